From an optimization exercise on the open Yosys and OpenROAD flow, aimed at small area; shortcuts taken in it are not production practice.
At most, simulation tests tie the RTL to the original design; equivalence was not proved.
The runs stand in the order in which they began. Some may have run side by side, so a run need not build on the results above it, and the first need not be the original design.
Some runs may be left out. An edit can pass the tests and still lose a function that they never use.
No functional check of the RTL was part of runs 4 and 12.
Power and IR drop assume default switching activity.

## flow/config.mk

```make
export PLATFORM = sky130hd
export DESIGN_NAME = top_module
export DESIGN_NICKNAME = top_module
export VERILOG_FILES = /design/flow/design.v
export SDC_FILE = /design/flow/constraint.sdc
export NUM_CORES = 4
export LEC_CHECK = 0
export CAP_MARGIN = 20
export CORE_MARGIN = 2
export CORE_UTILIZATION = 40
export SLEW_MARGIN = 20
```

## flow/constraint.sdc

```tcl
create_clock -name core_clock -period 10.0 [get_ports {mclk}]
set_input_delay 2.0000 -clock core_clock [delete_from_list [all_inputs] [get_ports {mclk}]]
set_output_delay 2.0000 -clock core_clock [all_outputs]
set_load 0.01 [all_outputs]
```

## flow/design.v

```verilog
`timescale 1ns / 1ps
module one_bit_fa(A,B,Cin,S,Cout);
input A,B,Cin;
output S,Cout;
assign S=(A^B)^Cin;
assign Cout=(A&B)|((A^B)&Cin);
endmodule
`timescale 1ns / 1ps
module four_bit_fa(A1,B1,S1_f);
input [3:0] A1,B1;
output [7:0] S1_f;
wire Cin1;
wire cout0, cout1, cout2, cout3;
wire [3:0] S1;
assign Cin1=1'b0;
one_bit_fa FA0(.A(A1[0]),.B(B1[0]),.Cin(Cin1),.S(S1[0]),.Cout(cout0));
one_bit_fa FA1(.A(A1[1]),.B(B1[1]),.Cin(cout0),.S(S1[1]),.Cout(cout1));
one_bit_fa FA2(.A(A1[2]),.B(B1[2]),.Cin(cout1),.S(S1[2]),.Cout(cout2));
one_bit_fa FA3(.A(A1[3]),.B(B1[3]),.Cin(cout2),.S(S1[3]),.Cout(cout3));
assign S1_f = {3'b0, cout3, S1};
endmodule
`timescale 1ns / 1ps
module sub_mod(
    input [3:0] a,
    input [3:0] b,
    output [7:0] result
);
    wire [3:0] b_complement;
    wire [3:0] difference; 
    assign b_complement = ~b + 1;
    four_bit_fa subtractor_adder(
        .A1(a),
        .B1(b_complement),
        .S1_f(difference)  
    );
    assign result = {4'b0, difference};  
endmodule
`timescale 1ns / 1ps
module combinational_mult(
    input [3:0] a,
    input [3:0] b,
    output [7:0] p
);
    wire [3:0] m0;
    wire [3:0] m1;
    wire [3:0] m2;
    wire [3:0] m3;
    wire [7:0] s1, s2, s3;
    assign m0 = {4{b[0]}} & a;
    assign m1 = {4{b[1]}} & a;
    assign m2 = {4{b[2]}} & a;
    assign m3 = {4{b[3]}} & a;
    assign s1 = m0 + (m1 << 1);
    assign s2 = s1 + (m2 << 2);
    assign s3 = s2 + (m3 << 3);
    assign p = s3;
endmodule
`timescale 1ns / 1ps
module divider_mod(
    input [3:0] dividend,
    input [3:0] divisor,
    output [7:0] quotient
);
    assign quotient = (divisor == 4'd0) ? 8'd0 : {4'b0, dividend / divisor};
endmodule
`timescale 1ns / 1ps
module and_mod(
    input [3:0] a,
    input [3:0] b,
    output [7:0] result
);
    assign result = {4'b0, a & b};
endmodule
`timescale 1ns / 1ps
module or_mod(
    input [3:0] a,
    input [3:0] b,
    output [7:0] result
);
    assign result = {4'b0, a | b};
endmodule
`timescale 1ns / 1ps
module xor_mod(
    input [3:0] a,
    input [3:0] b,
    output [7:0] result
);
    assign result = {4'b0, a ^ b};
endmodule
`timescale 1ns / 1ps
module not_mod(
    input [3:0] a,
    output [7:0] result
);
    assign result = {4'b0, ~a};
endmodule
`timescale 1ns / 1ps
module calculator(
    input clk,
    input rst,
    input [3:0] a,
    input [3:0] b,
    input [2:0] op,
    input button_press,              
    output reg [7:0] output_val,
    output reg done
);
    wire [7:0] add_val, sub_val, mult_val, div_val, and_val, or_val, xor_val, not_val;
    four_bit_fa add(.A1(a), .B1(b),.S1_f(add_val));
    sub_mod sub(.a(a), .b(b),.result(sub_val));
    combinational_mult mult(.a(a), .b(b),.p(mult_val));
    divider_mod div(.dividend(a), .divisor(b), .quotient(div_val));
    and_mod and_op(.a(a), .b(b), .result(and_val));
    or_mod or_op(.a(a), .b(b), .result(or_val));
    xor_mod xor_op(.a(a), .b(b), .result(xor_val));
    not_mod not_op(.a(a), .result(not_val));
    reg [2:0] state;
    parameter IDLE = 3'b000;
    parameter SETUP = 3'b001;
    parameter DONE = 3'b010;
    always @(posedge clk) begin
        if (rst) begin
            state <= IDLE;
            output_val <= 8'b0;
            done <= 0;
        end else begin
            case (state)
                IDLE: begin
                    done <= 0;
                    if (button_press) begin
                        state <= SETUP;
                    end
                end
                SETUP: begin
                    case (op)
                        3'b000: output_val <= add_val;      
                        3'b001: output_val <= sub_val;     
                        3'b010: output_val <= mult_val;    
                        3'b011: output_val <= div_val;  
                        3'b100: output_val <= and_val;
                        3'b101: output_val <= or_val;     
                        3'b110: output_val <= xor_val;   
                        3'b111: output_val <= not_val;    
                    endcase
                    done <= 1;
                    state <= DONE;
                end
                DONE: begin
                    if (!button_press) begin
                        state <= IDLE;
                        done <= 0;
                    end
                end
            endcase
        end
    end
endmodule
`timescale 1ns / 1ps
module debouncer(
    input wire RAW,
    input wire clk, input wire rst, output reg CLEAN
);
reg RAW_sync;
reg RAW_pipe;
reg[2:0] counter;
wire TC;
always @(posedge clk) begin
    if (rst) begin
        {RAW_sync, RAW_pipe} <= 2'b00;
        counter <= 3'b000;
    end else begin
    {RAW_sync, RAW_pipe} <= {RAW_pipe, RAW};
    if(~RAW_sync) 
        counter <= 3'b000;
    else
        counter <= counter + 3'b001;
    end
end
assign TC = (counter == 3'b111);
always @ (posedge clk) begin
    if(rst | ~RAW_sync)
        CLEAN <= 1'b0;
    else if (TC)
        CLEAN <= 1'b1;
    end
 endmodule
`timescale 1ns / 1ps
module double_dabble(
input clk,
input rst,
input en,
input [11:0] bin_d_in,
output [15:0] bcd_d_out,
output rdy
    );
    parameter IDLE=3'b000;
    parameter SETUP=3'b001;
    parameter ADD=3'b010;
    parameter SHIFT=3'b011;
    parameter DONE=3'b100;
    reg [27:0] bcd_data;
    reg [2:0] state;
    reg busy;
    reg [3:0] sh_counter;
    reg [1:0] add_counter;
    reg result_rdy;
    always @(posedge clk)
        begin
        if (rst) begin
            bcd_data <= 0;
            state <= 0;
            busy <= 0;
            sh_counter <= 0;
            add_counter <= 0;
            result_rdy <= 0;
        end else
        case(state)
            IDLE:
                begin
                    result_rdy<=0;
                    busy<=0;
                    if(en == 1)
                        state<= SETUP;
                end
            SETUP:
                begin
                busy<=1;
                bcd_data <= {16'b0, bin_d_in};  
                sh_counter <= 0;
                add_counter <= 0;
                state<=ADD;
                end
            ADD:
                begin
                case(add_counter)
                    0:
                        begin
                            if(bcd_data[15:12] >= 5)
                                bcd_data[15:12] <= bcd_data[15:12] + 3;
                            add_counter <= add_counter + 1;
                        end
                    1:
                        begin
                            if(bcd_data[19:16] >= 5)
                                bcd_data[19:16] <= bcd_data[19:16] + 3;
                            add_counter <= add_counter + 1;
                        end
                    2:
                        begin
                            if(bcd_data[23:20] >= 5)
                                bcd_data[23:20] <= bcd_data[23:20] + 3;
                            add_counter <= add_counter + 1;
                        end
                    3:
                        begin
                            if(bcd_data[27:24] >= 5)
                                bcd_data[27:24] <= bcd_data[27:24] + 3;
                            add_counter <= 0;
                            state <= SHIFT;
                        end
                    endcase
                end
            SHIFT:
                begin
                sh_counter<=sh_counter+1;
                bcd_data<=bcd_data<<1;
                if(sh_counter >= 11)
                    begin
                        state<=DONE;
                        result_rdy<=1;
                    end
                else
                    begin
                        state<=ADD;
                    end
                end
            DONE:
                begin
                result_rdy<=1;
                state<=IDLE;
                end
            default:
                begin
                state<=IDLE;
                end
            endcase
        end
    assign bcd_d_out=bcd_data[27:12];
    assign rdy=result_rdy;
endmodule
`timescale 1ns / 1ps
module seven_seg_decoder(
input [3:0] data_in,
output reg [6:0] seg
    );
always @*
    begin
        case (data_in)
            0:seg=7'b1000000;
            1:seg=7'b1111001;
            2:seg=7'b0100100;
            3:seg=7'b0110000;
            4:seg=7'b0011001;
            5:seg=7'b0010010;
            6:seg=7'b0000010;
            7:seg=7'b1111000;
            8:seg=7'b0000000;
            9:seg=7'b0010000;
            default: seg=7'b1111111;
        endcase
    end
endmodule
`timescale 1ns / 1ps
module anode_generator(clk,rst,bcd_in,seg_anode,bcd_out
);
    input clk;
    input rst;
    input [15:0] bcd_in;
    output reg [3:0] seg_anode;
    output reg [6:0] bcd_out;
    reg [9:0] g_count;
    reg [3:0] anode;
    always @(posedge clk)
        begin
        if (rst) begin
            g_count <= 0;
            anode <= 4'b1110;
            seg_anode <= 4'b1110;
            bcd_out <= 0;
        end else begin
        g_count <= g_count + 1;
        if (g_count == 1023) begin
            g_count <= 0;
            anode <= {anode[0], anode[3:1]};
        end
        seg_anode <= anode;
        case(anode)
            4'b1110: bcd_out <= bcd_in[3:0];
            4'b1101: bcd_out <= bcd_in[7:4];
            4'b1011: bcd_out <= bcd_in[11:8];
            4'b0111: bcd_out <= bcd_in[15:12];
            default: bcd_out <= 4'b1111;
        endcase
        end
    end
endmodule
`timescale 1ns / 1ps
module multiseg_driver(
input clk,
input rst,
input [15:0] bcd_in,
output [3:0] seg_anode,
output [6:0] seg_cathode
);
wire [3:0] bcd_val;
anode_generator AG(.clk(clk),.rst(rst),.bcd_in(bcd_in),.seg_anode(seg_anode),.bcd_out(bcd_val));
seven_seg_decoder SSD(.data_in(bcd_val),.seg(seg_cathode));
endmodule
`timescale 1ns / 1ps
module top_module(
    input mclk,            
    input [15:0] sw,        
    input rst,               
    input press,               
    output [6:0] seg,           
    output [3:0] an 
);
    wire [3:0] a = sw[3:0];  
    wire [3:0] b = sw[7:4];   
    wire [2:0] op = sw[15:13];     
    wire clean;
    reg press_status;
    debouncer button_debouncer(
        .RAW(press),
        .clk(mclk),
        .rst(rst),
        .CLEAN(clean)
    );
    always @(posedge mclk) begin
        if (rst)
            press_status <= 0;
        else
            press_status <= clean;
    end
    wire [7:0] calc_result;
    wire calc_done;
    reg [3:0] a_val, b_val;
    reg [2:0] op_val;
    always @(posedge mclk) begin
        if (rst) begin
            a_val <= 4'b0;
            b_val <= 4'b0;
            op_val <= 3'b0;
        end else if (clean && !press_status) begin
            a_val <= a;
            b_val <= b;
            op_val <= op;
        end 
    end
    calculator calculator(
        .clk(mclk),
        .rst(rst),
        .a(a_val),
        .b(b_val),
        .op(op_val),
        .button_press(clean && !press_status),
        .output_val(calc_result),
        .done(calc_done)
    );
    wire [15:0] bcd_result;
    wire bcd_ready;
    reg enable;
    reg [15:0] bcd_d_out;
    reg [2:0] state;
    parameter IDLE = 3'b000;
    parameter SETUP = 3'b001;
    parameter DONE = 3'b010;
    always @(posedge mclk) begin
        if (rst) begin
            enable <= 0;
            state <= IDLE;
            bcd_d_out <= 16'b0;
        end else begin
            case (state)
                IDLE: begin
                    if (calc_done) begin
                        enable <= 1;
                        state <= SETUP;
                    end
                end
                SETUP: begin
                    enable <= 0;
                    if (bcd_ready) begin
                        bcd_d_out <= bcd_result;
                        state <= DONE;
                    end
                end
                DONE: begin
                    if (clean && !press_status) begin
                        state <= IDLE;
                    end
                end
            endcase
        end
    end
    double_dabble dd(
        .clk(mclk),
        .rst(rst),
        .en(enable),
        .bin_d_in({4'b0, calc_result}),
        .bcd_d_out(bcd_result),
        .rdy(bcd_ready)
    );
    multiseg_driver ssd(
        .clk(mclk),
        .rst(rst),
        .bcd_in(bcd_d_out),
        .seg_anode(an),
        .seg_cathode(seg)
    );
endmodule
```

## flow/run.sh

```bash
#!/bin/bash
# synth_recipe.tcl (not shown) runs the flow's synth.tcl, then flattens the netlist and writes it again
# the make line also repeats each setting of config.mk as NAME=value (left out here)
make -C /OpenROAD-flow-scripts/flow DESIGN_CONFIG=/design/flow/config.mk WORK_HOME=/design/flow/orfs CLKGATE_MAP_FILE= SYNTH_SCRIPT=/design/flow/synth_recipe.tcl finish
```

==> flow_metrics.py, run 1 <==
metrics = {
    "logic_synthesis": {
        "synth-main-ff-cell": "dfxtp_1",
        "seq_area_frac_synth_pct": 33.5,
        "yosys_warnings": 8,
        "avgSynthCellArea_um2": 8.33,
        "synthMuxAreaShare_pct": 5.07,
        "synth_top_family_by_area": "simple AND/OR/NAND/NOR gates",
        "synthDominantCellAreaShare_pct": 33.5,
        "synth_edf_count": 0,
        "synth_fa_ha_area_share_pct": 14.2,
        "synthArstFlopShare_pct": 0,
        "synth_compound_area_share_pct": 18.1,
        "synthTopCellsByArea": "dfxtp_1 (34%), ha_1 (12%), a21oi_1 (6.1%)",
        "synth_xor_area_share_pct": 3.15,
        "ys_types": 67,
        "netlist_area_mm2": 0.00663,
        "synth_simple_gate_area_share_pct": 19.8,
        "syn-num-nets": 885,
        "syn_inst": 796,
        "synth-seq-cells": 111,
        "synth_area_leader_cell": "dfxtp_1",
    },
    "power": {
        "power.density_mw_per_mm2": 131,
        "p_leak_uw": 0.00275,
        "vdd_ir_drop_max_mv": 0.114,
        "power.total_uw": 948,
    },
    "worst_setup_path": {
        "ff2ff_setup_slack_ns": 5.41,
        "startpoint": "b_val[0]",
        "crit_arrival_ns": 4.79,
        "r2r_start": "b_val[0]",
        "r2r_cells": 17,
        "required_ns": 10.21,
        "cp-start-kind": "flop",
        "regToRegEndpoint": "calculator.output_val[0]",
        "critical_path_class": "flop to flop",
        "crit_fanout": 9,
        "cp-endpoint": "calculator.output_val[0]",
        "worst_setup_path_end_kind": "flop",
    },
    "finish": {
        "multiInputGateArea_mm2": 0.00400,
        "area_growth_pct": 9.24,
        "diodes": 0,
        "register_area_mm2": 0.00222,
        "fin_area_mm2": 0.00725,
        "nNetsFinal": 881,
        "drive_gt1_share_pct": 4.90,
        "fill_cells": 1644,
        "post-route-util_pct": 44.2,
    },
    "job": {
        "drv_cap": 0,
    },
    "routing": {
        "drtPass1Iterations": 4,
        "drcViolationCount": 0,
        "dr_total_vias": 5168,
        "routed_via_density": 5.09,
        "post_drt_wl_per_cell_um": 13.2,
        "ant_nets": 0,
        "drt_iter0_drc": 303,
        "routed_wl_mm": 13.4,
    },
    "cts": {
        "cts_made_buffers": 9,
        "cts_resized": 0,
        "ctsLongestPathBuffers": 2,
        "cts_tree": "done",
        "h-tree-depth": 3,
        "cts_root_buf": "clkbuf_16",
        "cts_sinks": 111,
        "clk_pin_slew_ns": 0.07,
        "hold_buffers": 0,
        "insertion_delay_ns": 0.35,
        "cts_setup_buffers": 0,
    },
    "placed_design": {
        "dp_hpwl_mm": 9.47,
        "place_area_mm2": 0.00697,
        "place.gp.congestion": 0.816,
        "numPortBuffers": 24,
    },
    "floorplan": {
        "num_rows": 47,
        "ios": 30,
        "die_x_um": 133,
        "dieArea_mm2": 0.0176,
        "die_h_um": 133,
        "core-area_mm2": 0.0164,
        "initial_core_util_pct": 40.4,
    },
    "global_routing": {
        "track_usage_pct": 15.7,
        "antenna_found_initial": 0,
        "grt_pass1_wl_mm": 22.9,
        "grt_pass1_vias": 4651,
        "gr-total-overflow": 0,
        "grt_max_degree": 53,
    },
    "sta": {
        "period_share_pct": 45.9,
        "finalHoldViolations": 0,
        "period_minus_slack_ns": 4.59,
        "slew_violations": 0,
        "fin_tns_setup_ns": 0,
        "fin_skew_ns": 0.00746,
        "tightest_slew_ns": 0.804,
        "rsz0062_at_grt": "false",
        "setup_violations": 0,
        "relSlewSlack_pct": 46.3,
        "fmax_ghz": 0.218,
        "worst_hold_slack_ns": 0.429,
    },
    "run_status": {
        "outcome": "complete, no violations",
    },
    "worst_hold_path": {
        "min_path_type": "flop to flop",
    },
}
[where the power goes]
group          leakage [µW]  internal (µW)  switching (µW)
combinational       0.00172           52.0            82.5
clock              0.000138            181             154
sequential         0.000896            460            18.3
[how the worst min path moves through the flow]
stage / startpoint / slack, ns / endpoint / cells past startpoint
6_report: button_debouncer.counter[0] / 0.43 / button_debouncer.counter[0] / 1
2_1_floorplan: button_debouncer.counter[0] / 0.40 / button_debouncer.counter[0] / 1
5_1_grt: button_debouncer.counter[0] / 0.45 / button_debouncer.counter[0] / 1
3_5_place_dp: button_debouncer.counter[0] / 0.42 / button_debouncer.counter[0] / 1
3_3_place_gp: button_debouncer.counter[0] / 0.41 / button_debouncer.counter[0] / 1
4_1_cts: button_debouncer.counter[0] / 0.43 / button_debouncer.counter[0] / 1
[logic make-up (layout without fill, tap and decap cells)]
kind of cell               after synthesis  count (layout)
AOI/OAI and AO/OA                      186             186
xor gates and xnor gates                23              23
adders and majority gates               70              70
buffers and inverters                   97              97
DFF                                    111             111
muxes                                   32              32
and+or+nand+nor                        277             277
[synthesized netlist by cell type, types with 5 or more instances]
cell type,n
buf_2,8
o21a_1,7
dfxtp_1,111
ha_1,61
fa_1,9
clkbuf_1,25
nand2_1,104
nor2_1,71
nor3b_1,5
nor3_1,10
a22oi_1,5
o21ai_0,23
xnor2_1,16
xor2_1,6
a211oi_1,12
a21o_1,10
nand3_1,12
nor2b_1,13
nand3b_1,17
buf_4,5
nand2b_1,15
inv_1,54
and3_1,6
a21oi_1,81
mux2i_1,28
[cell type report]
type,count,area share [%]
Clock buffer,12,3.54
Clock inverter,3,0.259
Inverter,54,2.80
Multi-Input combinational cell,588,55.2
Sequential cell,111,30.7
Tap cell,220,3.80
Timing Repair Buffer,28,3.70
[cells in the final DEF (no fill, tap or decap), types with 4 or more instances in the layout]
cell and count:
dfxtp_1 111, nand2_1 104, a21oi_1 81, nor2_1 71
ha_1 61, inv_1 54, mux2i_1 28, o21ai_0 23
clkdlybuf4s50_1 23, nand3b_1 17, xnor2_1 16, nand2b_1 15
nor2b_1 13, nand3_1 12, a211oi_1 12, nor3_1 10
a21o_1 10, fa_1 9, clkbuf_16 9, o21a_1 7
xor2_1 6, and3_1 6, nor3b_1 5, a22oi_1 5
buf_4 5, or2_2 4, a21boi_0 4
[state kept, by name (all words and copies together), names as in the netlist, 7 cells and up]
name,count
ssd.AG.g_count,10
dd.bcd_data,28
seg,7
calculator.output_val,8
bcd_d_out,16
[routing by layer]
metal	track usage (%)	up-vias	wire, µm
met5	0	-	0
met4	4.54	0	122
met3	3.10	5	397
met2	23.5	62	5790
met1	23.0	2395	7110
li1	-	2706	-
[stage by stage]
| stage | instances | setup WS [ns] |
|---|---|---|
| after floorplan | 796 | 6.15 |
| after global placement | 1001 | 5.37 |
| after detailed placement | 1001 | 5.38 |
| after CTS | 1016 | 5.37 |
| after global routing | 1016 | 5.09 |
| final | 1016 | 5.41 |
[worst max-delay path: stages, from the launching register on]
cell,delay [ns]
dfxtp_1,0.57
inv_1,0.21
ha_1,0.36
a21oi_1,0.19
ha_1,0.27
o21a_1,0.12
o21ai_1,0.27
or3_1,0.15
a21bo_2,0.22
ha_1,0.29
o21ai_0,0.08
a21oi_1,0.41
mux2_2,0.39
ha_1,0.27
o21a_1,0.10
o21a_1,0.16
o21ai_0,0.26
a211oi_1,0.12
==> run 2, diff against run 1 <==
==> flow/design.v (replaced) <==
`timescale 1ns / 1ps
`timescale 1ns / 1ps
`timescale 1ns / 1ps
`timescale 1ns / 1ps
`timescale 1ns / 1ps
`timescale 1ns / 1ps
`timescale 1ns / 1ps
`timescale 1ns / 1ps
`timescale 1ns / 1ps
`timescale 1ns / 1ps
`timescale 1ns / 1ps
`timescale 1ns / 1ps
`timescale 1ns / 1ps
`timescale 1ns / 1ps
`timescale 1ns / 1ps
`timescale 1ns / 1ps
module top_module(
    input mclk,
    input [15:0] sw,
    input rst,
    input press,
    output [6:0] seg,
    output [3:0] an
);
    reg [3:0] ds;
    localparam N0=4'd0, N1=4'd1, N2=4'd2, N3=4'd3, N4=4'd4, N5=4'd5, N6=4'd6, N7=4'd7,
               N8=4'd8, N9=4'd9, Q0=4'd10, Q9=4'd11, R0=4'd12, R1=4'd13, R9=4'd14;
    always @(posedge mclk) begin
        if (rst) ds <= N0;
        else case (ds)
            N0: ds <= press ? N1 : N0;
            N1: ds <= press ? N2 : N0;
            N2: ds <= press ? N3 : N0;
            N3: ds <= press ? N4 : N0;
            N4: ds <= press ? N5 : N0;
            N5: ds <= press ? N6 : N0;
            N6: ds <= press ? N7 : N0;
            N7: ds <= press ? N8 : N0;
            N8: ds <= press ? Q9 : Q0;
            N9: ds <= press ? N9 : N0;
            Q0: ds <= press ? R1 : R0;
            Q9: ds <= press ? R9 : R0;
            R0: ds <= press ? N1 : N0;
            R1: ds <= press ? N2 : N0;
            R9: ds <= press ? N9 : N0;
            default: ds <= N0;
        endcase
    end
    wire pe = (ds == R0) | (ds == R1) | (ds == R9);
    reg [6:0] t;
    wire tz = (t[5:0] == 6'd0);
    wire last = t[6] & tz;
    wire start = pe & tz;
    always @(posedge mclk) begin
        if (rst) t <= 7'd0;
        else if (start) t <= 7'b1100010;
        else t <= {t[5:0], (t[6] ^ t[5]) & ~tz};
    end
    wire [3:0] a = sw[3:0];
    wire [3:0] b = sw[7:4];
    wire [2:0] op = sw[15:13];
    reg [3:0] ra, rb;
    reg [4:0] ones;
    reg [3:0] tens;
    reg [1:0] hund;
    reg mdiv;
    reg [3:0] ones0;
    always @* case (op)
        3'd0: ones0 = a;
        3'd1: ones0 = a - b;
        3'd4: ones0 = a & b;
        3'd5: ones0 = a | b;
        3'd6: ones0 = a ^ b;
        3'd7: ones0 = ~a;
        default: ones0 = 4'd0;
    endcase
    wire [3:0] sub_s = mdiv ? ra : 4'd1;
    wire [3:0] add_s = mdiv ? 4'd1 : ra;
    wire [4:0] diff = {1'b0, rb} - {1'b0, sub_s};
    wire step = ~diff[4] & ~(mdiv & (ra == 4'd0));
    wire fold = (ones >= 5'd10);
    wire [4:0] sum = ones + (fold ? 5'b10110 : {1'b0, add_s});
    always @(posedge mclk) begin
        if (start) begin
            ra <= (op == 3'd0) ? 4'd1 : (op == 3'd3) ? b : a;
            rb <= (op == 3'd0 || op == 3'd2) ? b : (op == 3'd3) ? a : 4'd0;
            mdiv <= (op == 3'd3);
            ones <= {1'b0, ones0};
            tens <= 4'd0;
            hund <= 2'd0;
        end else begin
            if (fold | step) ones <= sum;
            if (fold) begin
                if (tens == 4'd9) begin tens <= 4'd0; hund <= hund + 2'd1; end
                else tens <= tens + 4'd1;
            end else if (step)
                rb <= diff[3:0];
        end
    end
    reg [9:0] d;
    always @(posedge mclk) begin
        if (rst) d <= 10'd0;
        else if (last) d <= {hund, tens, ones[3:0]};
    end
    reg [9:0] g;
    wire gz = (g[8:0] == 9'd0);
    reg fl;
    reg [1:0] sa;
    always @(posedge mclk) begin
        if (rst) begin g <= 10'd0; fl <= 1'b0; sa <= 2'd0; end
        else begin
            g <= {g[8:0], g[9] ^ g[6] ^ gz};
            fl <= 1'b1;
            if (gz & ~g[9] & fl) sa <= sa + 2'd1;
        end
    end
    reg [3:0] an_r;
    reg [3:0] dig;
    always @* case (sa)
        2'd0: begin an_r = 4'b1110; dig = d[3:0]; end
        2'd1: begin an_r = 4'b0111; dig = 4'd0; end
        2'd2: begin an_r = 4'b1011; dig = {2'b00, d[9:8]}; end
        default: begin an_r = 4'b1101; dig = d[7:4]; end
    endcase
    assign an = an_r;
    reg [6:0] s;
    always @* case (dig)
        4'd0: s = 7'b1000000;
        4'd1: s = 7'b1111001;
        4'd2: s = 7'b0100100;
        4'd3: s = 7'b0110000;
        4'd4: s = 7'b0011001;
        4'd5: s = 7'b0010010;
        4'd6: s = 7'b0000010;
        4'd7: s = 7'b1111000;
        4'd8: s = 7'b0000000;
        default: s = 7'b0010000;
    endcase
    assign seg = s;
endmodule
--- a/flow/config.mk
+++ b/flow/config.mk
@@ -5,6 +5,7 @@
 export SDC_FILE = /design/flow/constraint.sdc
 export NUM_CORES = 4
 export LEC_CHECK = 0
+export ABC_AREA = 1
 export CAP_MARGIN = 20
 export CORE_MARGIN = 2
 export CORE_UTILIZATION = 40
==> flow_metrics.py, run 2 <==
metrics = {
    "placed_design": {
        "numPortBuffers": 24,
        "dp_hpwl_mm": 5.01,
        "place.gp.congestion": 0.861,
    },
    "logic_synthesis": {
        "avgSynthCellArea_um2": 7.13,
        "netlist_area_mm2": 0.00336,
        "syn_inst": 472,
        "seq_area_frac_synth_pct": 36.0,
        "synth.most_common_cell": "nand2_1",
        "synth-seq-cells": 54,
        "yosys-top-cells-count": "nand2_1 (100), inv_1 (75), nor2_1 (60), dfxtp_1 (41), o21ai_0 (33)",
        "synth_edf_count": 13,
        "synth-main-ff-cell": "dfxtp_1",
        "synth_area_leader_cell": "dfxtp_1",
        "ys_types": 34,
        "syn-num-nets": 522,
        "synthTopCellsByArea": "dfxtp_1 (24%), edfxtp_1 (12%), nand2_1 (11%)",
        "synthDominantCellAreaShare_pct": 24.4,
        "synthArstFlopShare_pct": 0,
        "yosys_warnings": 1,
    },
    "power": {
        "power.density_mw_per_mm2": 180,
        "p_leak_uw": 0.00181,
        "vdd_ir_drop_max_mv": 0.0719,
    },
    "floorplan": {
        "ios": 30,
        "die_h_um": 95.7,
        "initial_core_util_pct": 41.2,
        "die_x_um": 95.7,
        "dieArea_mm2": 0.00916,
        "core-area_mm2": 0.00818,
        "num_rows": 33,
    },
    "worst_setup_path": {
        "cp_top_family": "buffers and inverters",
        "crit_buf_inv": 3,
        "required_ns": 8.00,
        "cp-start-kind": "flop",
        "r2r_cells": 10,
        "max_stage_delay_ns": 0.56,
        "cp_cell_sequence": "inv_1, ha_1, nand2_1, nand3_1, o21ai_0, inv_1, ha_1, nor3_1, clkdlybuf4s50_1",
        "crit_arrival_ns": 2.68,
        "slowest_stage": "clkdlybuf4s50_1",
        "cp.depth": 9,
        "worst_setup_path_end_kind": "output port",
        "critical_path_class": "flop to output port",
        "crit_fanout": 5,
    },
    "cts": {
        "clk_pin_slew_ns": 0.11,
        "cts_tree": "done",
        "cts_resized": 0,
        "h-tree-depth": 2,
        "cts_sinks": 54,
        "cts_made_buffers": 5,
        "cts_root_buf": "clkbuf_8",
        "hold_buffers": 0,
        "ctsLongestPathBuffers": 2,
        "insertion_delay_ns": 0.32,
        "cts_setup_buffers": 0,
    },
    "sta": {
        "slew_violations": 0,
        "rsz0062_at_grt": "false",
        "finalHoldViolations": 0,
        "tightest_slew_ns": 0.677,
        "setup_violations": 0,
        "fin_tns_setup_ns": 0,
        "relSlewSlack_pct": 54.7,
        "fin_skew_ns": 0.0112,
        "period_share_pct": 46.8,
        "period_minus_slack_ns": 4.68,
        "fmax_ghz": 0.213,
    },
    "routing": {
        "drtPass1Iterations": 4,
        "dr_total_vias": 2868,
        "ant_nets": 0,
        "top_layer": "met4",
        "wl_met1_mm": 3.36,
        "wl_met2_mm": 3.06,
        "routed_via_density": 4.80,
        "drcViolationCount": 0,
        "post_drt_wl_per_cell_um": 11.1,
        "routed_wl_mm": 6.65,
        "drt_iter0_drc": 112,
        "wl_met3_um": 198,
    },
    "worst_hold_path": {
        "hold_path_depth": 2,
        "min_path_type": "flop to flop",
    },
    "finish": {
        "nNetsFinal": 541,
        "multiInputGateArea_mm2": 0.00178,
        "post-route-util_pct": 46.0,
        "drive_gt1_share_pct": 4.67,
        "register_area_mm2": 0.00121,
        "area_growth_pct": 11.8,
        "top_regs": "d (10), g (10), t (7)",
        "final_common_cell": "nand2_1",
        "diodes": 0,
        "fill_cells": 853,
        "layout_common_cells": "nand2_1 (100), inv_1 (75), nor2_1 (60)",
    },
    "global_routing": {
        "grt_pass1_wl_mm": 11.7,
        "grt_max_degree": 20,
        "antenna_found_initial": 0,
        "track_usage_pct": 15.7,
        "grt_pass1_vias": 2728,
        "gr-total-overflow": 0,
    },
    "job": {
        "drv_cap": 0,
    },
    "run_status": {
        "outcome": "complete, no violations",
    },
}
## run 2: worst reg2reg max path, cell delays in order, from the launching register on
cell and delay (ns):
edfxtp_1 0.49, o21ai_1 0.24, nand2_1 0.28, inv_2 0.17
nand2_1 0.07, ha_1 0.33, a21oi_1 0.16, nand2_1 0.07
or2_2 0.27, nand3_1 0.07, nand2_1 0.06
## run 2: per-stage QoR
step | hold WS (ns) | std cells | setup slack (ns) | cell area, µm² | total power, µW
floorplan | 0.403 | 472 | 6.30 | 3360 | 491
finish | 0.428 | 597 | 5.32 | 3760 | 677
global route | 0.460 | 597 | 5.02 | 3760 | 740
global placement | 0.408 | 589 | 5.69 | 3660 | 544
CTS | 0.433 | 597 | 5.30 | 3760 | 687
detailed placement | 0.414 | 589 | 5.68 | 3660 | 550
## run 2: path summary, 6_finish.rpt
| path | startpoint | end | slack [ns] |
|---|---|---|---|
| setup / recovery | sa[0] | seg[1] | 5.32 |
| hold / removal | g[5] | g[6] | 0.43 |
| setup reg to reg | ones[1] | ones[3] | 7.57 |
| hold reg to reg | g[5] | g[6] | 0.43 |
## run 2: cell type report
cell class,instances,area share (%)
inverters,80,8.09
multi-input cells,326,47.2
well taps,105,3.49
clock buffers,5,1.83
clock inverters,3,0.765
repair buffers,24,6.39
flip-flops and latches,54,32.2
## run 2: power breakdown
group / leakage (µW) / switching [µW] / internal, µW
logic: 0.00130 / 142 / 101
clock network: 0.0000506 / 79.4 / 52.6
registers: 0.000458 / 28.3 / 274
## run 2: metal layers
metal | GRT usage (%) | vias to the layer above
li1 | - | 1546
met1 | 21.1 | 1287
met2 | 26.8 | 33
met3 | 2.11 | 2
met4 | 3.93 | 0
met5 | 0 | -
## run 2: kinds of logic (layout without fill, tap and decap cells)
group	after synthesis	in the layout	synth area share (%)
fa+ha+maj	31	31	12.2
simple gates	221	221	28.3
compound gates	71	71	11.5
flops	54	54	36.0
xor+xnor	3	3	0.781
buf+inv	92	112	11.2
==> run 3, diff against run 2 <==
==> flow/flow/run.sh (new file) <==
#!/bin/bash
# Layout flow: the standard ORFS flow, with three changes to how the
# layout is made:
#  - synthesis maps with an area-oriented ABC script (abc_area.script here)
#    and leaves adders to ABC instead of the full/half-adder cells;
#  - the port buffers are sky130_fd_sc_hd__buf_1.
# Everything else (registers, floorplan, power grid, CTS, routing) is the
# standard flow. Each step's full output goes to a log file in this folder.
set -euo pipefail
here=$(pwd)
mkdir -p "$here/synth_scripts"
cp -r "$FLOW_HOME/scripts/." "$here/synth_scripts/"
cp "$here/flow/abc_area.script" "$here/synth_scripts/abc_area.script"
bash standard.sh synth SCRIPTS_DIR="$here/synth_scripts" ADDER_MAP_FILE= > "$here/synth.log" 2>&1
bash standard.sh finish BUFFER_PORTS_ARGS="-buffer_cell sky130_fd_sc_hd__buf_1" > "$here/layout.log" 2>&1
test -f "$here/out/final.def"
==> flow/flow/abc_area.script (new file) <==
strash
&get -n
&fraig -x
&put
scorr
dc2
strash
&get -n
&dch -f
&nf -R 1000
&put
==> flow/standard.sh (new file) <==
#!/bin/bash
# synth_recipe.tcl (not shown) runs the flow's synth.tcl, then flattens the netlist and writes it again
# the make line also repeats each setting of config.mk as NAME=value (left out here)
make -C /OpenROAD-flow-scripts/flow DESIGN_CONFIG=/design/flow/config.mk WORK_HOME=/design/flow/orfs CLKGATE_MAP_FILE= SYNTH_SCRIPT=/design/flow/synth_recipe.tcl "${@:-finish}"
removed: flow/run.sh
==> flow_metrics.py, run 3 <==
metrics = {
    "run_status": {
        "outcome": "complete, no violations",
    },
    "placed_design": {
        "dp.cells": 423,
        "place.gp.congestion": 0.811,
        "numPortBuffers": 24,
        "dp_hpwl_mm": 3.93,
    },
    "worst_setup_path": {
        "cp-start-kind": "flop",
        "max_stage_delay_ns": 0.45,
        "crit_arrival_ns": 2.09,
        "crit_buf_inv": 2,
        "cp_top_family": "simple AND/OR/NAND/NOR gates",
        "required_ns": 8.00,
        "cp_cell_sequence": "clkinv_1, and3_1, a221oi_1, and2_0, nor2_1, and2_0, buf_1",
        "crit_top_cell": "and2_0",
        "slowest_stage": "dfxtp_1",
        "critical_path_class": "flop to output port",
        "crit_fanout": 8,
        "worst_setup_path_end_kind": "output port",
    },
    "floorplan": {
        "core-area_mm2": 0.00642,
        "die_x_um": 85.8,
        "die_h_um": 85.8,
        "dieArea_mm2": 0.00736,
        "initial_core_util_pct": 41.7,
        "num_rows": 29,
        "ios": 30,
    },
    "cts": {
        "cts_tree": "done",
        "insertion_delay_ns": 0.30,
        "clk_pin_slew_ns": 0.10,
        "cts_setup_buffers": 0,
        "cts_root_buf": "clkbuf_8",
        "cts_resized": 0,
        "ctsLongestPathBuffers": 2,
        "h-tree-depth": 2,
        "hold_buffers": 0,
        "cts_sinks": 54,
        "cts_made_buffers": 5,
    },
    "power": {
        "vdd_ir_drop_max_mv": 0.0811,
        "power.density_mw_per_mm2": 214,
        "p_leak_uw": 0.00108,
    },
    "job": {
        "drv_cap": 0,
    },
    "finish": {
        "top_regs": "d (10), g (10), t (7)",
        "diodes": 0,
        "layout_common_cells": "nand2_1 (49), dfxtp_1 (41), nor2_1 (35)",
        "fin_cells": 431,
        "nNetsFinal": 372,
        "area_growth_pct": 11.6,
        "final_common_cell": "nand2_1",
        "drive_gt1_share_pct": 2.54,
    },
    "sta": {
        "fin_tns_setup_ns": 0,
        "relSlewSlack_pct": 43.1,
        "period_minus_slack_ns": 4.09,
        "rsz0062_at_grt": "false",
        "worst_hold_slack_ns": 0.459,
        "fin_skew_ns": 0.00799,
        "period_share_pct": 40.9,
        "fmax_ghz": 0.244,
        "finalHoldViolations": 0,
        "slew_violations": 0,
        "setup_violations": 0,
        "tightest_slew_ns": 0.846,
    },
    "logic_synthesis": {
        "syn_inst": 321,
        "synthDominantCellAreaShare_pct": 30.7,
        "synth.most_common_cell": "nand2_1",
        "seq_area_frac_synth_pct": 45.3,
        "synth_area_leader_cell": "dfxtp_1",
        "avgSynthCellArea_um2": 8.33,
        "ys_types": 38,
        "yosys_warnings": 1,
        "syn-num-nets": 340,
        "netlist_area_mm2": 0.00268,
        "synthArstFlopShare_pct": 0,
        "synth-seq-cells": 54,
        "synthTopCellsByArea": "dfxtp_1 (31%), edfxtp_1 (15%), nand2_1 (6.9%)",
        "synth_edf_count": 13,
        "synth-main-ff-cell": "dfxtp_1",
        "yosys-top-cells-count": "nand2_1 (49), dfxtp_1 (41), nor2_1 (35), a21oi_1 (27), o21ai_0 (24)",
    },
    "routing": {
        "ant_nets": 0,
        "routed_wl_mm": 5.28,
        "drtPass1Iterations": 6,
        "drt_iter0_drc": 110,
        "drcViolationCount": 0,
        "dr_total_vias": 2263,
        "post_drt_wl_per_cell_um": 12.2,
        "routed_via_density": 5.25,
    },
    "global_routing": {
        "grt_pass1_wl_mm": 9.11,
        "grt_max_degree": 33,
        "track_usage_pct": 15.2,
        "grt_pass1_vias": 2012,
        "antenna_found_initial": 0,
        "gr-total-overflow": 0,
    },
    "worst_hold_path": {
        "min_path_type": "flop to flop",
    },
}
-- run 3: cell types whose count changed after synthesis, moves of 9 or more --
cell / before / now
inv_1: 75 / 0
nand2_1: 100 / 49
ha_1: 28 / 0
nor2_1: 60 / 35
nand3_1: 29 / 5
nor2b_1: 0 / 16
clkinv_1: 0 / 11
o21ai_0: 33 / 24
xor2_1: 1 / 10
-- run 3: area by class of cell --
type | count | area [µm²]
Fill cell | 632 | 3440
Multi-Input combinational cell | 256 | 1420
Sequential cell | 54 | 1210
Timing Repair Buffer | 25 | 97.6
Tap cell | 77 | 96.3
Clock buffer | 5 | 68.8
Clock inverter | 3 | 47.5
Inverter | 11 | 41.3
-- run 3: layer usage --
metal / share of wire, % / track usage [%] / up-vias
met3: 3.1 / 2.89 / 6
li1: - / - / 1202
met4: 0.93 / 3.90 / 0
met1: 51 / 21.7 / 1025
met5: 0 / 0 / -
met2: 45 / 23.8 / 30
-- run 3: report_power, final --
group          internal (µW)  leakage [µW]  switching, µW
logic                   80.1      0.000557            105
registers                275      0.000457           28.5
clock network           76.5     0.0000606           72.2
total                    432       0.00108            206
-- run 3: cells by family (layout without fill, tap and decap cells) --
logic type | count (synthesis) | after routing | synth area share, %
AND/OR/NAND/NOR | 154 | 154 | 27.8
AO/OA/AOI/OAI | 79 | 79 | 17.6
buffers and inverters | 11 | 44 | 1.54
flip-flops | 54 | 54 | 45.3
multiplexers | 3 | 3 | 1.12
adder cells (fa/ha/maj) | 3 | 3 | 1.12
XOR/XNOR | 17 | 17 | 5.57
-- run 3: final timing paths --
kind | start | endpoint | slack [ns] | cells after the start
setup reg to reg | t[1] | ones[2] | 6.67 | 7
setup / recovery | sa[0] | seg[1] | 5.91 | 7
hold reg to reg | d[5] | d[5] | 0.46 | 2
hold / removal | d[5] | d[5] | 0.46 | 2
-- run 3: worst min-delay path, stage by stage (launching register included) --
cell and delay (ns):
dfxtp_1 0.32, nand2_1 0.05, a21oi_1 0.05
-- run 3: through the flow --
step | worst slack, ns | total power [µW] | utilization, % | area, µm²
finish | 5.91 | 638 | 46.5 | 2990
global route | 5.65 | 685 | 46.5 | 2990
CTS | 5.89 | 645 | 46.5 | 2990
detailed placement | 5.99 | 493 | 44.7 | 2870
global placement | 6.03 | 487 | 44.7 | 2870
floorplan | 6.43 | 448 | - | 2680
==> run 4, diff against run 3 <==
--- a/flow/design.v
+++ b/flow/design.v
@@ -56,6 +56,7 @@
         else if (start) t <= 7'b1100010;
         else t <= {t[5:0], (t[6] ^ t[5]) & ~tz};
     end
+    localparam CNT = 2'd0, SUB = 2'd1, MUL = 2'd2, DIV = 2'd3;
     wire [3:0] a = sw[3:0];
     wire [3:0] b = sw[7:4];
     wire [2:0] op = sw[15:13];
@@ -63,29 +64,28 @@
     reg [4:0] ones;
     reg [3:0] tens;
     reg [1:0] hund;
-    reg mdiv;
-    reg [3:0] ones0;
-    always @* case (op)
-        3'd0: ones0 = a;
-        3'd1: ones0 = a - b;
-        3'd4: ones0 = a & b;
-        3'd5: ones0 = a | b;
-        3'd6: ones0 = a ^ b;
-        3'd7: ones0 = ~a;
-        default: ones0 = 4'd0;
+    reg [1:0] mode;
+    reg [3:0] lg;
+    always @* case (op[1:0])
+        2'd0: lg = a & b;
+        2'd1: lg = a | b;
+        2'd2: lg = a ^ b;
+        default: lg = ~a;
     endcase
-    wire [3:0] sub_s = mdiv ? ra : 4'd1;
-    wire [3:0] add_s = mdiv ? 4'd1 : ra;
+    wire use_ra = mode[0];                
+    wire [3:0] sub_s = use_ra ? ra : 4'd1;
+    wire [3:0] add_s = (mode == MUL) ? ra : 4'd1;
     wire [4:0] diff = {1'b0, rb} - {1'b0, sub_s};
-    wire step = ~diff[4] & ~(mdiv & (ra == 4'd0));
     wire fold = (ones >= 5'd10);
+    wire ok = ~diff[4] & ~((mode == DIV) & (ra == 4'd0));
+    wire step = ~fold & ok & (mode != SUB);
     wire [4:0] sum = ones + (fold ? 5'b10110 : {1'b0, add_s});
     always @(posedge mclk) begin
         if (start) begin
-            ra <= (op == 3'd0) ? 4'd1 : (op == 3'd3) ? b : a;
-            rb <= (op == 3'd0 || op == 3'd2) ? b : (op == 3'd3) ? a : 4'd0;
-            mdiv <= (op == 3'd3);
-            ones <= {1'b0, ones0};
+            ra <= b;
+            rb <= op[2] ? lg : a;
+            mode <= op[2] ? CNT : op[1:0];
+            ones <= (op == 3'd0) ? {1'b0, b} : 5'd0;
             tens <= 4'd0;
             hund <= 2'd0;
         end else begin
@@ -93,8 +93,9 @@
             if (fold) begin
                 if (tens == 4'd9) begin tens <= 4'd0; hund <= hund + 2'd1; end
                 else tens <= tens + 4'd1;
-            end else if (step)
-                rb <= diff[3:0];
+            end
+            if (step | (mode == SUB)) rb <= diff[3:0];
+            if (mode == SUB) mode <= CNT;
         end
     end
     reg [9:0] d;
==> flow/flow/run.sh (replaced) <==
#!/bin/bash
# Layout flow: the standard ORFS flow, with three changes to how the
# layout is made:
#  - synthesis maps with an area-oriented ABC script (abc_area.script here)
#    and leaves adders to ABC instead of the full/half-adder cells;
#  - the port buffers are sky130_fd_sc_hd__buf_1;
#  - clock tree synthesis clusters all sinks under few buffers and adds no
#    dummy loads.
# Everything else (registers, floorplan, power grid, CTS, routing) is the
# standard flow. Each step's full output goes to a log file in this folder.
set -euo pipefail
here=$(pwd)
mkdir -p "$here/synth_scripts"
cp -r "$FLOW_HOME/scripts/." "$here/synth_scripts/"
cp "$here/flow/abc_area.script" "$here/synth_scripts/abc_area.script"
bash standard.sh synth SCRIPTS_DIR="$here/synth_scripts" ADDER_MAP_FILE= > "$here/synth.log" 2>&1
bash standard.sh finish BUFFER_PORTS_ARGS="-buffer_cell sky130_fd_sc_hd__buf_1" \
  CTS_ARGS="-sink_clustering_enable -repair_clock_nets -dont_use_dummy_load -sink_clustering_size 64 -sink_clustering_max_diameter 300 -buf_list sky130_fd_sc_hd__clkbuf_16" > "$here/layout.log" 2>&1
test -f "$here/out/final.def"
==> flow_metrics.py, run 4 <==
metrics = {
    "cts": {
        "cts_root_buf": "clkbuf_16",
        "insertion_delay_ns": 0.29,
        "h-tree-depth": 2,
        "cts_tree": "done",
        "cts_sinks": 55,
        "cts_setup_buffers": 0,
        "cts_made_buffers": 5,
        "ctsLongestPathBuffers": 2,
        "cts_resized": 0,
        "clk_pin_slew_ns": 0.06,
        "hold_buffers": 0,
    },
    "routing": {
        "routed_via_density": 5.38,
        "drcViolationCount": 0,
        "post_drt_wl_per_cell_um": 12.7,
        "routed_wl_mm": 5.01,
        "ant_nets": 0,
        "dr_total_vias": 2120,
        "drt_iter0_drc": 84,
        "drtPass1Iterations": 4,
    },
    "power": {
        "internal-power_uw": 455,
        "p_leak_uw": 0.000995,
        "clkPwrFrac_pct": 23.9,
        "netSwitchingPower_uw": 204,
        "power.density_mw_per_mm2": 231,
        "p_seq_share_pct": 47.6,
        "vdd_ir_drop_max_mv": 0.119,
        "power_switching_share_pct": 31.0,
        "p_comb_share_pct": 28.5,
    },
    "sta": {
        "period_minus_slack_ns": 4.12,
        "tightest_slew_ns": 0.879,
        "period_share_pct": 41.2,
        "worst_hold_slack_ns": 0.456,
        "slew_violations": 0,
        "setup_violations": 0,
        "finalHoldViolations": 0,
        "fmax_ghz": 0.243,
        "rsz0062_at_grt": "false",
        "fin_skew_ns": 0.00826,
        "relSlewSlack_pct": 41.2,
        "fin_tns_setup_ns": 0,
    },
    "global_routing": {
        "track_usage_pct": 15.1,
        "gr-usage-met3_pct": 2.67,
        "top_usage_layer": "met2",
        "grt_pass1_vias": 1928,
        "grt_pass1_wl_mm": 8.75,
        "globalRouteMet1Util_pct": 21.1,
        "gr-total-overflow": 0,
        "grt_max_degree": 30,
        "grt_use_met2_pct": 22.9,
        "antenna_found_initial": 0,
    },
    "logic_synthesis": {
        "avgSynthCellArea_um2": 8.76,
        "synthTopCellsByArea": "dfxtp_1 (32%), edfxtp_1 (18%), a21oi_1 (5.9%)",
        "yosys_warnings": 1,
        "synthDominantCellAreaShare_pct": 31.6,
        "netlist_area_mm2": 0.00253,
        "synth_edf_count": 15,
        "ys_types": 36,
        "synth_area_leader_cell": "dfxtp_1",
        "seq_area_frac_synth_pct": 49.4,
        "syn_inst": 289,
        "synth.most_common_cell": "dfxtp_1",
        "yosys-top-cells-count": "dfxtp_1 (40), nand2_1 (38), a21oi_1 (30), nor2_1 (28), o21ai_0 (24)",
        "synth-seq-cells": 55,
        "synthArstFlopShare_pct": 0,
        "synth-main-ff-cell": "dfxtp_1",
        "syn-num-nets": 308,
    },
    "worst_setup_path": {
        "crit_arrival_ns": 2.12,
        "worst_setup_path_end_kind": "output port",
        "critical_path_class": "flop to output port",
        "crit_fanout": 7,
        "ff2ff_setup_slack_ns": 6.82,
        "required_ns": 8.00,
        "cp-start-kind": "flop",
    },
    "floorplan": {
        "die_x_um": 83.6,
        "ios": 30,
        "core-area_mm2": 0.00603,
        "dieArea_mm2": 0.00698,
        "die_h_um": 83.6,
        "initial_core_util_pct": 42.0,
        "num_rows": 28,
    },
    "finish": {
        "fin_area_mm2": 0.00285,
        "final_common_cell": "dfxtp_1",
        "layout_common_cells": "dfxtp_1 (40), nand2_1 (38), a21oi_1 (30)",
        "drive_gt1_share_pct": 1.88,
        "nNetsFinal": 340,
        "top_regs": "d (10), g (10), t (7)",
        "fin_cells": 394,
        "diodes": 0,
        "area_growth_pct": 12.5,
    },
    "placed_design": {
        "numPortBuffers": 24,
        "dp_hpwl_mm": 3.68,
        "dp.cells": 389,
        "place_area_mm2": 0.00272,
        "place.gp.congestion": 0.811,
    },
    "run_status": {
        "outcome": "complete, no violations",
    },
    "job": {
        "drv_cap": 0,
    },
    "worst_hold_path": {
        "min_path_type": "flop to flop",
    },
}
## run 4: cell count changes after synthesis, sizes merged, moves of 3 or more
cell    delta
a21oi      +3
a221oi     -4
a31oi      +5
and2       -4
mux2i      -3
nand2     -11
nand3      -4
nor2       -7
nor3       -7
o22ai      +3
xnor2      -3
## run 4: logic make-up after synthesis
family / synth area share [%]
flip-flops: 49.4
AO/OA/AOI/OAI: 20.9
AND/OR/NAND/NOR: 23.3
adder cells (fa/ha/maj): 0.395
XOR/XNOR: 4.50
buffers and inverters: 1.48
## run 4: layer usage
layer  wire length [µm]  share of wire (%)  vias to the layer above
li1                   -                  -                     1116
met1               2590                 52                      954
met2               2090                 42                       39
met3                228                4.5                       11
met4                107                2.1                        0
met5                  0                  0                        -
## run 4: stage by stage
| stage | worst slack [ns] | utilization, % | total power, µW |
|---|---|---|---|
| 2_1_floorplan | 6.33 | - | 461 |
| 3_3_place_gp | 6.19 | 45.2 | 502 |
| 3_5_place_dp | 6.18 | 45.2 | 505 |
| 4_1_cts | 5.87 | 47.3 | 665 |
| 5_1_grt | 5.60 | 47.3 | 709 |
| 6_report | 5.88 | 47.3 | 659 |
## run 4: final timing paths
kind	cells past startpoint	endpoint	start
setup / recovery	7	seg[1]	sa[1]
hold / removal	2	d[4]	d[4]
setup reg to reg	6	ones[3]	t[1]
hold reg to reg	2	d[4]	d[4]
## run 4: layout make-up
| type | instances | area (µm²) |
|---|---|---|
| clock buffers | 5 | 125 |
| fillers | 601 | 3180 |
| inverters | 10 | 37.5 |
| multi-input cells | 224 | 1240 |
| flip-flops and latches | 55 | 1250 |
| well taps | 75 | 93.8 |
| repair buffers | 25 | 97.6 |
## run 4: power groups by stage
stage | Combinational [µW] | Sequential, µW | Clock [µW]
after floorplan | 152 | 309 | 0
after global placement | 185 | 317 | 0
after detailed placement | 187 | 318 | 0
after CTS | 189 | 313 | 162
after global routing | 219 | 319 | 171
final | 188 | 314 | 158
## run 4: critical path, cell delays in order (launching register included)
cell	delay, ns
dfxtp_1	0.42
and2_0	0.31
clkinv_1	0.15
o221ai_1	0.16
o21bai_1	0.22
o21ai_0	0.21
nor3_1	0.21
buf_1	0.17
==> run 5, diff against run 4 <==
--- a/flow/design.v
+++ b/flow/design.v
@@ -22,31 +22,19 @@
     output [6:0] seg,
     output [3:0] an
 );
-    reg [3:0] ds;
-    localparam N0=4'd0, N1=4'd1, N2=4'd2, N3=4'd3, N4=4'd4, N5=4'd5, N6=4'd6, N7=4'd7,
-               N8=4'd8, N9=4'd9, Q0=4'd10, Q9=4'd11, R0=4'd12, R1=4'd13, R9=4'd14;
+    reg p1, p2;
+    reg [3:0] dc;
     always @(posedge mclk) begin
-        if (rst) ds <= N0;
-        else case (ds)
-            N0: ds <= press ? N1 : N0;
-            N1: ds <= press ? N2 : N0;
-            N2: ds <= press ? N3 : N0;
-            N3: ds <= press ? N4 : N0;
-            N4: ds <= press ? N5 : N0;
-            N5: ds <= press ? N6 : N0;
-            N6: ds <= press ? N7 : N0;
-            N7: ds <= press ? N8 : N0;
-            N8: ds <= press ? Q9 : Q0;
-            N9: ds <= press ? N9 : N0;
-            Q0: ds <= press ? R1 : R0;
-            Q9: ds <= press ? R9 : R0;
-            R0: ds <= press ? N1 : N0;
-            R1: ds <= press ? N2 : N0;
-            R9: ds <= press ? N9 : N0;
-            default: ds <= N0;
-        endcase
+        if (rst) begin p1 <= 1'b0; p2 <= 1'b0; dc <= 4'd0; end
+        else begin
+            p1 <= press;
+            p2 <= p1;
+            if (!p2) dc <= 4'd0;
+            else if (dc[3]) dc <= 4'b1001;
+            else dc <= dc + 4'd1;
+        end
     end
-    wire pe = (ds == R0) | (ds == R1) | (ds == R9);
+    wire pe = dc[3] & ~dc[0];
     reg [6:0] t;
     wire tz = (t[5:0] == 6'd0);
     wire last = t[6] & tz;
--- a/flow/flow/run.sh
+++ b/flow/flow/run.sh
@@ -15,5 +15,5 @@
 cp "$here/flow/abc_area.script" "$here/synth_scripts/abc_area.script"
 bash standard.sh synth SCRIPTS_DIR="$here/synth_scripts" ADDER_MAP_FILE= > "$here/synth.log" 2>&1
 bash standard.sh finish BUFFER_PORTS_ARGS="-buffer_cell sky130_fd_sc_hd__buf_1" \
-  CTS_ARGS="-sink_clustering_enable -repair_clock_nets -dont_use_dummy_load -sink_clustering_size 64 -sink_clustering_max_diameter 300 -buf_list sky130_fd_sc_hd__clkbuf_16" > "$here/layout.log" 2>&1
+  CTS_ARGS="-sink_clustering_enable -repair_clock_nets -dont_use_dummy_load -sink_clustering_size 64 -sink_clustering_max_diameter 300 -buf_list {sky130_fd_sc_hd__clkbuf_2 sky130_fd_sc_hd__clkbuf_4}" > "$here/layout.log" 2>&1
 test -f "$here/out/final.def"
--- a/flow/config.mk
+++ b/flow/config.mk
@@ -8,5 +8,5 @@
 export ABC_AREA = 1
 export CAP_MARGIN = 20
 export CORE_MARGIN = 2
-export CORE_UTILIZATION = 40
+export CORE_UTILIZATION = 70
 export SLEW_MARGIN = 20
==> flow_metrics.py, run 5 <==
metrics = {
    "worst_setup_path": {
        "crit_fanout": 7,
        "crit_arrival_ns": 2.31,
        "startpoint": "sa[1]",
        "ff2ff_setup_slack_ns": 7.26,
        "cp-endpoint": "seg[3]",
        "worst_setup_path_end_kind": "output port",
        "regToRegEndpoint": "rb[0]",
        "r2r_cells": 8,
        "r2r_start": "mode[0]",
        "critical_path_class": "flop to output port",
        "required_ns": 8.00,
        "cp-start-kind": "flop",
    },
    "sta": {
        "fin_tns_setup_ns": 0,
        "period_share_pct": 43.1,
        "rsz0062_at_grt": "false",
        "fin_skew_ns": 0.0218,
        "finalHoldViolations": 0,
        "layout_setup_ws_ns": 5.69,
        "relSlewSlack_pct": 30.3,
        "fmax_ghz": 0.232,
        "tightest_slew_ns": 1.03,
        "slew_violations": 0,
        "setup_violations": 0,
        "period_minus_slack_ns": 4.31,
    },
    "logic_synthesis": {
        "synthTopCellsByArea": "dfxtp_1 (33%), edfxtp_1 (18%), a21oi_1 (5.0%)",
        "seq_area_frac_synth_pct": 51.4,
        "synth_edf_count": 15,
        "synth-seq-cells": 57,
        "avgSynthCellArea_um2": 9.09,
        "yosys_warnings": 1,
        "ys_types": 39,
        "synthDominantCellAreaShare_pct": 33.5,
        "syn-num-nets": 295,
        "yosys-top-cells-count": "dfxtp_1 (42), nand2_1 (33), nor2_1 (26), a21oi_1 (25), nor2b_1 (19)",
        "netlist_area_mm2": 0.00251,
        "syn_inst": 276,
        "synth-main-ff-cell": "dfxtp_1",
        "synth_area_leader_cell": "dfxtp_1",
        "synthArstFlopShare_pct": 0,
        "synth.most_common_cell": "dfxtp_1",
    },
    "floorplan": {
        "dieArea_mm2": 0.00408,
        "core-area_mm2": 0.00339,
        "ios": 30,
        "die_x_um": 63.9,
        "num_rows": 21,
        "die_h_um": 63.9,
        "initial_core_util_pct": 74.0,
    },
    "cts": {
        "cts_tree": "done",
        "clk_pin_slew_ns": 0.09,
        "cts_made_buffers": 9,
        "cts_root_buf": "clkbuf_4",
        "cts_sinks": 57,
        "h-tree-depth": 3,
        "insertion_delay_ns": 0.39,
        "ctsLongestPathBuffers": 2,
        "cts_setup_buffers": 0,
        "hold_buffers": 0,
        "cts_resized": 0,
    },
    "power": {
        "vdd_ir_drop_max_mv": 0.129,
        "p_leak_uw": 0.000964,
        "power.density_mw_per_mm2": 224,
    },
    "finish": {
        "multiInputGateArea_mm2": 0.00118,
        "fill_cells": 239,
        "register_area_mm2": 0.00129,
        "final_common_cell": "dfxtp_1",
        "nNetsFinal": 333,
        "top_regs": "d (10), g (10), t (7)",
        "layout_common_cells": "dfxtp_1 (42), nand2_1 (33), nor2_1 (26)",
        "area_growth_pct": 9.47,
        "drive_gt1_share_pct": 3.85,
        "diodes": 0,
    },
    "routing": {
        "post_drt_wl_per_cell_um": 14.0,
        "ant_nets": 0,
        "drcViolationCount": 0,
        "routed_via_density": 5.94,
        "drtPass1Iterations": 6,
        "routed_wl_mm": 5.01,
        "dr_total_vias": 2127,
        "drt_iter0_drc": 206,
    },
    "job": {
        "drv_cap": 0,
    },
    "placed_design": {
        "dp_hpwl_mm": 3.52,
        "numPortBuffers": 24,
        "dp_slack_ns": 6.12,
        "place.gp.congestion": 0.812,
    },
    "global_routing": {
        "antenna_found_initial": 0,
        "track_usage_pct": 27.1,
        "gr-total-overflow": 0,
        "grt_pass1_wl_mm": 8.49,
        "grt_max_degree": 32,
        "grt_pass1_vias": 1951,
    },
    "worst_hold_path": {
        "min_path_type": "flop to flop",
    },
    "run_status": {
        "outcome": "complete, no violations",
    },
}
-- run 5: cell count changes after synthesis, moves of 3 or more --
cell and delta:
nand2_1 -5, a21oi_1 -5, xnor2_1 +3, nor3_1 +5
o21ai_0 -6, o22ai_1 -3
-- run 5: worst min-delay path by stage --
stage	from	to	cells past startpoint
6_report	p1	p2	1
3_5_place_dp	d[0]	d[0]	2
4_1_cts	t[2]	t[3]	1
2_1_floorplan	p1	p2	1
3_3_place_gp	p1	p2	1
5_1_grt	p1	p2	1
-- run 5: cell families (layout without fill, tap and decap cells) --
| kind of cell | count (synthesis) | in the layout | synth area share, % |
|---|---|---|---|
| AND/OR/NAND/NOR | 119 | 119 | 23.6 |
| AO/OA/AOI/OAI | 74 | 74 | 18.0 |
| flip-flops | 57 | 57 | 51.4 |
| XOR/XNOR | 14 | 14 | 4.89 |
| buffers and inverters | 11 | 47 | 1.65 |
| adder cells (fa/ha/maj) | 1 | 1 | 0.399 |
-- run 5: layout make-up --
class | count | area share, %
Tap cell | 46 | 2.09
Clock buffer | 9 | 2.46
Multi-Input combinational cell | 208 | 42.9
Sequential cell | 57 | 47.0
Timing Repair Buffer | 27 | 4.10
Inverter | 11 | 1.50
-- run 5: power breakdown --
| part | internal [µW] | switching [µW] | leakage (µW) |
|---|---|---|---|
| sequential | 290 | 30.7 | 0.000487 |
| clock | 41.7 | 69.8 | 0.0000414 |
| combinational | 82.2 | 102 | 0.000435 |
-- run 5: routing by layer --
metal	vias up	part of all wire (%)	wire length, µm	global-route usage (%)
met1	979	45	2230	33.6
li1	1070	-	-	-
met5	-	0	0	0
met4	0	1.6	82	12.2
met2	70	48	2390	44.4
met3	8	6.0	302	6.87
-- run 5: critical path, stage by stage (launching register included) --
cell and delay (ns):
dfxtp_1 0.46, and2_0 0.34, clkinv_1 0.14, o221ai_1 0.16, o21bai_1 0.22, and2_0 0.27, nor2_1 0.06, nor2_1 0.11
buf_1 0.16
-- run 5: stage by stage --
stage | util, % | std cells | hold WS, ns | instance area [µm²] | total power [µW]
6_report | 81.1 | 358 | 0.458 | 2750 | 616
5_1_grt | 81.1 | 358 | 0.470 | 2750 | 652
4_1_cts | 81.1 | 358 | 0.461 | 2750 | 615
3_5_place_dp | 79.1 | 349 | 0.447 | 2680 | 502
3_3_place_gp | 79.1 | 349 | 0.418 | 2680 | 494
2_1_floorplan | - | 276 | 0.414 | 2510 | 457
==> run 6, diff against run 5 <==
--- a/flow/flow/run.sh
+++ b/flow/flow/run.sh
@@ -15,5 +15,5 @@
 cp "$here/flow/abc_area.script" "$here/synth_scripts/abc_area.script"
 bash standard.sh synth SCRIPTS_DIR="$here/synth_scripts" ADDER_MAP_FILE= > "$here/synth.log" 2>&1
 bash standard.sh finish BUFFER_PORTS_ARGS="-buffer_cell sky130_fd_sc_hd__buf_1" \
-  CTS_ARGS="-sink_clustering_enable -repair_clock_nets -dont_use_dummy_load -sink_clustering_size 64 -sink_clustering_max_diameter 300 -buf_list {sky130_fd_sc_hd__clkbuf_2 sky130_fd_sc_hd__clkbuf_4}" > "$here/layout.log" 2>&1
+  CTS_ARGS="-sink_clustering_enable -repair_clock_nets -dont_use_dummy_load -sink_clustering_size 64 -sink_clustering_max_diameter 300 -buf_list sky130_fd_sc_hd__clkbuf_4" > "$here/layout.log" 2>&1
 test -f "$here/out/final.def"
--- a/flow/config.mk
+++ b/flow/config.mk
@@ -8,5 +8,5 @@
 export ABC_AREA = 1
 export CAP_MARGIN = 20
 export CORE_MARGIN = 2
-export CORE_UTILIZATION = 70
+export CORE_UTILIZATION = 40
 export SLEW_MARGIN = 20
==> flow_metrics.py, run 6 <==
metrics = {
    "power": {
        "power.density_mw_per_mm2": 220,
        "vdd_ir_drop_max_mv": 0.0937,
        "p_leak_uw": 0.000964,
    },
    "job": {
        "drv_cap": 0,
    },
    "cts": {
        "cts_resized": 0,
        "cts_setup_buffers": 0,
        "clk_pin_slew_ns": 0.11,
        "ctsLongestPathBuffers": 2,
        "insertion_delay_ns": 0.40,
        "cts_made_buffers": 9,
        "h-tree-depth": 3,
        "cts_sinks": 57,
        "cts_tree": "done",
        "cts_root_buf": "clkbuf_4",
        "hold_buffers": 0,
    },
    "routing": {
        "post_drt_wl_per_cell_um": 13.3,
        "ant_nets": 0,
        "drt_iter0_drc": 105,
        "dr_total_vias": 2067,
        "drtPass1Iterations": 4,
        "routed_wl_mm": 5.16,
        "drcViolationCount": 0,
        "routed_via_density": 5.34,
    },
    "logic_synthesis": {
        "synth-main-ff-cell": "dfxtp_1",
        "synth-seq-cells": 57,
        "synth_area_leader_cell": "dfxtp_1",
        "seq_area_frac_synth_pct": 51.4,
        "syn_inst": 276,
        "synthMuxAreaShare_pct": 0,
        "synth_compound_area_share_pct": 18.0,
        "synth_top_family_by_area": "simple AND/OR/NAND/NOR gates",
        "synth_fa_ha_area_share_pct": 0.399,
        "synth_simple_gate_area_share_pct": 23.6,
        "avgSynthCellArea_um2": 9.09,
        "synth_edf_count": 15,
        "synth_xor_area_share_pct": 4.89,
        "ys_types": 39,
        "synthDominantCellAreaShare_pct": 33.5,
        "netlist_area_mm2": 0.00251,
        "syn-num-nets": 295,
        "synth.most_common_cell": "dfxtp_1",
        "synthTopCellsByArea": "dfxtp_1 (33%), edfxtp_1 (18%), a21oi_1 (5.0%)",
        "yosys_warnings": 1,
        "yosys-top-cells-count": "dfxtp_1 (42), nand2_1 (33), nor2_1 (26), a21oi_1 (25), nor2b_1 (19)",
        "synthArstFlopShare_pct": 0,
    },
    "floorplan": {
        "initial_core_util_pct": 41.9,
        "die_h_um": 83.2,
        "dieArea_mm2": 0.00692,
        "die_x_um": 83.2,
        "core-area_mm2": 0.00599,
        "ios": 30,
        "num_rows": 28,
    },
    "worst_setup_path": {
        "worst_setup_path_end_kind": "output port",
        "critical_path_class": "flop to output port",
        "crit_fanout": 7,
        "max_stage_delay_ns": 0.45,
        "cp-start-kind": "flop",
        "required_ns": 8.00,
        "crit_arrival_ns": 2.33,
        "slowest_stage": "dfxtp_1",
        "r2r_start": "t[1]",
        "cp_top_family": "simple AND/OR/NAND/NOR gates",
        "crit_buf_inv": 2,
        "startpoint": "sa[1]",
        "cp_cell_sequence": "and2_0, clkinv_1, o221ai_1, o21bai_1, and2_0, nor2_1, nor2_1, buf_1",
    },
    "finish": {
        "fill_cells": 590,
        "diodes": 0,
        "drive_gt1_share_pct": 3.85,
        "nNetsFinal": 333,
        "area_growth_pct": 10.9,
        "top_regs": "d (10), g (10), t (7)",
        "final_common_cell": "dfxtp_1",
        "register_area_mm2": 0.00129,
        "multiInputGateArea_mm2": 0.00118,
        "layout_common_cells": "dfxtp_1 (42), nand2_1 (33), nor2_1 (26)",
    },
    "global_routing": {
        "gr-total-overflow": 0,
        "grt_pass1_vias": 1951,
        "grt_max_degree": 32,
        "grt_pass1_wl_mm": 8.73,
        "track_usage_pct": 15.7,
        "antenna_found_initial": 0,
    },
    "sta": {
        "layout_setup_ws_ns": 5.67,
        "worst_hold_slack_ns": 0.452,
        "finalHoldViolations": 0,
        "period_share_pct": 43.3,
        "relSlewSlack_pct": 49.2,
        "slew_violations": 0,
        "fin_tns_setup_ns": 0,
        "setup_violations": 0,
        "fmax_ghz": 0.231,
        "fin_skew_ns": 0.0286,
        "period_minus_slack_ns": 4.33,
        "rsz0062_at_grt": "false",
        "tightest_slew_ns": 0.750,
    },
    "placed_design": {
        "dp_hpwl_mm": 3.73,
        "dp_slack_ns": 6.10,
        "numPortBuffers": 24,
        "place.gp.congestion": 0.766,
    },
    "worst_hold_path": {
        "min_path_type": "flop to flop",
        "hold_start": "p1",
    },
    "run_status": {
        "outcome": "complete, no violations",
    },
}
run 6: where the power goes:
| group | switching (µW) | leakage (µW) | internal (µW) |
|---|---|---|---|
| logic | 96.7 | 0.000436 | 82.5 |
| registers | 28.5 | 0.000487 | 290 |
| clock network | 74.7 | 0.0000414 | 41.8 |
| total | 200 | 0.000964 | 414 |
run 6: final timing paths:
| path | to | slack (ns) | cells after the start |
|---|---|---|---|
| worst max-delay path | seg[0] | 5.67 | 8 |
| worst min-delay path | p2 | 0.45 | 1 |
| worst max register to register | rb[1] | 7.32 | 8 |
| worst min register to register | p2 | 0.45 | 1 |
run 6: final cells by class:
cell class	count	share of cell area, %
well taps	75	3.37
repair buffers	27	4.04
flip-flops and latches	57	46.4
multi-input cells	208	42.3
inverters	11	1.48
clock buffers	9	2.43
run 6: metal layers:
metal	part of all wire (%)	track usage, %	up-vias
met5	0	0	-
met1	51	21.3	957
met3	3.1	3.38	5
met2	44	23.2	35
li1	-	-	1070
met4	0.95	8.79	0
run 6: cells by family after synthesis:
| family | count (synthesis) |
|---|---|
| and+or+nand+nor | 119 |
| AOI/OAI and AO/OA | 74 |
| DFF | 57 |
| xor gates and xnor gates | 14 |
| buffers and inverters | 11 |
| adders and majority gates | 1 |
run 6: metrics by stage:
step	std cells	utilization (%)	total power [µW]	area [µm²]
after global routing	387	46.5	661	2780
after global placement	378	45.3	498	2720
after detailed placement	378	45.3	503	2720
final	387	46.5	614	2780
after CTS	387	46.5	619	2780
after floorplan	276	-	457	2510
==> run 7, diff against run 6 <==
==> flow/flow/abc_area.script (replaced) <==
strash
&get -n
&fraig -x
&put
scorr
dc2
strash
&get -n
&deepsyn -T 60
&put
strash
&get -n
&dch -f
&nf -R 1000
&put
==> flow_metrics.py, run 7 <==
metrics = {
    "run_status": {
        "outcome": "complete, no violations",
    },
    "finish": {
        "fill_cells": 584,
        "drive_gt1_share_pct": 3.51,
        "area_growth_pct": 10.8,
        "final_common_cell": "dfxtp_1",
        "top_regs": "d (10), g (10), t (7)",
        "diodes": 0,
        "layout_common_cells": "dfxtp_1 (42), nand2_1 (27), buf_1 (24)",
        "nNetsFinal": 306,
        "fin_cells": 360,
    },
    "global_routing": {
        "gr-total-overflow": 0,
        "grt_max_degree": 22,
        "track_usage_pct": 15.6,
        "grt_pass1_vias": 1685,
        "grt_pass1_wl_mm": 7.76,
        "antenna_found_initial": 0,
    },
    "cts": {
        "cts_tree": "done",
        "ctsLongestPathBuffers": 2,
        "clk_pin_slew_ns": 0.08,
        "cts_setup_buffers": 0,
        "cts_resized": 0,
        "cts_sinks": 57,
        "hold_buffers": 0,
        "h-tree-depth": 3,
        "insertion_delay_ns": 0.38,
        "cts_root_buf": "clkbuf_4",
        "cts_made_buffers": 9,
    },
    "sta": {
        "finalHoldViolations": 0,
        "fmax_ghz": 0.230,
        "tightest_slew_ns": 0.849,
        "fin_tns_setup_ns": 0,
        "relSlewSlack_pct": 42.9,
        "setup_violations": 0,
        "worst_hold_slack_ns": 0.449,
        "period_share_pct": 43.5,
        "rsz0062_at_grt": "false",
        "slew_violations": 0,
        "fin_skew_ns": 0.0148,
        "period_minus_slack_ns": 4.35,
    },
    "placed_design": {
        "place.gp.congestion": 0.780,
        "dp_hpwl_mm": 3.25,
        "dp.cells": 351,
        "numPortBuffers": 24,
    },
    "worst_setup_path": {
        "worst_setup_path_end_kind": "output port",
        "crit_fanout": 5,
        "cp-start-kind": "flop",
        "required_ns": 8.00,
        "slowest_stage": "dfxtp_1",
        "cp_cell_sequence": "nor2b_1, a22o_1, a21oi_1, nand3_1, o22ai_1, nand2b_1, nor2_1, nor2b_1, and2_0, buf_1",
        "critical_path_class": "flop to output port",
        "crit_arrival_ns": 2.35,
        "crit_top_cell": "nor2b_1",
        "max_stage_delay_ns": 0.35,
    },
    "logic_synthesis": {
        "syn-num-nets": 270,
        "synthArstFlopShare_pct": 0,
        "synth-main-ff-cell": "dfxtp_1",
        "synth_edf_count": 15,
        "synth-seq-cells": 57,
        "synthDominantCellAreaShare_pct": 35.0,
        "yosys-top-cells-count": "dfxtp_1 (42), nand2_1 (27), nor2b_1 (23), nor2_1 (22), o21ai_0 (20)",
        "ys_types": 34,
        "netlist_area_mm2": 0.00240,
        "seq_area_frac_synth_pct": 53.7,
        "synthTopCellsByArea": "dfxtp_1 (35%), edfxtp_1 (19%), nor2b_1 (6.0%)",
        "avgSynthCellArea_um2": 9.58,
        "yosys_warnings": 1,
        "synth.most_common_cell": "dfxtp_1",
        "synth_area_leader_cell": "dfxtp_1",
        "syn_inst": 251,
    },
    "routing": {
        "drcViolationCount": 0,
        "drtPass1Iterations": 4,
        "drt_iter0_drc": 108,
        "routed_via_density": 5.05,
        "ant_nets": 0,
        "post_drt_wl_per_cell_um": 12.4,
        "routed_wl_mm": 4.48,
        "dr_total_vias": 1819,
    },
    "floorplan": {
        "initial_core_util_pct": 41.1,
        "die_h_um": 81.5,
        "num_rows": 28,
        "ios": 30,
        "die_x_um": 81.5,
        "core-area_mm2": 0.00585,
        "dieArea_mm2": 0.00665,
    },
    "worst_hold_path": {
        "min_path_type": "flop to flop",
    },
    "power": {
        "p_leak_uw": 0.000984,
        "vdd_ir_drop_max_mv": 0.101,
        "power.density_mw_per_mm2": 239,
    },
    "job": {
        "drv_cap": 0,
    },
}
-- run 7: layer usage --
layer / part of all wire (%) / track usage, %
met2: 42 / 21.8
met1: 53 / 21.5
met3: 3.6 / 4.62
met4: 1.7 / 8.14
met5: 0 / 0
-- run 7: worst max-delay path, delay by kind of cell, from the launching register on --
kind,cells,cell delay [ns]
AND/OR/NAND/NOR,6,0.77
AO/OA/AOI/OAI,3,0.69
flip-flops,1,0.35
buffers and inverters,1,0.15
-- run 7: final timing paths --
path	endpoint	from	slack (ns)	depth (start not counted)
max reg2reg	rb[1]	t[1]	7.12	7
min	p2	p1	0.45	1
min reg2reg	p2	p1	0.45	1
max	seg[2]	sa[1]	5.65	10
-- run 7: power breakdown --
| group | total [µW] | switching, µW | internal (µW) | leakage [µW] |
|---|---|---|---|---|
| clock network | 109 | 67.3 | 41.7 | 0.0000414 |
| registers | 328 | 32.7 | 295 | 0.000490 |
| logic | 199 | 112 | 87.1 | 0.000453 |
| total | 636 | 212 | 424 | 0.000984 |
-- run 7: cell type report --
type,count,area [µm²],area share (%)
Tap cell,75,93.8,3.52
Sequential cell,57,1290,48.5
Inverter,8,30.0,1.13
Multi-Input combinational cell,186,1080,40.7
Clock buffer,9,67.6,2.54
Timing Repair Buffer,25,97.6,3.66
-- run 7: through the flow --
step           util [%]  setup slack (ns)  power (µW)  instance area (µm²)
2_1_floorplan         -              5.94         485                 2400
3_3_place_gp       44.4              6.12         528                 2600
3_5_place_dp       44.4              6.07         531                 2600
4_1_cts            45.5              5.63         642                 2660
5_1_grt            45.5              5.41         690                 2660
6_report           45.5              5.65         636                 2660
-- run 7: kinds of logic after synthesis --
family          Yosys count  share of synthesized area (%)
simple gates            106                           22.1
compound gates           65                           17.3
flops                    57                           53.7
xor+xnor                 12                           4.37
buf+inv                   8                           1.25
mux                       2                          0.832
fa+ha+maj                 1                          0.416
==> run 8, diff against run 7 <==
--- a/flow/flow/run.sh
+++ b/flow/flow/run.sh
@@ -15,5 +15,5 @@
 cp "$here/flow/abc_area.script" "$here/synth_scripts/abc_area.script"
 bash standard.sh synth SCRIPTS_DIR="$here/synth_scripts" ADDER_MAP_FILE= > "$here/synth.log" 2>&1
 bash standard.sh finish BUFFER_PORTS_ARGS="-buffer_cell sky130_fd_sc_hd__buf_1" \
-  CTS_ARGS="-sink_clustering_enable -repair_clock_nets -dont_use_dummy_load -sink_clustering_size 64 -sink_clustering_max_diameter 300 -buf_list sky130_fd_sc_hd__clkbuf_4" > "$here/layout.log" 2>&1
+  CTS_ARGS="-sink_clustering_enable -repair_clock_nets -dont_use_dummy_load -sink_clustering_size 64 -sink_clustering_max_diameter 300 -buf_list sky130_fd_sc_hd__clkbuf_8" > "$here/layout.log" 2>&1
 test -f "$here/out/final.def"
==> flow_metrics.py, run 8 <==
metrics = {
    "run_status": {
        "outcome": "complete, no violations",
    },
    "finish": {
        "register_area_mm2": 0.00129,
        "top_regs": "d (10), g (10), t (7)",
        "multiInputGateArea_mm2": 0.00108,
        "final_common_cell": "dfxtp_1",
        "drive_gt1_share_pct": 3.51,
        "layout_common_cells": "dfxtp_1 (42), nand2_1 (27), buf_1 (24)",
        "fill_cells": 572,
        "diodes": 0,
        "area_growth_pct": 13.1,
        "fin_area_mm2": 0.00272,
        "nNetsFinal": 306,
    },
    "global_routing": {
        "antenna_found_initial": 0,
        "track_usage_pct": 15.8,
        "gr-total-overflow": 0,
        "grt_max_degree": 22,
        "grt_pass1_vias": 1691,
        "grt_pass1_wl_mm": 7.79,
    },
    "job": {
        "drv_cap": 0,
    },
    "routing": {
        "routed_via_density": 5.08,
        "ant_nets": 0,
        "routed_wl_mm": 4.49,
        "post_drt_wl_per_cell_um": 12.5,
        "drt_iter0_drc": 117,
        "dr_total_vias": 1830,
        "drcViolationCount": 0,
        "drtPass1Iterations": 4,
    },
    "logic_synthesis": {
        "netlist_area_mm2": 0.00240,
        "synth_edf_count": 15,
        "synth-main-ff-cell": "dfxtp_1",
        "seq_area_frac_synth_pct": 53.7,
        "yosys_warnings": 1,
        "syn_inst": 251,
        "syn-num-nets": 270,
        "synthDominantCellAreaShare_pct": 35.0,
        "synth_area_leader_cell": "dfxtp_1",
        "synth.most_common_cell": "dfxtp_1",
        "synthArstFlopShare_pct": 0,
        "ys_types": 34,
        "synth-seq-cells": 57,
        "yosys-top-cells-count": "dfxtp_1 (42), nand2_1 (27), nor2b_1 (23), nor2_1 (22), o21ai_0 (20)",
        "synthTopCellsByArea": "dfxtp_1 (35%), edfxtp_1 (19%), nor2b_1 (6.0%)",
        "avgSynthCellArea_um2": 9.58,
    },
    "sta": {
        "tightest_slew_ns": 0.764,
        "setup_violations": 0,
        "worst_hold_slack_ns": 0.442,
        "period_share_pct": 42.8,
        "relSlewSlack_pct": 48.6,
        "fin_tns_setup_ns": 0,
        "period_minus_slack_ns": 4.28,
        "fmax_ghz": 0.233,
        "slew_violations": 0,
        "layout_setup_ws_ns": 5.72,
        "fin_skew_ns": 0.00970,
        "rsz0062_at_grt": "false",
        "finalHoldViolations": 0,
    },
    "cts": {
        "clk_pin_slew_ns": 0.06,
        "cts_made_buffers": 9,
        "cts_tree": "done",
        "insertion_delay_ns": 0.33,
        "cts_root_buf": "clkbuf_8",
        "cts_sinks": 57,
        "hold_buffers": 0,
        "cts_resized": 0,
        "ctsLongestPathBuffers": 2,
        "h-tree-depth": 3,
        "cts_setup_buffers": 0,
    },
    "floorplan": {
        "die_h_um": 81.5,
        "die_x_um": 81.5,
        "num_rows": 28,
        "initial_core_util_pct": 41.1,
        "core-area_mm2": 0.00585,
        "ios": 30,
        "dieArea_mm2": 0.00665,
    },
    "placed_design": {
        "dp_hpwl_mm": 3.25,
        "dp_slack_ns": 6.07,
        "place_area_mm2": 0.00260,
        "numPortBuffers": 24,
        "place.gp.congestion": 0.780,
    },
    "power": {
        "vdd_ir_drop_max_mv": 0.107,
        "power.total_uw": 680,
        "power.density_mw_per_mm2": 250,
        "p_leak_uw": 0.00101,
    },
    "worst_setup_path": {
        "critical_path_class": "flop to output port",
        "crit_arrival_ns": 2.28,
        "crit_fanout": 5,
        "required_ns": 8.00,
        "cp-start-kind": "flop",
        "worst_setup_path_end_kind": "output port",
    },
    "worst_hold_path": {
        "min_path_type": "flop to flop",
    },
}
-- run 8: cells by family after synthesis --
| group | count (synthesis) | synth area share [%] |
|---|---|---|
| adders and majority gates | 1 | 0.416 |
| and+or+nand+nor | 106 | 22.1 |
| buffers and inverters | 8 | 1.25 |
| xor gates and xnor gates | 12 | 4.37 |
| muxes | 2 | 0.832 |
| AOI/OAI and AO/OA | 65 | 17.3 |
| DFF | 57 | 53.7 |
-- run 8: per-stage QoR --
step / std cells / util, %
2_1_floorplan: 251 / -
3_3_place_gp: 351 / 44.4
3_5_place_dp: 351 / 44.4
4_1_cts: 360 / 46.5
5_1_grt: 360 / 46.5
6_report: 360 / 46.5
-- run 8: final cells by class --
cell class,count,area share (%)
Inverter,8,1.10
Tap cell,75,3.45
Clock buffer,9,4.55
Sequential cell,57,47.5
Multi-Input combinational cell,186,39.8
Timing Repair Buffer,25,3.59
-- run 8: metal layers --
layer,global-route usage [%],wire length (µm)
met1,21.4,2340
met2,21.8,1860
met4,7.80,80
met5,0,0
met3,5.93,208
-- run 8: worst max-delay path: stages, from the launching register on --
cell	delay, ns
dfxtp_1	0.34
nor2b_1	0.17
a22o_1	0.23
a21oi_1	0.29
nand3_1	0.14
o22ai_1	0.17
nand2b_1	0.15
nor2_1	0.05
nor2b_1	0.13
and2_0	0.13
buf_1	0.15
-- run 8: power breakdown --
group          total (µW)  switching, µW  internal [µW]
combinational         199            112           87.1
sequential            329           32.9            296
clock                 152           72.7           79.5
-- run 8: path summary, 6_finish.rpt --
| kind | start | endpoint | slack (ns) | depth (start not counted) |
|---|---|---|---|---|
| max | sa[1] | seg[2] | 5.72 | 10 |
| min | p1 | p2 | 0.44 | 1 |
| max reg2reg | t[1] | rb[1] | 7.11 | 7 |
| min reg2reg | p1 | p2 | 0.44 | 1 |
==> run 9, diff against run 8 <==
--- a/flow/flow/run.sh
+++ b/flow/flow/run.sh
@@ -14,6 +14,7 @@
 cp -r "$FLOW_HOME/scripts/." "$here/synth_scripts/"
 cp "$here/flow/abc_area.script" "$here/synth_scripts/abc_area.script"
 bash standard.sh synth SCRIPTS_DIR="$here/synth_scripts" ADDER_MAP_FILE= > "$here/synth.log" 2>&1
-bash standard.sh finish BUFFER_PORTS_ARGS="-buffer_cell sky130_fd_sc_hd__buf_1" \
-  CTS_ARGS="-sink_clustering_enable -repair_clock_nets -dont_use_dummy_load -sink_clustering_size 64 -sink_clustering_max_diameter 300 -buf_list sky130_fd_sc_hd__clkbuf_8" > "$here/layout.log" 2>&1
+{ cat constraint.sdc; echo 'set_max_transition 0.10 -clock_path [all_clocks]'; } > "$here/layout.sdc"
+bash standard.sh finish SDC_FILE="$here/layout.sdc" BUFFER_PORTS_ARGS="-buffer_cell sky130_fd_sc_hd__buf_1" \
+  CTS_ARGS="-sink_clustering_enable -repair_clock_nets -dont_use_dummy_load -sink_clustering_size 64 -sink_clustering_max_diameter 300 -buf_list sky130_fd_sc_hd__clkbuf_4" > "$here/layout.log" 2>&1
 test -f "$here/out/final.def"
==> flow_metrics.py, run 9 <==
metrics = {
    "run_status": {
        "outcome": "complete, no violations",
    },
    "sta": {
        "slew_violations": 0,
        "period_minus_slack_ns": 4.44,
        "rsz0062_at_grt": "false",
        "fmax_ghz": 0.225,
        "fin_tns_setup_ns": 0,
        "finalHoldViolations": 0,
        "setup_violations": 0,
        "tightest_slew_ns": 0.763,
        "layout_setup_ws_ns": 5.56,
        "period_share_pct": 44.4,
        "relSlewSlack_pct": 48.6,
        "fin_skew_ns": 0.0367,
    },
    "cts": {
        "cts_resized": 0,
        "insertion_delay_ns": 0.39,
        "cts_tree": "done",
        "h-tree-depth": 3,
        "cts_root_buf": "clkbuf_4",
        "cts_made_buffers": 9,
        "ctsLongestPathBuffers": 2,
        "hold_buffers": 0,
        "cts_setup_buffers": 0,
        "clk_pin_slew_ns": 0.11,
        "cts_sinks": 57,
    },
    "logic_synthesis": {
        "netlist_area_mm2": 0.00315,
        "synthTopCellsByArea": "dfxtp_1 (27%), edfxtp_1 (14%), ha_1 (11%)",
        "synth-seq-cells": 57,
        "synth_area_leader_cell": "dfxtp_1",
        "synthMuxAreaShare_pct": 0,
        "yosys-top-cells-count": "inv_1 (68), nand2_1 (65), nor2_1 (51), dfxtp_1 (42), nand3_1 (28)",
        "yosys_warnings": 1,
        "synth_fa_ha_area_share_pct": 12.0,
        "synth_xor_area_share_pct": 0.835,
        "ys_types": 35,
        "synthDominantCellAreaShare_pct": 26.7,
        "avgSynthCellArea_um2": 7.84,
        "synth_edf_count": 15,
        "syn_inst": 401,
        "seq_area_frac_synth_pct": 41.1,
        "synthArstFlopShare_pct": 0,
        "syn-num-nets": 449,
        "synth_compound_area_share_pct": 10.5,
        "synth_top_family_by_area": "simple AND/OR/NAND/NOR gates",
        "synth-main-ff-cell": "dfxtp_1",
        "synth_simple_gate_area_share_pct": 25.1,
        "synth.most_common_cell": "inv_1",
    },
    "routing": {
        "drtPass1Iterations": 4,
        "drcViolationCount": 0,
        "post_drt_wl_per_cell_um": 10.6,
        "routed_via_density": 4.61,
        "routed_wl_mm": 5.58,
        "ant_nets": 0,
        "dr_total_vias": 2427,
        "drt_iter0_drc": 110,
    },
    "worst_hold_path": {
        "hold_start": "g[0]",
        "min_path_type": "flop to flop",
    },
    "floorplan": {
        "num_rows": 32,
        "initial_core_util_pct": 40.9,
        "die_h_um": 92.7,
        "dieArea_mm2": 0.00859,
        "die_x_um": 92.7,
        "core-area_mm2": 0.00769,
        "ios": 30,
    },
    "global_routing": {
        "track_usage_pct": 14.4,
        "grt_pass1_vias": 2299,
        "grt_max_degree": 22,
        "grt_pass1_wl_mm": 9.89,
        "gr-total-overflow": 0,
        "antenna_found_initial": 0,
    },
    "finish": {
        "nNetsFinal": 474,
        "fill_cells": 803,
        "layout_common_cells": "inv_1 (68), nand2_1 (65), nor2_1 (51)",
        "drive_gt1_share_pct": 6.84,
        "area_growth_pct": 6.96,
        "diodes": 0,
        "top_regs": "d (10), g (10), t (7)",
        "final_common_cell": "inv_1",
    },
    "power": {
        "p_comb_share_pct": 34.4,
        "netSwitchingPower_uw": 230,
        "p_seq_share_pct": 48.4,
        "vdd_ir_drop_max_mv": 0.0788,
        "internal-power_uw": 420,
        "power.density_mw_per_mm2": 193,
        "p_leak_uw": 0.00157,
        "clkPwrFrac_pct": 17.2,
        "power_switching_share_pct": 35.4,
    },
    "worst_setup_path": {
        "required_ns": 8.00,
        "cp-start-kind": "flop",
        "r2r_start": "mode[0]",
        "crit_fanout": 7,
        "critical_path_class": "flop to output port",
        "worst_setup_path_end_kind": "output port",
        "crit_arrival_ns": 2.44,
        "startpoint": "sa[0]",
    },
    "job": {
        "drv_cap": 0,
    },
    "placed_design": {
        "dp_slack_ns": 5.96,
        "place.gp.congestion": 0.774,
        "dp_hpwl_mm": 4.30,
        "numPortBuffers": 24,
    },
}
==> run 9: cell count changes in the layout (fill, tap and decap cells not counted), sizes merged, moves of 9 or more <==
cell   previous run  this run
a22o             13         0
nand2            27        65
ha                0        27
nor2             22        60
nand3             4        29
inv               0        70
o21ai            20        29
nor2b            23         0
a21oi            14        23
==> run 9: metal layers <==
layer	up-vias	part of all wire, %	GRT usage (%)
met1	1058	51	18.5
met3	7	3.1	3.25
met2	32	44	23.3
li1	1330	-	-
met4	0	1.4	5.88
met5	-	0	0
==> run 9: worst paths after layout <==
kind	to	slack, ns	cells past startpoint
max	seg[1]	5.56	7
max reg2reg	ones[1]	7.47	10
min reg2reg	g[1]	0.41	2
min	g[1]	0.41	2
==> run 9: cell type report <==
class | count | area (µm²) | area share [%]
Clock buffer | 9 | 67.6 | 2.01
Inverter | 70 | 263 | 7.81
Multi-Input combinational cell | 264 | 1530 | 45.3
Sequential cell | 57 | 1290 | 38.4
Tap cell | 102 | 128 | 3.79
Timing Repair Buffer | 24 | 90.1 | 2.68
==> run 9: power groups by stage <==
stage / clock network [µW] / logic (µW) / registers, µW
after CTS: 117 / 224 / 315
after detailed placement: 0 / 221 / 320
final: 112 / 223 / 314
after global routing: 127 / 266 / 321
after global placement: 0 / 219 / 319
after floorplan: 0 / 179 / 313
==> run 9: kinds of logic after synthesis <==
logic type,Yosys count
fa+ha+maj,29
flops,57
simple gates,173
buf+inv,80
xor+xnor,3
compound gates,59
==> run 9: stage by stage <==
stage          std cells  power, µW  area (µm²)  util (%)  hold slack, ns
6_report             526        649        3360      43.8           0.408
5_1_grt              526        713        3360      43.8           0.423
4_1_cts              526        656        3360      43.8           0.402
3_5_place_dp         517        541        3300      42.9           0.403
3_3_place_gp         517        538        3300      42.9           0.397
2_1_floorplan        401        493        3150         -           0.388
==> run 9: worst max-delay path, cell delays in order (launching register included) <==
cell and delay [ns]:
dfxtp_1 0.39, ha_1 0.22, inv_1 0.12, o21ai_0 0.51, inv_1 0.15, ha_1 0.33
nor3_1 0.19, buf_1 0.17
==> run 10, diff against run 9 <==
--- a/flow/flow/run.sh
+++ b/flow/flow/run.sh
@@ -14,7 +14,6 @@
 cp -r "$FLOW_HOME/scripts/." "$here/synth_scripts/"
 cp "$here/flow/abc_area.script" "$here/synth_scripts/abc_area.script"
 bash standard.sh synth SCRIPTS_DIR="$here/synth_scripts" ADDER_MAP_FILE= > "$here/synth.log" 2>&1
-{ cat constraint.sdc; echo 'set_max_transition 0.10 -clock_path [all_clocks]'; } > "$here/layout.sdc"
-bash standard.sh finish SDC_FILE="$here/layout.sdc" BUFFER_PORTS_ARGS="-buffer_cell sky130_fd_sc_hd__buf_1" \
+bash standard.sh finish BUFFER_PORTS_ARGS="-buffer_cell sky130_fd_sc_hd__buf_1" \
   CTS_ARGS="-sink_clustering_enable -repair_clock_nets -dont_use_dummy_load -sink_clustering_size 64 -sink_clustering_max_diameter 300 -buf_list sky130_fd_sc_hd__clkbuf_4" > "$here/layout.log" 2>&1
 test -f "$here/out/final.def"
--- a/flow/config.mk
+++ b/flow/config.mk
@@ -8,5 +8,5 @@
 export ABC_AREA = 1
 export CAP_MARGIN = 20
 export CORE_MARGIN = 2
-export CORE_UTILIZATION = 40
+export CORE_UTILIZATION = 85
 export SLEW_MARGIN = 20
==> flow_metrics.py, run 10 <==
metrics = {
    "logic_synthesis": {
        "synthArstFlopShare_pct": 0,
        "yosys-top-cells-count": "dfxtp_1 (42), nand2_1 (27), nor2b_1 (23), nor2_1 (22), o21ai_0 (20)",
        "yosys_warnings": 1,
        "synth-seq-cells": 57,
        "synth_edf_count": 15,
        "synthDominantCellAreaShare_pct": 35.0,
        "avgSynthCellArea_um2": 9.58,
        "netlist_area_mm2": 0.00240,
        "synth_area_leader_cell": "dfxtp_1",
        "synth-main-ff-cell": "dfxtp_1",
        "synth.most_common_cell": "dfxtp_1",
        "syn_inst": 251,
        "seq_area_frac_synth_pct": 53.7,
        "syn-num-nets": 270,
        "ys_types": 34,
        "synthTopCellsByArea": "dfxtp_1 (35%), edfxtp_1 (19%), nor2b_1 (6.0%)",
    },
    "placed_design": {
        "numPortBuffers": 24,
    },
    "floorplan": {
        "num_rows": 19,
        "ios": 30,
        "die_h_um": 57.2,
        "initial_core_util_pct": 88.7,
        "die_x_um": 57.2,
    },
    "run_status": {
        "stop_stage": "global placement (3_3_place_gp)",
        "tool.error": "[ERROR GPL-0301] Utilization 102.774 % exceeds 100%.",
        "outcome": "aborted with a tool error",
    },
}
-- run 10: changes by cell type after synthesis, sizes merged, moves of 13 or more --
cell   before  now
nor2b       0   23
ha         27    0
nand2      65   27
nor2       60   22
a22o        0   13
inv        70    0
nand3      29    4
-- run 10: cell families after synthesis --
logic type | share of synthesized area [%]
AND/OR/NAND/NOR | 22.1
AO/OA/AOI/OAI | 17.3
flip-flops | 53.7
XOR/XNOR | 4.37
buffers and inverters | 1.25
multiplexers | 0.832
adder cells (fa/ha/maj) | 0.416
==> run 11, diff against run 10 <==
--- a/flow/config.mk
+++ b/flow/config.mk
@@ -8,5 +8,5 @@
 export ABC_AREA = 1
 export CAP_MARGIN = 20
 export CORE_MARGIN = 2
-export CORE_UTILIZATION = 85
+export CORE_UTILIZATION = 70
 export SLEW_MARGIN = 20
==> flow_metrics.py, run 11 <==
metrics = {
    "run_status": {
        "outcome": "complete, no violations",
    },
    "logic_synthesis": {
        "synthArstFlopShare_pct": 0,
        "ys_types": 34,
        "netlist_area_mm2": 0.00240,
        "synth_simple_gate_area_share_pct": 22.1,
        "synthTopCellsByArea": "dfxtp_1 (35%), edfxtp_1 (19%), nor2b_1 (6.0%)",
        "syn-num-nets": 270,
        "synthDominantCellAreaShare_pct": 35.0,
        "yosys_warnings": 1,
        "synthMuxAreaShare_pct": 0.832,
        "syn_inst": 251,
        "synth-main-ff-cell": "dfxtp_1",
        "synth_area_leader_cell": "dfxtp_1",
        "seq_area_frac_synth_pct": 53.7,
        "synth_edf_count": 15,
        "avgSynthCellArea_um2": 9.58,
        "synth_xor_area_share_pct": 4.37,
        "synth_top_family_by_area": "simple AND/OR/NAND/NOR gates",
        "synth.most_common_cell": "dfxtp_1",
        "yosys-top-cells-count": "dfxtp_1 (42), nand2_1 (27), nor2b_1 (23), nor2_1 (22), o21ai_0 (20)",
        "synth-seq-cells": 57,
        "synth_compound_area_share_pct": 17.3,
        "synth_fa_ha_area_share_pct": 0.416,
    },
    "worst_setup_path": {
        "required_ns": 8.00,
        "max_stage_delay_ns": 0.42,
        "crit_top_cell": "nor2b_1",
        "crit_arrival_ns": 2.36,
        "crit_fanout": 6,
        "cp_cell_sequence": "nor2b_1, a22o_1, a21oi_1, nand3_1, o22ai_1, nand2b_1, nor2_1, nor2b_1, and2_0, buf_1",
        "cp-start-kind": "flop",
        "critical_path_class": "flop to output port",
        "startpoint": "sa[0]",
        "worst_setup_path_end_kind": "output port",
        "r2r_start": "mode[0]",
        "slowest_stage": "dfxtp_1",
    },
    "routing": {
        "wl_met3_um": 257,
        "top_layer": "met4",
        "wl_met1_mm": 2.05,
        "ant_nets": 0,
        "wl_met2_mm": 2.20,
        "drcViolationCount": 0,
        "post_drt_wl_per_cell_um": 13.7,
        "dr_total_vias": 1924,
        "routed_wl_mm": 4.53,
        "routed_via_density": 5.81,
        "drt_iter0_drc": 230,
        "drtPass1Iterations": 5,
    },
    "finish": {
        "top_regs": "d (10), g (10), t (7)",
        "fin_cells": 331,
        "register_area_mm2": 0.00129,
        "multiInputGateArea_mm2": 0.00108,
        "fill_cells": 269,
        "fin_area_mm2": 0.00263,
        "final_common_cell": "dfxtp_1",
        "area_growth_pct": 9.26,
        "nNetsFinal": 306,
        "layout_common_cells": "dfxtp_1 (42), nand2_1 (27), buf_1 (24)",
        "drive_gt1_share_pct": 3.51,
        "diodes": 0,
    },
    "floorplan": {
        "dieArea_mm2": 0.00392,
        "initial_core_util_pct": 72.6,
        "core-area_mm2": 0.00331,
        "die_h_um": 62.6,
        "num_rows": 21,
        "ios": 30,
        "die_x_um": 62.6,
    },
    "cts": {
        "cts_sinks": 57,
        "insertion_delay_ns": 0.39,
        "h-tree-depth": 3,
        "ctsLongestPathBuffers": 2,
        "hold_buffers": 0,
        "clk_pin_slew_ns": 0.09,
        "cts_setup_buffers": 0,
        "cts_made_buffers": 9,
        "cts_root_buf": "clkbuf_4",
        "cts_tree": "done",
        "cts_resized": 0,
    },
    "sta": {
        "tightest_slew_ns": 0.788,
        "period_share_pct": 43.6,
        "fin_skew_ns": 0.0348,
        "layout_setup_ws_ns": 5.64,
        "relSlewSlack_pct": 47.0,
        "fin_tns_setup_ns": 0,
        "fmax_ghz": 0.229,
        "finalHoldViolations": 0,
        "period_minus_slack_ns": 4.36,
        "rsz0062_at_grt": "false",
        "setup_violations": 0,
        "slew_violations": 0,
    },
    "power": {
        "netSwitchingPower_uw": 218,
        "power.density_mw_per_mm2": 244,
        "clkPwrFrac_pct": 17.0,
        "p_comb_share_pct": 31.8,
        "power_switching_share_pct": 33.9,
        "p_leak_uw": 0.000984,
        "p_seq_share_pct": 51.2,
        "vdd_ir_drop_max_mv": 0.139,
        "internal-power_uw": 424,
    },
    "worst_hold_path": {
        "hold_start": "p1",
        "min_path_type": "flop to flop",
    },
    "placed_design": {
        "place.gp.congestion": 0.825,
        "dp_hpwl_mm": 3.30,
        "dp.cells": 322,
        "place_area_mm2": 0.00256,
        "dp_slack_ns": 6.05,
        "numPortBuffers": 24,
    },
    "job": {
        "drv_cap": 0,
    },
    "global_routing": {
        "grt_max_degree": 22,
        "antenna_found_initial": 0,
        "grt_pass1_wl_mm": 8.16,
        "gr-total-overflow": 0,
        "grt_pass1_vias": 1939,
        "track_usage_pct": 27.1,
    },
}
## run 11: worst max-delay path: cells and delay by family (launching register included)
family                 cells  cell delay, ns
AND/OR/NAND/NOR            6            0.72
flip-flops                 1            0.42
AO/OA/AOI/OAI              3            0.68
buffers and inverters      1            0.14
## run 11: cell families (layout without fill, tap and decap cells)
group                    after synthesis  in the layout
AND/OR/NAND/NOR                      106            106
AO/OA/AOI/OAI                         65             65
flip-flops                            57             57
XOR/XNOR                              12             12
buffers and inverters                  8             42
multiplexers                           2              2
adder cells (fa/ha/maj)                1              1
## run 11: layer usage
| layer | up-vias | GRT usage, % |
|---|---|---|
| met3 | 4 | 11.4 |
| met1 | 894 | 33.5 |
| met4 | 0 | 8.89 |
| met2 | 57 | 43.0 |
| li1 | 969 | - |
| met5 | - | 0 |
## run 11: power by group through the flow
stage                     registers, µW  logic [µW]  clock network (µW)
after floorplan                     323         162                   0
after global placement              332         192                   0
after detailed placement            333         200                   0
after CTS                           328         202                 115
after global routing                334         232                 125
final                               328         204                 109
## run 11: final cells by class
cell class	instances	share of cell area (%)
sequential	57	49.1
multi-input combinational	186	41.2
timing repair buffer	25	3.71
clock buffer	9	2.57
tap	46	2.19
inverter	8	1.14
## run 11: final timing paths
check	to	slack (ns)	cells past startpoint
worst min-delay path	p2	0.45	1
worst min register to register	p2	0.45	1
worst max register to register	ones[3]	6.97	10
worst max-delay path	seg[2]	5.64	10
## run 11: stage by stage
stage	power (µW)	utilization, %	hold slack (ns)
CTS	645	79.4	0.465
detailed placement	534	77.3	0.425
global route	690	79.4	0.469
floorplan	485	-	0.414
global placement	524	77.3	0.416
finish	642	79.4	0.454
==> run 12, diff against run 11 <==
--- a/flow/design.v
+++ b/flow/design.v
@@ -50,8 +50,7 @@
     wire [2:0] op = sw[15:13];
     reg [3:0] ra, rb;
     reg [4:0] ones;
-    reg [3:0] tens;
-    reg [1:0] hund;
+    reg [4:0] tc;                         
     reg [1:0] mode;
     reg [3:0] lg;
     always @* case (op[1:0])
@@ -74,23 +73,22 @@
             rb <= op[2] ? lg : a;
             mode <= op[2] ? CNT : op[1:0];
             ones <= (op == 3'd0) ? {1'b0, b} : 5'd0;
-            tens <= 4'd0;
-            hund <= 2'd0;
+            tc <= 5'd0;
         end else begin
             if (fold | step) ones <= sum;
-            if (fold) begin
-                if (tens == 4'd9) begin tens <= 4'd0; hund <= hund + 2'd1; end
-                else tens <= tens + 4'd1;
-            end
+            if (fold) tc <= tc + 5'd1;
             if (step | (mode == SUB)) rb <= diff[3:0];
             if (mode == SUB) mode <= CNT;
         end
     end
-    reg [9:0] d;
+    reg [8:0] d;
     always @(posedge mclk) begin
-        if (rst) d <= 10'd0;
-        else if (last) d <= {hund, tens, ones[3:0]};
+        if (rst) d <= 9'd0;
+        else if (last) d <= {tc, ones[3:0]};
     end
+    wire [4:0] dt = d[8:4];
+    wire [1:0] dh = (dt >= 5'd20) ? 2'd2 : (dt >= 5'd10) ? 2'd1 : 2'd0;
+    wire [3:0] dtens = (dt >= 5'd20) ? dt - 5'd20 : (dt >= 5'd10) ? dt - 5'd10 : dt;
     reg [9:0] g;
     wire gz = (g[8:0] == 9'd0);
     reg fl;
@@ -108,8 +106,8 @@
     always @* case (sa)
         2'd0: begin an_r = 4'b1110; dig = d[3:0]; end
         2'd1: begin an_r = 4'b0111; dig = 4'd0; end
-        2'd2: begin an_r = 4'b1011; dig = {2'b00, d[9:8]}; end
-        default: begin an_r = 4'b1101; dig = d[7:4]; end
+        2'd2: begin an_r = 4'b1011; dig = {2'b00, dh}; end
+        default: begin an_r = 4'b1101; dig = dtens; end
     endcase
     assign an = an_r;
     reg [6:0] s;
==> flow/flow/run.sh (replaced) <==
#!/bin/bash
# Layout flow: the standard ORFS flow (standard.sh), with these changes to
# how the layout is made:
#  - synthesis maps with an area-oriented ABC script (abc_area.script here)
#    and leaves adders to ABC instead of the full/half-adder cells; the
#    registers are the standard synthesis's;
#  - the port buffers are sky130_fd_sc_hd__buf_1;
#  - clock tree synthesis uses clkbuf_4 and no dummy loads; if the routed
#    layout then has a flip-flop clock-pin slew over 115 ps, the clock tree
#    and everything after it are redone with clkbuf_8.
# Each step's full output goes to a log file in this folder.
set -euo pipefail
here=$(pwd)
res="$here/orfs/results/sky130hd/top_module/base"
mkdir -p "$here/synth_scripts"
cp -r "$FLOW_HOME/scripts/." "$here/synth_scripts/"
cp "$here/flow/abc_area.script" "$here/synth_scripts/abc_area.script"
bash standard.sh synth SCRIPTS_DIR="$here/synth_scripts" ADDER_MAP_FILE= > "$here/synth.log" 2>&1

CTS_COMMON="-sink_clustering_enable -repair_clock_nets -dont_use_dummy_load -sink_clustering_size 64 -sink_clustering_max_diameter 300"
PORTS="-buffer_cell sky130_fd_sc_hd__buf_1"
bash standard.sh finish BUFFER_PORTS_ARGS="$PORTS" \
  CTS_ARGS="$CTS_COMMON -buf_list sky130_fd_sc_hd__clkbuf_4" > "$here/layout.log" 2>&1
RES="$res" openroad -no_init -exit "$here/flow/clkslew.tcl" > "$here/clkslew.log" 2>&1
slew=$(awk '/^CLKSLEW/ {print $2}' "$here/clkslew.log")
if [[ -z "$slew" ]] || awk -v s="$slew" 'BEGIN { exit !(s > 115) }'; then
  bash standard.sh clean_cts clean_route clean_finish > "$here/clean.log" 2>&1
  bash standard.sh finish BUFFER_PORTS_ARGS="$PORTS" \
    CTS_ARGS="$CTS_COMMON -buf_list sky130_fd_sc_hd__clkbuf_8" > "$here/layout2.log" 2>&1
  RES="$res" openroad -no_init -exit "$here/flow/clkslew.tcl" > "$here/clkslew2.log" 2>&1
fi
test -f "$here/out/final.def"
==> flow/flow/clkslew.tcl (new file) <==
# Prints the largest slew at a flip-flop clock pin of the routed layout, in ps.
read_liberty $::env(FLOW_HOME)/platforms/sky130hd/lib/sky130_fd_sc_hd__tt_025C_1v80.lib
read_db $::env(RES)/6_final.odb
read_sdc $::env(RES)/6_final.sdc
read_spef $::env(RES)/6_final.spef
set_propagated_clock [all_clocks]
set worst 0
foreach pin [all_registers -clock_pins -edge_triggered] {
  foreach edge {rise fall} {
    foreach analysis {min max} {
      set s [sta::time_ui_sta [get_property $pin slew_${analysis}_$edge]]
      set worst [expr {max($worst, $s * 1e12)}]
    }
  }
}
puts "CLKSLEW [format %.1f $worst]"
==> flow_metrics.py, run 12 <==
metrics = {
    "floorplan": {
        "ios": 30,
        "num_rows": 21,
        "die_h_um": 63.0,
        "initial_core_util_pct": 73.1,
        "core-area_mm2": 0.00334,
        "dieArea_mm2": 0.00397,
        "die_x_um": 63.0,
    },
    "global_routing": {
        "gr-total-overflow": 0,
        "grt_max_degree": 23,
        "grt_pass1_vias": 1851,
        "track_usage_pct": 25.6,
        "grt_pass1_wl_mm": 8.01,
        "antenna_found_initial": 0,
    },
    "finish": {
        "largest_register_ffs": 10,
        "fill_cells": 242,
        "nNetsFinal": 315,
        "layout_common_cells": "dfxtp_1 (40), nor2_1 (32), nand2_1 (25)",
        "diodes": 0,
        "top_regs": "g (10), d (9), t (7)",
        "final_common_cell": "dfxtp_1",
        "area_growth_pct": 9.18,
        "drive_gt1_share_pct": 2.04,
        "largest-register": "g",
    },
    "worst_setup_path": {
        "worst_setup_path_end_kind": "output port",
        "max_stage_delay_ns": 0.45,
        "critical_path_class": "flop to output port",
        "slowest_stage": "a221oi_1",
        "crit_fanout": 5,
        "crit_arrival_ns": 2.86,
        "cp-start-kind": "flop",
        "required_ns": 8.00,
        "cp_cell_sequence": "nor2b_1, nor2_1, a21oi_1, nand2_1, a221oi_1, and2_0, nand2_1, and3_1, or2_0, nor3_1, buf_1",
        "crit_top_cell": "nand2_1",
        "r2r_start": "t[1]",
        "startpoint": "d[8]",
    },
    "routing": {
        "routed_via_density": 5.64,
        "drtPass1Iterations": 4,
        "routed_wl_mm": 4.50,
        "drt_iter0_drc": 98,
        "ant_nets": 0,
        "dr_total_vias": 1918,
        "drcViolationCount": 0,
        "post_drt_wl_per_cell_um": 13.2,
    },
    "cts": {
        "insertion_delay_ns": 0.30,
        "ctsLongestPathBuffers": 2,
        "cts_tree": "done",
        "cts_made_buffers": 5,
        "cts_setup_buffers": 0,
        "cts_resized": 0,
        "cts_sinks": 55,
        "hold_buffers": 0,
        "clk_pin_slew_ns": 0.10,
        "cts_root_buf": "clkbuf_8",
        "h-tree-depth": 2,
    },
    "logic_synthesis": {
        "synthTopCellsByArea": "dfxtp_1 (33%), edfxtp_1 (18%), nor2_1 (4.9%)",
        "yosys-top-cells-count": "dfxtp_1 (40), nor2_1 (32), nand2_1 (25), a21oi_1 (19), nor2b_1 (19)",
        "synthArstFlopShare_pct": 0,
        "syn_inst": 264,
        "synth-main-ff-cell": "dfxtp_1",
        "ys_types": 35,
        "yosys_warnings": 1,
        "seq_area_frac_synth_pct": 51.3,
        "synthDominantCellAreaShare_pct": 32.8,
        "synth_area_leader_cell": "dfxtp_1",
        "syn-num-nets": 283,
        "avgSynthCellArea_um2": 9.24,
        "netlist_area_mm2": 0.00244,
        "synth_edf_count": 15,
        "synth.most_common_cell": "dfxtp_1",
        "synth-seq-cells": 55,
    },
    "sta": {
        "finalHoldViolations": 0,
        "slew_violations": 0,
        "fin_skew_ns": 0.0269,
        "worst_hold_slack_ns": 0.448,
        "fmax_ghz": 0.206,
        "setup_violations": 0,
        "tightest_slew_ns": 0.773,
        "relSlewSlack_pct": 48.4,
        "rsz0062_at_grt": "false",
        "period_minus_slack_ns": 4.86,
        "fin_tns_setup_ns": 0,
        "period_share_pct": 48.6,
    },
    "worst_hold_path": {
        "min_path_type": "flop to flop",
        "hold_start": "p1",
    },
    "power": {
        "p_leak_uw": 0.000959,
        "vdd_ir_drop_max_mv": 0.122,
        "power.total_uw": 609,
        "power.density_mw_per_mm2": 229,
    },
    "run_status": {
        "outcome": "complete, no violations",
    },
    "job": {
        "drv_cap": 0,
    },
    "placed_design": {
        "dp_hpwl_mm": 3.31,
        "place.gp.congestion": 0.815,
        "numPortBuffers": 24,
    },
}
run 12: cell types whose count changed after synthesis, moves of 4 or more:
cell / before / now
a21oi_1: 14 / 19
xor2_1: 6 / 2
nor3_1: 9 / 13
xnor2_1: 6 / 11
nor2_1: 22 / 32
nor2b_1: 23 / 19
run 12: kinds of logic after synthesis:
kind of cell	after synthesis	share of synthesized area, %
muxes	3	1.23
xor gates and xnor gates	13	4.67
buffers and inverters	7	1.08
DFF	55	51.3
and+or+nand+nor	123	25.4
AOI/OAI and AO/OA	62	15.9
adders and majority gates	1	0.410
run 12: path summary, 6_finish.rpt:
path,to,slack (ns),cells after the start
hold reg to reg,p2,0.45,1
setup / recovery,seg[1],5.14,11
hold / removal,p2,0.45,1
setup reg to reg,ones[1],7.41,6
run 12: power breakdown:
group / internal [µW] / switching [µW]
registers: 281 / 25.6
logic: 91.6 / 107
clock network: 45.2 / 58.9
total: 418 / 191
run 12: layout make-up:
| class | count | area (µm²) | area share, % |
|---|---|---|---|
| Clock buffer | 5 | 68.8 | 2.58 |
| Inverter | 7 | 26.3 | 0.987 |
| Multi-Input combinational cell | 202 | 1160 | 43.6 |
| Sequential cell | 55 | 1250 | 47.0 |
| Tap cell | 46 | 57.6 | 2.16 |
| Timing Repair Buffer | 25 | 97.6 | 3.67 |
run 12: per-stage QoR:
step | instance area [µm²] | worst slack [ns] | instances | util, %
2_1_floorplan | 2440 | 5.72 | 264 | -
3_3_place_gp | 2590 | 5.62 | 335 | 77.7
3_5_place_dp | 2590 | 5.60 | 335 | 77.7
4_1_cts | 2660 | 5.18 | 340 | 79.8
5_1_grt | 2660 | 4.77 | 340 | 79.8
6_report | 2660 | 5.14 | 340 | 79.8
run 12: per-layer routing:
| layer | part of all wire [%] | track usage [%] | vias to the layer above |
|---|---|---|---|
| met4 | 1.0 | 8.06 | 0 |
| li1 | - | - | 999 |
| met3 | 3.0 | 4.86 | 7 |
| met5 | 0 | 0 | - |
| met1 | 48 | 33.1 | 881 |
| met2 | 48 | 43.5 | 31 |
run 12: worst max-delay path: cells and delay by family (launching register included):
| family | cells | cell delay, ns |
|---|---|---|
| simple gates | 8 | 1.28 |
| compound gates | 2 | 0.71 |
| flops | 1 | 0.39 |
| buf+inv | 1 | 0.17 |
==> run 13, diff against run 12 <==
--- a/flow/design.v
+++ b/flow/design.v
@@ -50,7 +50,8 @@
     wire [2:0] op = sw[15:13];
     reg [3:0] ra, rb;
     reg [4:0] ones;
-    reg [4:0] tc;                         
+    reg [3:0] tens;
+    reg [1:0] hund;
     reg [1:0] mode;
     reg [3:0] lg;
     always @* case (op[1:0])
@@ -73,22 +74,23 @@
             rb <= op[2] ? lg : a;
             mode <= op[2] ? CNT : op[1:0];
             ones <= (op == 3'd0) ? {1'b0, b} : 5'd0;
-            tc <= 5'd0;
+            tens <= 4'd0;
+            hund <= 2'd0;
         end else begin
             if (fold | step) ones <= sum;
-            if (fold) tc <= tc + 5'd1;
+            if (fold) begin
+                if (tens == 4'd9) begin tens <= 4'd0; hund <= hund + 2'd1; end
+                else tens <= tens + 4'd1;
+            end
             if (step | (mode == SUB)) rb <= diff[3:0];
             if (mode == SUB) mode <= CNT;
         end
     end
-    reg [8:0] d;
+    reg [9:0] d;
     always @(posedge mclk) begin
-        if (rst) d <= 9'd0;
-        else if (last) d <= {tc, ones[3:0]};
+        if (rst) d <= 10'd0;
+        else if (last) d <= {hund, tens, ones[3:0]};
     end
-    wire [4:0] dt = d[8:4];
-    wire [1:0] dh = (dt >= 5'd20) ? 2'd2 : (dt >= 5'd10) ? 2'd1 : 2'd0;
-    wire [3:0] dtens = (dt >= 5'd20) ? dt - 5'd20 : (dt >= 5'd10) ? dt - 5'd10 : dt;
     reg [9:0] g;
     wire gz = (g[8:0] == 9'd0);
     reg fl;
@@ -106,8 +108,8 @@
     always @* case (sa)
         2'd0: begin an_r = 4'b1110; dig = d[3:0]; end
         2'd1: begin an_r = 4'b0111; dig = 4'd0; end
-        2'd2: begin an_r = 4'b1011; dig = {2'b00, dh}; end
-        default: begin an_r = 4'b1101; dig = dtens; end
+        2'd2: begin an_r = 4'b1011; dig = {2'b00, d[9:8]}; end
+        default: begin an_r = 4'b1101; dig = d[7:4]; end
     endcase
     assign an = an_r;
     reg [6:0] s;
--- a/flow/config.mk
+++ b/flow/config.mk
@@ -8,5 +8,5 @@
 export ABC_AREA = 1
 export CAP_MARGIN = 20
 export CORE_MARGIN = 2
-export CORE_UTILIZATION = 70
+export CORE_UTILIZATION = 40
 export SLEW_MARGIN = 20
==> flow_metrics.py, run 13 <==
metrics = {
    "finish": {
        "fill_cells": 584,
        "register_area_mm2": 0.00129,
        "fin_cells": 360,
        "post-route-util_pct": 45.5,
        "top_regs": "d (10), g (10), t (7)",
        "layout_common_cells": "dfxtp_1 (42), nand2_1 (27), buf_1 (24)",
        "multiInputGateArea_mm2": 0.00108,
        "area_growth_pct": 10.8,
        "final_common_cell": "dfxtp_1",
        "nNetsFinal": 306,
        "diodes": 0,
        "drive_gt1_share_pct": 3.51,
    },
    "cts": {
        "cts_tree": "done",
        "insertion_delay_ns": 0.38,
        "clk_pin_slew_ns": 0.08,
        "hold_buffers": 0,
        "cts_made_buffers": 9,
        "h-tree-depth": 3,
        "cts_root_buf": "clkbuf_4",
        "cts_sinks": 57,
        "cts_resized": 0,
        "cts_setup_buffers": 0,
        "ctsLongestPathBuffers": 2,
    },
    "routing": {
        "drtPass1Iterations": 4,
        "dr_total_vias": 1819,
        "post_drt_wl_per_cell_um": 12.4,
        "drcViolationCount": 0,
        "ant_nets": 0,
        "routed_via_density": 5.05,
        "drt_iter0_drc": 108,
        "routed_wl_mm": 4.48,
    },
    "logic_synthesis": {
        "avgSynthCellArea_um2": 9.58,
        "ys_types": 34,
        "seq_area_frac_synth_pct": 53.7,
        "synthMuxAreaShare_pct": 0.832,
        "synth_edf_count": 15,
        "synth_simple_gate_area_share_pct": 22.1,
        "synth_area_leader_cell": "dfxtp_1",
        "synth-seq-cells": 57,
        "synth_compound_area_share_pct": 17.3,
        "syn-num-nets": 270,
        "synthTopCellsByArea": "dfxtp_1 (35%), edfxtp_1 (19%), nor2b_1 (6.0%)",
        "synthDominantCellAreaShare_pct": 35.0,
        "netlist_area_mm2": 0.00240,
        "synthArstFlopShare_pct": 0,
        "syn_inst": 251,
        "synth.most_common_cell": "dfxtp_1",
        "yosys_warnings": 1,
        "synth_xor_area_share_pct": 4.37,
        "synth_top_family_by_area": "simple AND/OR/NAND/NOR gates",
        "synth_fa_ha_area_share_pct": 0.416,
        "synth-main-ff-cell": "dfxtp_1",
        "yosys-top-cells-count": "dfxtp_1 (42), nand2_1 (27), nor2b_1 (23), nor2_1 (22), o21ai_0 (20)",
    },
    "sta": {
        "rsz0062_at_grt": "false",
        "fmax_ghz": 0.230,
        "worst_hold_slack_ns": 0.449,
        "setup_violations": 0,
        "period_minus_slack_ns": 4.35,
        "fin_skew_ns": 0.0148,
        "finalHoldViolations": 0,
        "slew_violations": 0,
        "tightest_slew_ns": 0.849,
        "relSlewSlack_pct": 42.9,
        "fin_tns_setup_ns": 0,
        "period_share_pct": 43.5,
    },
    "job": {
        "drv_cap": 0,
    },
    "global_routing": {
        "gr-total-overflow": 0,
        "grt_pass1_wl_mm": 7.76,
        "grt_pass1_vias": 1685,
        "grt_max_degree": 22,
        "antenna_found_initial": 0,
        "track_usage_pct": 15.6,
    },
    "power": {
        "p_seq_share_pct": 51.5,
        "p_comb_share_pct": 31.3,
        "vdd_ir_drop_max_mv": 0.101,
        "p_leak_uw": 0.000984,
        "clkPwrFrac_pct": 17.1,
        "power.density_mw_per_mm2": 239,
        "power_switching_share_pct": 33.4,
        "power.total_uw": 636,
        "netSwitchingPower_uw": 212,
        "internal-power_uw": 424,
    },
    "worst_setup_path": {
        "cp-start-kind": "flop",
        "crit_fanout": 5,
        "crit_arrival_ns": 2.35,
        "r2r_cells": 7,
        "required_ns": 8.00,
        "r2r_start": "t[1]",
        "critical_path_class": "flop to output port",
        "regToRegEndpoint": "rb[1]",
        "ff2ff_setup_slack_ns": 7.12,
        "worst_setup_path_end_kind": "output port",
        "startpoint": "sa[1]",
    },
    "floorplan": {
        "initial_core_util_pct": 41.1,
        "num_rows": 28,
        "ios": 30,
        "core-area_mm2": 0.00585,
        "die_h_um": 81.5,
        "die_x_um": 81.5,
        "dieArea_mm2": 0.00665,
    },
    "worst_hold_path": {
        "hold_start": "p1",
        "min_path_type": "flop to flop",
        "hold_path_depth": 1,
        "worstHoldEndpoint": "p2",
    },
    "placed_design": {
        "place.gp.congestion": 0.780,
        "numPortBuffers": 24,
        "dp_hpwl_mm": 3.25,
        "dp.cells": 351,
    },
    "run_status": {
        "outcome": "complete, no violations",
    },
}
==> run 13: layout make-up <==
type                    instances  area share [%]
repair buffers                 25            3.66
inverters                       8            1.13
flip-flops and latches         57            48.5
well taps                      75            3.52
clock buffers                   9            2.54
multi-input cells             186            40.7
==> run 13: metal layers <==
| metal | part of all wire (%) | global-route usage (%) | wire (µm) |
|---|---|---|---|
| met1 | 53 | 21.5 | 2380 |
| met2 | 42 | 21.8 | 1870 |
| met3 | 3.6 | 4.62 | 163 |
| met4 | 1.7 | 8.14 | 76 |
| met5 | 0 | 0 | 0 |
==> run 13: how the worst max path moves through the flow <==
stage	slack [ns]	end	depth (start not counted)
floorplan	5.94	seg[2]	9
global placement	6.12	seg[2]	10
detailed placement	6.07	seg[2]	10
CTS	5.63	seg[2]	10
global route	5.41	seg[2]	11
finish	5.65	seg[2]	10
==> run 13: worst max-delay path, cell delays in order, from the launching register on <==
cell,delay (ns)
dfxtp_1,0.35
nor2b_1,0.17
a22o_1,0.23
a21oi_1,0.29
nand3_1,0.14
o22ai_1,0.17
nand2b_1,0.15
nor2_1,0.05
nor2b_1,0.13
and2_0,0.13
buf_1,0.15
==> run 13: per-stage QoR <==
step | worst slack [ns] | area (µm²)
2_1_floorplan | 5.94 | 2400
3_3_place_gp | 6.12 | 2600
3_5_place_dp | 6.07 | 2600
4_1_cts | 5.63 | 2660
5_1_grt | 5.41 | 2660
6_report | 5.65 | 2660
==> run 13: power by group through the flow <==
stage / Clock (µW) / Combinational, µW / Sequential (µW)
after floorplan: 0 / 162 / 323
after global placement: 0 / 196 / 332
after detailed placement: 0 / 198 / 333
after CTS: 114 / 200 / 328
after global routing: 125 / 231 / 335
final: 109 / 199 / 328
==> run 13: cells by family after synthesis <==
logic type                 after synthesis
and+or+nand+nor                        106
AOI/OAI and AO/OA                       65
DFF                                     57
xor gates and xnor gates                12
buffers and inverters                    8
muxes                                    2
adders and majority gates                1
==> run 14, diff against run 13 <==
--- a/flow/design.v
+++ b/flow/design.v
@@ -22,19 +22,20 @@
     output [6:0] seg,
     output [3:0] an
 );
-    reg p1, p2;
     reg [3:0] dc;
+    reg pe;
     always @(posedge mclk) begin
-        if (rst) begin p1 <= 1'b0; p2 <= 1'b0; dc <= 4'd0; end
+        if (rst) begin dc <= 4'd0; pe <= 1'b0; end
         else begin
-            p1 <= press;
-            p2 <= p1;
-            if (!p2) dc <= 4'd0;
-            else if (dc[3]) dc <= 4'b1001;
-            else dc <= dc + 4'd1;
+            pe <= dc[3] & dc[1];
+            case (dc)
+                4'd8:  dc <= press ? 4'd11 : 4'd10;
+                4'd9, 4'd11: dc <= press ? 4'd9 : 4'd0;
+                4'd10: dc <= press ? 4'd1 : 4'd0;
+                default: dc <= press ? dc + 4'd1 : 4'd0;
+            endcase
         end
     end
-    wire pe = dc[3] & ~dc[0];
     reg [6:0] t;
     wire tz = (t[5:0] == 6'd0);
     wire last = t[6] & tz;
@@ -79,7 +80,8 @@
         end else begin
             if (fold | step) ones <= sum;
             if (fold) begin
-                if (tens == 4'd9) begin tens <= 4'd0; hund <= hund + 2'd1; end
+                if (tens[3] & tens[0]) begin    
+                    tens <= 4'd0; hund <= hund + 2'd1; end
                 else tens <= tens + 4'd1;
             end
             if (step | (mode == SUB)) rb <= diff[3:0];
@@ -100,15 +102,15 @@
         else begin
             g <= {g[8:0], g[9] ^ g[6] ^ gz};
             fl <= 1'b1;
-            if (gz & ~g[9] & fl) sa <= sa + 2'd1;
+            if (gz & ~g[9] & fl) sa <= {sa[0], ~sa[1]};    
         end
     end
     reg [3:0] an_r;
     reg [3:0] dig;
     always @* case (sa)
-        2'd0: begin an_r = 4'b1110; dig = d[3:0]; end
-        2'd1: begin an_r = 4'b0111; dig = 4'd0; end
-        2'd2: begin an_r = 4'b1011; dig = {2'b00, d[9:8]}; end
+        2'b00: begin an_r = 4'b1110; dig = d[3:0]; end
+        2'b01: begin an_r = 4'b0111; dig = 4'd0; end
+        2'b11: begin an_r = 4'b1011; dig = {2'b00, d[9:8]}; end
         default: begin an_r = 4'b1101; dig = d[7:4]; end
     endcase
     assign an = an_r;
@@ -123,7 +125,13 @@
         4'd6: s = 7'b0000010;
         4'd7: s = 7'b1111000;
         4'd8: s = 7'b0000000;
-        default: s = 7'b0010000;
+        4'd9: s = 7'b0010000;
+        4'd10: s = 7'b0100100;
+        4'd11: s = 7'b0110000;
+        4'd12: s = 7'b0011000;
+        4'd13: s = 7'b0010010;
+        4'd14: s = 7'b0000010;
+        default: s = 7'b1111000;
     endcase
     assign seg = s;
 endmodule
==> flow_metrics.py, run 14 <==
metrics = {
    "logic_synthesis": {
        "synth-seq-cells": 56,
        "netlist_area_mm2": 0.00242,
        "synth-main-ff-cell": "dfxtp_1",
        "synth.most_common_cell": "dfxtp_1",
        "avgSynthCellArea_um2": 9.26,
        "seq_area_frac_synth_pct": 52.6,
        "yosys-top-cells-count": "dfxtp_1 (41), nand2_1 (35), o21ai_0 (23), nor2_1 (22), nor2b_1 (18)",
        "syn_inst": 261,
        "synthDominantCellAreaShare_pct": 34.0,
        "yosys_warnings": 1,
        "synth_area_leader_cell": "dfxtp_1",
        "ys_types": 31,
        "synthTopCellsByArea": "dfxtp_1 (34%), edfxtp_1 (19%), nand2_1 (5.4%)",
        "syn-num-nets": 280,
        "synth_edf_count": 15,
        "synthArstFlopShare_pct": 0,
    },
    "routing": {
        "drtPass1Iterations": 4,
        "routed_wl_mm": 4.66,
        "ant_nets": 0,
        "wl_met1_mm": 2.47,
        "drcViolationCount": 0,
        "routed_via_density": 5.16,
        "top_layer": "met4",
        "drt_iter0_drc": 86,
        "wl_met3_um": 106,
        "dr_total_vias": 1885,
        "wl_met2_mm": 2.02,
        "post_drt_wl_per_cell_um": 12.8,
    },
    "finish": {
        "nNetsFinal": 311,
        "fill_cells": 594,
        "area_growth_pct": 10.5,
        "fin_cells": 365,
        "top_regs": "d (10), g (10), t (7)",
        "final_common_cell": "dfxtp_1",
        "drive_gt1_share_pct": 1.72,
        "layout_common_cells": "dfxtp_1 (41), nand2_1 (35), buf_1 (24)",
        "diodes": 0,
    },
    "sta": {
        "period_share_pct": 41.6,
        "finalHoldViolations": 0,
        "rsz0062_at_grt": "false",
        "fin_skew_ns": 0.0304,
        "fin_tns_setup_ns": 0,
        "tightest_slew_ns": 0.848,
        "fmax_ghz": 0.241,
        "slew_violations": 0,
        "relSlewSlack_pct": 43.4,
        "setup_violations": 0,
        "period_minus_slack_ns": 4.16,
    },
    "worst_setup_path": {
        "crit_buf_inv": 2,
        "crit_arrival_ns": 2.16,
        "r2r_start": "ones[1]",
        "cp_cell_sequence": "nor2_1, a221o_1, a221o_1, clkinv_1, nand3_1, a21oi_1, buf_1",
        "cp-start-kind": "flop",
        "r2r_cells": 11,
        "critical_path_class": "flop to output port",
        "crit_top_cell": "a221o_1",
        "ff2ff_setup_slack_ns": 7.38,
        "startpoint": "sa[0]",
        "worst_setup_path_end_kind": "output port",
        "slowest_stage": "dfxtp_1",
        "cp_top_family": "compound AO/OA/AOI/OAI gates",
        "regToRegEndpoint": "ones[3]",
        "max_stage_delay_ns": 0.47,
        "required_ns": 8.00,
        "crit_fanout": 8,
    },
    "cts": {
        "cts_root_buf": "clkbuf_8",
        "ctsLongestPathBuffers": 2,
        "h-tree-depth": 2,
        "clk_pin_slew_ns": 0.11,
        "cts_resized": 0,
        "cts_tree": "done",
        "insertion_delay_ns": 0.31,
        "hold_buffers": 0,
        "cts_setup_buffers": 0,
        "cts_made_buffers": 5,
        "cts_sinks": 56,
    },
    "floorplan": {
        "die_h_um": 81.7,
        "initial_core_util_pct": 41.1,
        "num_rows": 28,
        "die_x_um": 81.7,
        "ios": 30,
        "dieArea_mm2": 0.00668,
        "core-area_mm2": 0.00589,
    },
    "global_routing": {
        "gr-total-overflow": 0,
        "antenna_found_initial": 0,
        "track_usage_pct": 15.2,
        "grt_pass1_vias": 1683,
        "grt_max_degree": 21,
        "grt_pass1_wl_mm": 7.81,
    },
    "placed_design": {
        "place.gp.congestion": 0.840,
        "numPortBuffers": 24,
        "dp.cells": 360,
        "dp_hpwl_mm": 3.35,
    },
    "worst_hold_path": {
        "hold_path_depth": 1,
        "hold_start": "g[7]",
        "worstHoldEndpoint": "g[8]",
        "min_path_type": "flop to flop",
    },
    "job": {
        "drv_cap": 0,
    },
    "power": {
        "power.density_mw_per_mm2": 229,
        "p_leak_uw": 0.000993,
        "power.total_uw": 610,
        "vdd_ir_drop_max_mv": 0.105,
    },
    "run_status": {
        "outcome": "complete, no violations",
    },
}
==> run 14: cells by family after synthesis <==
group,synth area share (%)
AOI/OAI and AO/OA,17.9
xor gates and xnor gates,5.08
buffers and inverters,1.09
and+or+nand+nor,23.3
DFF,52.6
==> run 14: worst max-delay path by stage <==
| stage | to | slack (ns) | cells after the start |
|---|---|---|---|
| after floorplan | seg[0] | 6.41 | 6 |
| after global routing | seg[0] | 5.69 | 7 |
| after detailed placement | d[5] | 6.18 | 4 |
| after CTS | seg[0] | 5.84 | 7 |
| final | seg[0] | 5.84 | 7 |
| after global placement | d[8] | 6.18 | 4 |
==> run 14: power breakdown <==
part           leakage [µW]  switching (µW)  internal [µW]  total, µW
clock             0.0000359            62.7           45.4        108
combinational      0.000477             104           77.4        181
sequential         0.000479            32.7            288        320
total              0.000993             200            410        610
==> run 14: area by class of cell <==
type / count / area (µm²) / share of cell area [%]
Tap cell: 75 / 93.8 / 3.52
Clock buffer: 5 / 68.8 / 2.58
Multi-Input combinational cell: 198 / 1120 / 41.9
Inverter: 7 / 26.3 / 0.985
Sequential cell: 56 / 1270 / 47.6
Timing Repair Buffer: 24 / 90.1 / 3.38
==> run 14: through the flow <==
| stage | hold slack (ns) | util [%] | setup slack (ns) | cell area, µm² |
|---|---|---|---|---|
| after floorplan | 0.429 | - | 6.41 | 2420 |
| after global placement | 0.448 | 44.2 | 6.18 | 2600 |
| after detailed placement | 0.453 | 44.2 | 6.18 | 2600 |
| after CTS | 0.448 | 45.3 | 5.84 | 2670 |
| after global routing | 0.469 | 45.3 | 5.69 | 2670 |
| final | 0.445 | 45.3 | 5.84 | 2670 |
==> run 14: metal layers <==
metal / vias up / track usage [%]
li1: 999 / -
met1: 866 / 22.6
met5: - / 0
met3: 4 / 2.97
met4: 0 / 5.33
met2: 16 / 22.0

-- what the ideal ports hide --
How much do the figures lean on ideal ports? The routed layouts below were timed once more, with nothing changed but the port constraints. Step 1 assumes that a clkbuf_16 drives the clock port and a buf_2 every other input. Step 2 also shifts input and output timing later by t, the mid clock arrival at the registers, as if the neighbouring blocks saw the same clock. Three values: no drivers, after step 1, after step 2; two values: the first two.
run | t, ns | setup WS [ns] | worst setup path at the end | clock arrival spread, ns | worst slew at a driven data input, ns
run 1 | 0.386 | 5.414 / 5.414 / 5.414 | register to register | 0.008 / 0.007 | 0.04
run 2 | 0.337 | 5.316 / 5.289 / 5.626 | register to output | 0.011 / 0.011 | 0.03
run 3 | 0.329 | 5.908 / 5.879 / 5.946 | input to register | 0.008 / 0.008 | 0.03
run 4 | 0.316 | 5.878 / 5.846 / 6.161 | register to output | 0.009 / 0.009 | 0.03
run 5 | 0.405 | 5.691 / 5.664 / 6.069 | register to output | 0.029 / 0.029 | 0.03
run 6 | 0.405 | 5.669 / 5.644 / 6.049 | register to output | 0.040 / 0.040 | 0.04
run 7 | 0.401 | 5.648 / 5.624 / 6.026 | register to output | 0.017 / 0.017 | 0.03
run 8 | 0.349 | 5.717 / 5.691 / 6.040 | register to output | 0.009 / 0.010 | 0.03
run 9 | 0.397 | 5.558 / 5.529 / 5.927 | register to output | 0.038 / 0.037 | 0.03
run 11 | 0.397 | 5.643 / 5.618 / 6.016 | register to output | 0.035 / 0.035 | 0.03
run 12 | 0.319 | 5.139 / 5.110 / 5.429 | register to output | 0.027 / 0.027 | 0.03
run 13 | 0.401 | 5.648 / 5.624 / 6.026 | register to output | 0.017 / 0.017 | 0.03
run 14 | 0.322 | 5.844 / 5.814 / 6.136 | register to output | 0.031 / 0.031 | 0.03
After both steps setup and hold are still met in every run listed.
